This is an optimization exercise on Yosys and OpenROAD, whose aim is small area, not a production implementation.
At most, simulation tests tie the RTL to the original design; equivalence was not proved.
The runs stand in the order in which they began. Some may have run side by side, so a run need not build on the results above it, and the first need not be the original design.
Some runs may be left out. An edit can pass the tests and still lose a function that they never use.
No functional check of the RTL was part of run 1.
The clock cells of runs 6 to 13 come from the design's own scripts or RTL, not from TritonCTS.
No driver is modelled on the clock port, so clock power and skew are understated where the tree is cut down; a real chip needs a root buffer or a tree.
Power figures rest on the tool's default switching activity, not on a simulated workload.

<file path="design.v">
module top(
    input logic clk,         
    input logic rst,         
    output logic RGB_R,      
    output logic RGB_G,      
    output logic RGB_B       
);
    localparam CLK_FREQ = 12_000_000;  
    localparam PWM_RESOLUTION = 8;   
    localparam PWM_MAX = (1 << PWM_RESOLUTION) - 1;   
    localparam PWM_CYCLES = 256;   
    localparam DEGREES_MAX = 360;
    localparam CYCLES_PER_DEGREE = CLK_FREQ / DEGREES_MAX;   
    typedef enum logic [1:0] {
        STATE_PWM_COUNT,
        STATE_DEGREE_COUNT,
        STATE_HSV_CALC,
        STATE_PWM_OUTPUT
    } state_t;
    logic [PWM_RESOLUTION-1:0] pwm_counter;
    logic [PWM_RESOLUTION-1:0] red_pwm_value, green_pwm_value, blue_pwm_value;
    logic [31:0] degree_counter;
    logic [8:0] current_degree;
    state_t current_state;
    state_t next_state;
    always_ff @(posedge clk) begin
        if (rst) current_state <= STATE_PWM_COUNT;
        else current_state <= next_state;
    end
    always_comb begin  
        case (current_state)
            STATE_PWM_COUNT: begin
                if (degree_counter == CYCLES_PER_DEGREE - 1) begin
                    next_state = STATE_DEGREE_COUNT;
                end else begin
                    next_state = STATE_PWM_COUNT;
                end
            end
            STATE_DEGREE_COUNT: begin
                next_state = STATE_HSV_CALC;
            end
            STATE_HSV_CALC: begin
                next_state = STATE_PWM_OUTPUT;
            end
            STATE_PWM_OUTPUT: begin
                next_state = STATE_PWM_COUNT;
            end
            default: begin
                next_state = STATE_PWM_COUNT;
            end
        endcase
    end
    always_ff @(posedge clk) begin
        if (rst) begin
            pwm_counter <= 0;
            degree_counter <= 0;
            current_degree <= 0;
            red_pwm_value <= 0;
            green_pwm_value <= 0;
            blue_pwm_value <= 0;
        end else
        case (current_state)
            STATE_PWM_COUNT: begin
                pwm_counter <= pwm_counter + 1;                
                if (degree_counter == CYCLES_PER_DEGREE - 1) begin
                    degree_counter <= 0;
                end else begin
                    degree_counter <= degree_counter + 1;
                end
            end
            STATE_DEGREE_COUNT: begin
                if (current_degree == DEGREES_MAX - 1) begin
                    current_degree <= 0;
                end else begin
                    current_degree <= current_degree + 1;
                end
            end
            STATE_HSV_CALC: begin
                if (current_degree < 60) begin
                    red_pwm_value <= PWM_MAX;
                end else if (current_degree < 120) begin
                    red_pwm_value <= PWM_MAX - ((current_degree - 60) * PWM_MAX / 60);
                end else if (current_degree < 240) begin
                    red_pwm_value <= 0;
                end else if (current_degree < 300) begin
                    red_pwm_value <= (current_degree - 240) * PWM_MAX / 60;
                end else begin
                    red_pwm_value <= PWM_MAX;
                end
                if (current_degree < 60) begin
                    green_pwm_value <= current_degree * PWM_MAX / 60;
                end else if (current_degree < 180) begin
                    green_pwm_value <= PWM_MAX;
                end else if (current_degree < 240) begin
                    green_pwm_value <= PWM_MAX - ((current_degree - 180) * PWM_MAX / 60);
                end else begin
                    green_pwm_value <= 0;
                end
                if (current_degree < 120) begin
                    blue_pwm_value <= 0;
                end else if (current_degree < 180) begin
                    blue_pwm_value <= (current_degree - 120) * PWM_MAX / 60;
                end else if (current_degree < 300) begin
                    blue_pwm_value <= PWM_MAX;
                end else begin
                    blue_pwm_value <= PWM_MAX - ((current_degree - 300) * PWM_MAX / 60);
                end
            end
            STATE_PWM_OUTPUT: begin
            end
        endcase
    end
    assign RGB_R = (pwm_counter > red_pwm_value) ? 1'b1 : 1'b0;
    assign RGB_G = (pwm_counter > green_pwm_value) ? 1'b1 : 1'b0;
    assign RGB_B = (pwm_counter > blue_pwm_value) ? 1'b1 : 1'b0;
endmodule
</file>
<file path="run.sh">
#!/bin/bash
# synth_recipe.tcl (not shown) runs the flow's synth.tcl, then flattens the netlist and writes it again
# the make line also repeats each setting of config.mk as NAME=value (left out here)
make -C /OpenROAD-flow-scripts/flow DESIGN_CONFIG=/design/flow/config.mk WORK_HOME=/design/flow/orfs CLKGATE_MAP_FILE= SYNTH_SCRIPT=/design/flow/synth_recipe.tcl finish
</file>
<file path="config.mk">
export PLATFORM = sky130hd
export DESIGN_NAME = top
export DESIGN_NICKNAME = top
export VERILOG_FILES = /design/flow/design.v
export SDC_FILE = /design/flow/constraint.sdc
export NUM_CORES = 4
export LEC_CHECK = 0
export CAP_MARGIN = 20
export CORE_MARGIN = 2
export CORE_UTILIZATION = 40
export SLEW_MARGIN = 20
</file>
<file path="constraint.sdc">
create_clock -name core_clock -period 14.0 [get_ports {clk}]
set_input_delay 2.8000 -clock core_clock [delete_from_list [all_inputs] [get_ports {clk}]]
set_output_delay 2.8000 -clock core_clock [all_outputs]
set_load 0.01 [all_outputs]
</file>
==> metrics.cfg, run 1 <==
[clocking]
hold_buffers=0
cts.sinks=75
cts_tree=built
max-clock-path-buffers=2
htree_levels=3
cts_resized=0
numCtsBuffers=9
clk_latency_ps=370
post_cts_buffers=0
cts-root-buf=clkbuf_16
clk_pin_slew_ps=80

[floorplan]
dieArea_sq_um=72400
rows=97
die_x_um=269
num_io_pins=5
floorplan.initialDensity=0.403
core-area_sq_um=69800
dieHeight_um=269

[finish]
regArea_sq_um=1500
fin_area_sq_um=29100
area_delta_synth_final_pct=3.63
fillers=7167
num_antenna_cells=0
nets=3958
multiInputGateArea_sq_um=24100
drive_gt1_frac=0.0722

[hold_path]
holdPathStages=2
hold_start=green_pwm_value[2]
worstHoldEndpoint=green_pwm_value[2]
hp-class=flop to flop

[yosys]
synth_top_area_frac=0.154
synth_common_cells=483 x inv_1, 258 x nand2_1, 241 x ha_1
yosysWarnings=1
ys_seq_elements=75
ys_seq_area_frac=0.0535
synth_top_area_cell=fa_1
synth-async-reset-ratio=0
syn_inst=3569
syn-cell-area_sq_um=28100
synth_cell_types=159
avgSynthCellArea_sq_um=7.87
synth_flop_cell=dfxtp_1
synth.net_count=4028
synth_edf_count=0
synth_area_leaders=fa_1 15%, ha_1 11%, inv_1 6.5%
post-synth-top-count-cell=inv_1

[global_route]
grt.met1_usage=0.289
gr-total-overflow=0
grt_use_total=0.204
use_met2=0.338
first_global_vias=24100
gr-max-usage-layer=met2
grt_pass1_wl_um=123000
grt_max_degree=38
gr-usage-met3=0.0224
antenna_found_initial=0

[route]
via_per_inst=5.81
drc=0
ant_nets=0
routed_wirelength_um=74800
drt-initial-drc-count=1734
vias=25800
dr.pass1.iters=5
avgRoutedWirePerCell_um=16.8

[timing]
finalHoldViolations=0
relSlewSlack=0.232
rsz0062_at_grt=no
clock_skew_ps=12.7
setup_viol=0
post-route-min-period_ps=12820
post-route-period-util=0.915
fin_tns_setup_ps=0
slew_violations=0
tightest_slew_ps=1140
fmax_ghz=0.0780
fin_hold_ws_ps=465

[critical_path]
slowest_delay_ps=940
critPathMostFrequentCell=inv_1
r2r-start=current_degree[6]
cp.required_ps=14230
reg2regPathDepth=37
reg2reg_slack_ps=1180
worst_ep_arrival_time_ps=13050
r2r-end=blue_pwm_value[1]
crit_start=current_degree[6]
slowest_stage=dfxtp_1
end_kind=flop
cp-start-kind=flop
cp_max_fo=17
critical_path_class=flop to flop

[job]
maxCapViolCount=0

[status]
status=no timing/DRC/antenna violations

[placement]
placed_area_sq_um=28800
port_buffers=4
gp_congestion=0.931
place_hpwl_um=61900

## cell families after synthesis
kind of cell             share of synthesized area
adder cells (fa/ha/maj)                      0.263
buffers and inverters                       0.0885
XOR/XNOR                                    0.0860
AO/OA/AOI/OAI                                0.300
AND/OR/NAND/NOR                              0.183
multiplexers                                0.0261
flip-flops                                  0.0535
## per-stage QoR
step | util | std cells | worst slack, ps
final | 0.417 | 4444 | 1180
after global routing | 0.417 | 4444 | 201
after CTS | 0.417 | 4444 | 1380
after detailed placement | 0.413 | 4428 | 1430
after global placement | 0.412 | 4428 | 1340
after floorplan | - | 3569 | 2910
## worst max-delay path, delay by kind of cell (launching register included)
kind | cells | cell delay, ps
and+or+nand+nor | 4 | 960
AOI/OAI and AO/OA | 19 | 5770
DFF | 1 | 940
adders and majority gates | 6 | 2850
xor gates and xnor gates | 2 | 1290
buffers and inverters | 6 | 850
## worst max path at each step
stage	to	slack (ps)	cells past startpoint
4_1_cts	blue_pwm_value[1]	1380	38
6_report	blue_pwm_value[1]	1180	37
3_3_place_gp	blue_pwm_value[2]	1340	37
2_1_floorplan	blue_pwm_value[0]	2910	39
5_1_grt	blue_pwm_value[2]	200	36
3_5_place_dp	blue_pwm_value[1]	1430	37
## area by class of cell
type / instances / area share
Multi-Input combinational cell: 2904 / 0.829
Inverter: 489 / 0.0632
Sequential cell: 75 / 0.0516
Tap cell: 940 / 0.0404
Clock buffer: 9 / 0.00774
Timing Repair Buffer: 20 / 0.00550
Clock inverter: 7 / 0.00284
## cell usage in the layout (no fill, tap or decap), types with 48 or more instances in the layout
cell and instances:
xnor2_1 155, a21o_1 66, o21ai_0 139, ha_1 241, inv_1 483, nor3_1 62, xor2_1 99, nor2_1 223
nand3_1 102, nand4_1 48, o211ai_1 64, a21oi_1 213, a211oi_1 67, nand2_1 258, dfxtp_1 75, fa_1 216
## state kept, by name, summed over array words and instances, names as in the netlist
signal / flops
current_degree: 9
red_pwm_value: 8
pwm_counter: 8
blue_pwm_value: 8
green_pwm_value: 8
degree_counter: 32
current_state: 2
## metal layers
layer	share of wire	wire length, um	vias up
met1	0.48	36200	12400
li1	-	-	12800
met3	0.047	3490	63
met2	0.45	33900	577
met4	0.017	1270	0
met5	0	0	-
Power of run 1 is not shown: the default activity estimate is doubtful for this run.
==> inputs of run 2 (changes only) <==
==> design.v (replaced) <==
module top(
    input logic clk,         
    input logic rst,         
    output logic RGB_R,      
    output logic RGB_G,      
    output logic RGB_B       
);
    localparam logic [15:0] LFSR_INIT = 16'hb6d4;
    logic [15:0] dc;         
    logic [7:0]  pwm;        
    logic [2:0]  seg;        
    logic [5:0]  x;          
    wire upd_phase = ~|dc[15:3];            
    wire calc      = upd_phase & dc[1];     
    wire wrap      = upd_phase & dc[2];     
    wire fb        = dc[15] ^ dc[8] ^ dc[6] ^ dc[1];
    always_ff @(posedge clk) begin
        if (rst | wrap) dc <= LFSR_INIT;
        else            dc <= {dc[14:0], fb};
    end
    always_ff @(posedge clk) begin
        if (rst)             pwm <= 8'd0;
        else if (!upd_phase) pwm <= pwm + 8'd1;
    end
    wire invalid = seg[2] & seg[1];
    always_ff @(posedge clk) begin
        if (rst) begin
            seg <= 3'd6;
            x   <= 6'd0;
        end else if (calc) begin
            if (invalid) begin
                seg <= 3'd0;
                x   <= 6'd1;
            end else if (x == 6'd59) begin
                x   <= 6'd0;
                seg <= (seg == 3'd5) ? 3'd0 : seg + 3'd1;
            end else begin
                x   <= x + 6'd1;
            end
        end
    end
    wire [7:0] up = {x, 2'b00} + {4'b0, x[5:2]};
    wire ramp_gt = seg[0] ? (pwm > ~up) : (pwm > up);
    wire nz = |pwm;
    always_comb begin
        case (seg)
            3'd0: {RGB_R, RGB_G, RGB_B} = {1'b0,    ramp_gt, nz};
            3'd1: {RGB_R, RGB_G, RGB_B} = {ramp_gt, 1'b0,    nz};
            3'd2: {RGB_R, RGB_G, RGB_B} = {nz,      1'b0,    ramp_gt};
            3'd3: {RGB_R, RGB_G, RGB_B} = {nz,      ramp_gt, 1'b0};
            3'd4: {RGB_R, RGB_G, RGB_B} = {ramp_gt, nz,      1'b0};
            3'd5: {RGB_R, RGB_G, RGB_B} = {1'b0,    nz,      ramp_gt};
            default: {RGB_R, RGB_G, RGB_B} = {nz,   nz,      nz};
        endcase
    end
endmodule
==> metrics.cfg, run 2 <==
[status]
status=no timing/DRC/antenna violations

[yosys]
avgSynthCellArea_sq_um=9.16
yosysWarnings=1
post-synth-top-count-cell=dfxtp_1
syn-cell-area_sq_um=1990
synth_flop_cell=dfxtp_1
ys_seq_area_frac=0.332
synth_top_area_frac=0.332
ys_seq_elements=33
synth_cell_types=44
synth.net_count=244
synth_area_leaders=dfxtp_1 33%, ha_1 15%, nor2_1 5.1%
synth-async-reset-ratio=0
synth_edf_count=0
syn_inst=217
synth_top_area_cell=dfxtp_1
synth_common_cells=33 x dfxtp_1, 27 x nor2_1, 24 x ha_1

[route]
routed_wirelength_um=3510
drt-initial-drc-count=46
vias=1444
dr.pass1.iters=4
avgRoutedWirePerCell_um=12.2
drc=0
via_per_inst=5.03
ant_nets=0

[clocking]
post_cts_buffers=0
cts_tree=built
cts_resized=0
numCtsBuffers=5
cts-root-buf=clkbuf_8
hold_buffers=0
htree_levels=2
clk_pin_slew_ps=70
clk_latency_ps=280
cts.sinks=33
max-clock-path-buffers=2

[global_route]
grt_use_total=0.149
gr-usage-met3=0.0366
first_global_vias=1401
antenna_found_initial=0
use_met2=0.231
gr-total-overflow=0
gr-max-usage-layer=met2
grt.met1_usage=0.196
grt_max_degree=29
grt_pass1_wl_um=6270

[timing]
clock_skew_ps=5.02
post-route-min-period_ps=6530
post-route-period-util=0.466
rsz0062_at_grt=no
relSlewSlack=0.388
setup_viol=0
slew_violations=0
fin_tns_setup_ps=0
tightest_slew_ps=915
fmax_ghz=0.153
finalHoldViolations=0

[floorplan]
core-area_sq_um=4750
dieArea_sq_um=5550
dieHeight_um=74.5
num_io_pins=5
die_x_um=74.5
rows=25
floorplan.initialDensity=0.418

[finish]
area_delta_synth_final_pct=10.1
biggestRegsByFlops=dc: 16 flops, pwm: 8 flops, x: 6 flops
fin_area_sq_um=2190
drive_gt1_frac=0.0682
layout_common_cells=33 x dfxtp_1, 27 x nor2_1, 24 x ha_1, 16 x inv_1, 11 x xnor2_1
max_flop_register=dc
num_antenna_cells=0
nets=246
layout.cells.non_filler=287
largest_register_ffs=16
fillers=488
final_common_cell=dfxtp_1

[power]
power_density_nw_per_um2=97.0
vdd_drop_max_v=0.0000758
p_leak_nw=0.965

[placement]
place_hpwl_um=2670
placedCellCount=279
placed_area_sq_um=2070
port_buffers=4
gp_congestion=0.784

[critical_path]
worst-path-buf-inv=1
slowest_stage=nor4b_1
crit_start=x[4]
cp-start-kind=flop
slowest_delay_ps=480
critPathMostFrequentCell=ha_1
critPathTopFamily=adder cells
crit_end=RGB_B
path_cells=ha_1 -> fa_1 -> nand3_1 -> xnor2_1 -> ha_1 -> nor4b_1 -> a21oi_1 -> o21ai_0 -> o311a_1 -> o32ai_1 -> a211o_1 -> clkdlybuf4s50_1
r2r-start=dc[11]
end_kind=primary output
reg2regPathDepth=5
cp.depth=12
reg2reg_slack_ps=12110
r2r-end=dc[11]
worst_ep_arrival_time_ps=3730
cp.required_ps=11200
cp_max_fo=7
critical_path_class=flop to primary output

[hold_path]
holdPathStages=1
hp-class=flop to flop

[job]
maxCapViolCount=0

run 2: changes by cell type in the layout (fill, tap and decap cells not counted), sizes merged, moves of 105 or more:
cell   delta
inv     -476
nand2   -255
a21oi   -223
ha      -217
fa      -215
nor2    -199
o21ai   -171
xnor2   -149
nand3   -105
run 2: how the worst min path moves through the flow:
stage	startpoint	end
finish	dc[0]	dc[1]
global route	dc[0]	dc[1]
CTS	dc[0]	dc[1]
detailed placement	dc[0]	dc[1]
global placement	dc[0]	dc[1]
floorplan	dc[0]	dc[1]
run 2: layout make-up:
class | instances | area, sq um | share of cell area
Clock buffer | 5 | 68.8 | 0.0314
Timing Repair Buffer | 4 | 40.0 | 0.0183
Multi-Input combinational cell | 159 | 1230 | 0.561
Inverter | 16 | 60.1 | 0.0274
Tap cell | 67 | 83.8 | 0.0383
Sequential cell | 33 | 661 | 0.302
Clock inverter | 3 | 46.3 | 0.0212
run 2: metrics by stage:
step,power (mW),hold WS (ps),utilization,worst slack (ps)
after floorplan,0.119,406,-,8560
after detailed placement,0.125,421,0.436,7790
after global placement,0.125,411,0.436,7850
after CTS,0.216,436,0.460,7470
after global routing,0.223,445,0.460,7180
final,0.212,439,0.460,7470
run 2: logic make-up after synthesis:
kind of cell    synth area share
mux                      0.00503
flops                      0.332
fa+ha+maj                  0.161
simple gates               0.258
xor+xnor                  0.0837
buf+inv                   0.0497
compound gates             0.110
run 2: per-layer routing:
layer,share of wire,vias up,wire length (um)
met2,0.45,13,1580
met4,0.014,0,48
met5,0,-,0
met3,0.022,2,76
li1,-,756,-
met1,0.51,673,1800
run 2: power by group:
part	switching (mW)	internal, mW
clock	0.0360	0.0532
sequential	0.00323	0.0982
combinational	0.0102	0.0115
total	0.0495	0.163
==> inputs of run 3 (changes only) <==
--- a/config.mk
+++ b/config.mk
@@ -6,4 +6,5 @@
 export NUM_CORES = 4
 export LEC_CHECK = 0
+export ABC_AREA = 1
 export CAP_MARGIN = 20
 export CORE_MARGIN = 2
==> metrics.cfg, run 3 <==
[clocking]
post_cts_buffers=0
numCtsBuffers=5
cts-root-buf=clkbuf_8
clk_latency_ps=290
htree_levels=2
max-clock-path-buffers=2
cts_resized=0
hold_buffers=0
cts.sinks=33
clk_pin_slew_ps=70
cts_tree=built

[critical_path]
worst-path-buf-inv=2
reg2regPathDepth=10
critPathTopFamily=adder cells
critPathMostFrequentCell=nand2_1
cp-start-kind=flop
slowest_stage=clkdlybuf4s50_1
worst_ep_arrival_time_ps=3000
end_kind=primary output
path_cells=ha_1 -> fa_1 -> nand3_1 -> xor2_1 -> ha_1 -> inv_1 -> nand2_1 -> nor2_1 -> nor2b_1 -> nor2_1 -> nand2_1 -> nand2_1 -> nand2_1 -> nand2_1 -> clkdlybuf4s50_1
cp_max_fo=7
reg2reg_slack_ps=12320
slowest_delay_ps=470
r2r-start=dc[4]
critical_path_class=flop to primary output
r2r-end=dc[3]
cp.required_ps=11200

[job]
maxCapViolCount=0

[route]
ant_nets=0
dr.pass1.iters=4
routed_wirelength_um=3970
via_per_inst=4.52
vias=1731
drc=0
drt-initial-drc-count=54
avgRoutedWirePerCell_um=10.4

[placement]
placedCellCount=375
place_hpwl_um=3080
gp_congestion=0.818
port_buffers=4

[floorplan]
floorplan.initialDensity=0.415
die_x_um=77.0
dieHeight_um=77.0
dieArea_sq_um=5930
num_io_pins=5
rows=26
core-area_sq_um=5140

[finish]
max_flop_register=dc
final_common_cell=nand2_1
layout_common_cells=82 x nand2_1, 44 x inv_1, 35 x nor2_1, 33 x dfxtp_1, 24 x ha_1
biggestRegsByFlops=dc: 16 flops, pwm: 8 flops, x: 6 flops
drive_gt1_frac=0.0735
nets=339
area_delta_synth_final_pct=8.98
largest_register_ffs=16
num_antenna_cells=0
fillers=580
layout.cells.non_filler=383

[timing]
fmax_ghz=0.173
clock_skew_ps=7.17
relSlewSlack=0.737
post-route-min-period_ps=5800
tightest_slew_ps=393
post-route-period-util=0.414
finalHoldViolations=0
fin_tns_setup_ps=0
setup_viol=0
slew_violations=0
fin_hold_ws_ps=415
rsz0062_at_grt=no

[hold_path]
hp-class=flop to flop
hold_start=dc[0]
holdPathStages=2
worstHoldEndpoint=dc[1]

[yosys]
avgSynthCellArea_sq_um=6.92
synth.net_count=335
synth_cell_types=28
synth_top_area_cell=dfxtp_1
synth_flop_cell=dfxtp_1
ys_seq_elements=33
syn_inst=308
synth_edf_count=0
ys_seq_area_frac=0.310
synth-async-reset-ratio=0
yosysWarnings=1
synth_common_cells=82 x nand2_1, 44 x inv_1, 35 x nor2_1
syn-cell-area_sq_um=2130
synth_area_leaders=dfxtp_1 31%, nand2_1 14%, ha_1 14%
synth_top_area_frac=0.310
post-synth-top-count-cell=nand2_1

[power]
switchingPower_uw=49.5
p_leak_nw=1.17
power.total_uw=209
pwr-share-comb=0.088
p_sw_frac=0.237
seq_power_share=0.482
p_clk_frac=0.430
power_density_nw_per_um2=90.0
vdd_drop_max_v=0.0000820
p_int_uw=160

[global_route]
antenna_found_initial=0
first_global_vias=1633
gr-total-overflow=0
grt_use_total=0.151
grt_pass1_wl_um=7200
grt_max_degree=14

[status]
status=no timing/DRC/antenna violations

==> run 3: how the worst max path moves through the flow <==
stage,start,end,slack (ps),cells after the start
after detailed placement,x[0],RGB_G,8510,15
after CTS,x[0],RGB_G,8180,15
final,x[0],RGB_G,8200,15
after floorplan,x[0],RGB_R,9080,14
after global placement,x[0],RGB_R,8540,15
after global routing,x[2],RGB_R,7890,15
==> run 3: power by group through the flow <==
stage	clock (mW)	sequential, mW	combinational (mW)
finish	0.0899	0.101	0.0183
global route	0.0962	0.101	0.0212
CTS	0.0933	0.101	0.0187
detailed placement	0	0.103	0.0186
global placement	0	0.103	0.0185
floorplan	0	0.102	0.0135
==> run 3: cells by family after synthesis <==
family / synth area share
AOI/OAI and AO/OA: 0.0740
xor gates and xnor gates: 0.0411
adders and majority gates: 0.150
buffers and inverters: 0.107
DFF: 0.310
and+or+nand+nor: 0.318
==> run 3: final cells by class <==
class	instances	area (sq um)	area share
clock inverter	3	46.3	0.0199
clock buffer	5	68.8	0.0296
multi-input combinational	221	1240	0.535
timing repair buffer	4	40.0	0.0172
inverter	47	176	0.0760
sequential	33	661	0.284
tap	70	87.6	0.0377
==> run 3: routing by layer <==
| layer | track usage | wire length, um | vias to the layer above |
|---|---|---|---|
| met4 | 0.0536 | 46 | 0 |
| met3 | 0.0388 | 101 | 5 |
| met5 | 0 | 0 | - |
| met1 | 0.197 | 2080 | 753 |
| met2 | 0.241 | 1740 | 14 |
| li1 | - | - | 959 |
==> run 3: metrics by stage <==
stage	utilization	setup WS, ps	area, sq um
after floorplan	-	9080	2130
after global placement	0.429	8540	2210
after detailed placement	0.429	8510	2210
after CTS	0.452	8180	2320
after global routing	0.452	7890	2320
final	0.452	8200	2320
==> run 3: tightest hold or removal path: cells and delay by family (launching register included) <==
kind,cells,cell delay (ps)
buffers and inverters,1,40
AND/OR/NAND/NOR,1,30
flip-flops,1,300
==> inputs of run 4 (changes only) <==
--- a/config.mk
+++ b/config.mk
@@ -10,3 +10,6 @@
 export CORE_MARGIN = 2
 export CORE_UTILIZATION = 40
+export CTS_BUF_LIST = sky130_fd_sc_hd__clkbuf_8
+export CTS_CLUSTER_DIAMETER = 200
+export CTS_CLUSTER_SIZE = 50
 export SLEW_MARGIN = 20
==> metrics.cfg, run 4 <==
[clocking]
numCtsBuffers=5
cts_tree=built
hold_buffers=0
cts_resized=0
post_cts_buffers=0
max-clock-path-buffers=2
htree_levels=2
clk_pin_slew_ps=70
clk_latency_ps=290
cts-root-buf=clkbuf_8
cts.sinks=33

[critical_path]
r2r-start=dc[4]
cp-start-kind=flop
slowest_delay_ps=470
cp.required_ps=11200
cp.depth=15
critPathMostFrequentCell=nand2_1
path_cells=ha_1 -> fa_1 -> nand3_1 -> xor2_1 -> ha_1 -> inv_1 -> nand2_1 -> nor2_1 -> nor2b_1 -> nor2_1 -> nand2_1 -> nand2_1 -> nand2_1 -> nand2_1 -> clkdlybuf4s50_1
worst_ep_arrival_time_ps=3000
crit_end=RGB_G
slowest_stage=clkdlybuf4s50_1
critPathTopFamily=adder cells
cp_max_fo=7
worst-path-buf-inv=2
r2r-end=dc[3]
critical_path_class=flop to primary output
reg2regPathDepth=10
reg2reg_slack_ps=12320
end_kind=primary output
crit_start=x[0]

[placement]
place_hpwl_um=3080
port_buffers=4
gp_congestion=0.818

[yosys]
synth_top_area_cell=dfxtp_1
ys_seq_area_frac=0.310
synth-async-reset-ratio=0
synth_edf_count=0
syn-cell-area_sq_um=2130
post-synth-top-count-cell=nand2_1
synth_cell_types=28
synth.net_count=335
syn_inst=308
synth_top_area_frac=0.310
yosysWarnings=1
ys_seq_elements=33
synth_flop_cell=dfxtp_1
synth_area_leaders=dfxtp_1 31%, nand2_1 14%, ha_1 14%
avgSynthCellArea_sq_um=6.92
synth_common_cells=82 x nand2_1, 44 x inv_1, 35 x nor2_1

[global_route]
gr-total-overflow=0
first_global_vias=1633
antenna_found_initial=0
grt_use_total=0.151
grt_pass1_wl_um=7200
grt_max_degree=14

[power]
p_leak_nw=1.17
power.total_uw=209
p_clk_frac=0.430
p_sw_frac=0.237
vdd_drop_max_v=0.0000820
switchingPower_uw=49.5
p_int_uw=160
seq_power_share=0.482
pwr-share-comb=0.088
power_density_nw_per_um2=90.0

[timing]
relSlewSlack=0.737
finalHoldViolations=0
tightest_slew_ps=393
clock_skew_ps=7.17
fmax_ghz=0.173
post-route-period-util=0.414
fin_tns_setup_ps=0
setup_viol=0
post-route-min-period_ps=5800
rsz0062_at_grt=no
slew_violations=0

[finish]
multiInputGateArea_sq_um=1240
biggestRegsByFlops=dc: 16 flops, pwm: 8 flops, x: 6 flops
num_antenna_cells=0
drive_gt1_frac=0.0735
fin_util=0.452
fillers=580
area_delta_synth_final_pct=8.98
nets=339
regArea_sq_um=661
largest_register_ffs=16
max_flop_register=dc
layout_common_cells=82 x nand2_1, 44 x inv_1, 35 x nor2_1, 33 x dfxtp_1, 24 x ha_1
final_common_cell=nand2_1

[floorplan]
floorplan.initialDensity=0.415
core-area_sq_um=5140
num_io_pins=5
dieArea_sq_um=5930
dieHeight_um=77.0
die_x_um=77.0
rows=26

[route]
vias=1731
drt-initial-drc-count=54
via_per_inst=4.52
routed_wirelength_um=3970
avgRoutedWirePerCell_um=10.4
drc=0
ant_nets=0
dr.pass1.iters=4

[status]
status=no timing/DRC/antenna violations

[hold_path]
holdPathStages=2
hp-class=flop to flop

[job]
maxCapViolCount=0

-- run 4: cell counts after synthesis --
No cell type changed its count.
-- run 4: layout make-up --
type,instances,share of cell area
multi-input cells,221,0.535
flip-flops and latches,33,0.284
inverters,47,0.0760
well taps,70,0.0377
clock buffers,5,0.0296
clock inverters,3,0.0199
repair buffers,4,0.0172
-- run 4: metrics by stage --
stage / instances / area (sq um) / setup slack (ps) / hold slack [ps]
2_1_floorplan: 308 / 2130 / 9080 / 394
3_3_place_gp: 375 / 2210 / 8540 / 397
3_5_place_dp: 375 / 2210 / 8510 / 404
4_1_cts: 383 / 2320 / 8180 / 416
5_1_grt: 383 / 2320 / 7890 / 431
6_report: 383 / 2320 / 8200 / 415
-- run 4: worst reg2reg max path: cells and delay by family (launching register included) --
| family | cells | cell delay, ps |
|---|---|---|
| and+or+nand+nor | 7 | 900 |
| buffers and inverters | 3 | 370 |
| DFF | 1 | 320 |
-- run 4: worst min-delay path by stage --
stage | end | slack (ps) | from
final | dc[1] | 410 | dc[0]
after floorplan | dc[1] | 390 | dc[0]
after detailed placement | dc[1] | 400 | dc[0]
after global routing | dc[1] | 430 | dc[0]
after CTS | dc[1] | 420 | dc[0]
after global placement | dc[1] | 400 | dc[0]
-- run 4: cell families (layout without fill, tap and decap cells) --
kind of cell             after synthesis  after routing  share of synthesized area
AO/OA/AOI/OAI                         30             30                     0.0740
adder cells (fa/ha/maj)               25             25                      0.150
flip-flops                            33             33                      0.310
XOR/XNOR                              10             10                     0.0411
AND/OR/NAND/NOR                      156            156                      0.318
buffers and inverters                 54             59                      0.107
-- run 4: power groups by stage --
stage	sequential (mW)	combinational, mW	clock (mW)
CTS	0.101	0.0187	0.0933
detailed placement	0.103	0.0186	0
finish	0.101	0.0183	0.0899
global route	0.101	0.0212	0.0962
floorplan	0.102	0.0135	0
global placement	0.103	0.0185	0
-- run 4: metal layers --
layer  wire [um]  GRT usage  up-vias  share of wire
met5           0          0        -              0
met2        1740      0.241       14           0.44
met4          46     0.0536        0          0.012
met3         101     0.0388        5          0.025
met1        2080      0.197      753           0.52
li1            -          -      959              -
==> inputs of run 5 (changes only) <==
--- a/design.v
+++ b/design.v
@@ -6,16 +6,16 @@
     output logic RGB_B       
 );
-    localparam logic [15:0] LFSR_INIT = 16'hb6d4;
+    localparam logic [15:0] DC_INIT = 16'hb6d4 ^ 16'haaaa;
     logic [15:0] dc;         
     logic [7:0]  pwm;        
     logic [2:0]  seg;        
     logic [5:0]  x;          
-    wire upd_phase = ~|dc[15:3];            
-    wire calc      = upd_phase & dc[1];     
-    wire wrap      = upd_phase & dc[2];     
+    wire upd_phase = (dc[15:3] == 13'h1555);    
+    wire calc      = upd_phase & ~dc[1];        
+    wire wrap      = upd_phase & dc[2];         
     wire fb        = dc[15] ^ dc[8] ^ dc[6] ^ dc[1];
     always_ff @(posedge clk) begin
-        if (rst | wrap) dc <= LFSR_INIT;
-        else            dc <= {dc[14:0], fb};
+        if (rst | wrap) dc <= DC_INIT;
+        else            dc <= {~dc[14:0], fb};
     end
     always_ff @(posedge clk) begin
@@ -24,4 +24,5 @@
     end
     wire invalid = seg[2] & seg[1];
+    wire x_last  = x[5] & x[4] & x[3] & x[1] & x[0];    
     always_ff @(posedge clk) begin
         if (rst) begin
@@ -29,17 +30,12 @@
             x   <= 6'd0;
         end else if (calc) begin
-            if (invalid) begin
-                seg <= 3'd0;
-                x   <= 6'd1;
-            end else if (x == 6'd59) begin
-                x   <= 6'd0;
-                seg <= (seg == 3'd5) ? 3'd0 : seg + 3'd1;
-            end else begin
-                x   <= x + 6'd1;
-            end
+            x <= x_last ? 6'd0 : x + 6'd1;
+            if (invalid | x_last)
+                seg <= (seg[2] & (seg[1] | seg[0])) ? 3'd0 : seg + 3'd1;
         end
     end
     wire [7:0] up = {x, 2'b00} + {4'b0, x[5:2]};
-    wire ramp_gt = seg[0] ? (pwm > ~up) : (pwm > up);
+    wire [8:0] sum = {1'b0, pwm} + {1'b0, up ^ {8{~seg[0]}}};
+    wire ramp_gt = sum[8];
     wire nz = |pwm;
     always_comb begin
==> flow/run.sh (new file) <==
#!/bin/bash
# Own layout flow: the standard synthesis, then its combinational logic
# re-mapped by ABC for area (registers kept as they are), then the standard
# layout with a smaller clock tree, small port buffers and power recovery.
set -euo pipefail
R=orfs/results/sky130hd/top/base
LIB=$FLOW_HOME/platforms/sky130hd/lib/sky130_fd_sc_hd__tt_025C_1v80.lib

bash standard.sh synth > 1_synth_standard.log 2>&1
cp $R/1_2_yosys.v $R/1_2_yosys_standard.v

python3 flow/gen_models.py $LIB models.v > gen_models.log 2>&1
DU=""
for c in $(sed -n '/^export DONT_USE_CELLS/,/^#/p' $FLOW_HOME/platforms/sky130hd/config.mk | grep -o 'sky130_fd_sc_hd__[a-z0-9_]*'); do
  DU="$DU -dont_use $c"
done
ABC_SCRIPT="+strash;&get,-n;&deepsyn,-T,${RESYN_SECONDS:-30};&put;&get,-n;&dch,-f;&nf,-R,1000;&put"
yosys -l resyn.log -p "
read_verilog models.v
read_verilog flow/dff_stub.v
read_verilog $R/1_2_yosys_standard.v
hierarchy -top $FLOW_TOP
flatten
opt -purge
techmap
opt -fast
abc -script $ABC_SCRIPT -liberty $LIB $DU
opt_clean -purge
setundef -zero
hilomap -singleton -hicell sky130_fd_sc_hd__conb_1 HI -locell sky130_fd_sc_hd__conb_1 LO
splitnets
opt_clean -purge
rename -hide w:*.*
tee -o resyn_stat.txt stat -liberty $LIB
write_verilog -noattr -nohex -nodec $R/1_2_yosys.v
" > /dev/null 2>&1
touch $R/1_2_yosys.v

bash standard.sh \
  CTS_ARGS="-sink_clustering_enable -repair_clock_nets -dont_use_dummy_load -sink_clustering_size 50 -sink_clustering_max_diameter 1000 -buf_list sky130_fd_sc_hd__clkbuf_8" \
  BUFFER_PORTS_ARGS="-buffer_cell sky130_fd_sc_hd__buf_1" \
  RECOVER_POWER=100 \
  finish > 2_layout_standard.log 2>&1
==> flow/dff_stub.v (new file) <==
(* blackbox *)
module sky130_fd_sc_hd__dfxtp_1(input CLK, input D, output Q);
endmodule
==> flow/gen_models.py (new file) <==
# Write Verilog models of the combinational sky130hd cells from the liberty file.
import re,sys
lib=open(sys.argv[1]).read()
out=[]
# split into cells
for m in re.finditer(r'\n    cell \("(\w+)"\) \{(.*?)\n    \}', lib, re.S):
    name, body = m.group(1), m.group(2)
    if re.search(r'\n\s*(ff|latch|statetable)\s*\(', body): continue
    pins=[]; funcs={}
    for pm in re.finditer(r'\n        pin \("(\w+)"\) \{(.*?)\n        \}', body, re.S):
        pn, pb = pm.group(1), pm.group(2)
        d=re.search(r'direction : "(\w+)"',pb).group(1)
        f=re.search(r'function : "([^"]*)"',pb)
        pins.append((pn,d))
        if d=='output':
            if not f: break
            funcs[pn]=f.group(1)
    else:
        outs=[p for p,d in pins if d=='output']
        if not outs or any(o not in funcs for o in outs): continue
        if any('VPWR' in f or 'VGND' in f for f in funcs.values()): continue
        ports=", ".join(("input " if d=='input' else "output ")+p for p,d in pins)
        out.append("module %s(%s);"%(name,ports))
        for o in outs:
            f=funcs[o].replace('!','~').replace('+','|').replace('*','&')
            out.append("  assign %s = %s;"%(o,f))
        out.append("endmodule")
open(sys.argv[2],'w').write("\n".join(out)+"\n")
print(len([l for l in out if l.startswith('module')]),"models")
==> standard.sh (new file) <==
#!/bin/bash
# synth_recipe.tcl (not shown) runs the flow's synth.tcl, then flattens the netlist and writes it again
# the make line also repeats each setting of config.mk as NAME=value (left out here)
make -C /OpenROAD-flow-scripts/flow DESIGN_CONFIG=/design/flow/config.mk WORK_HOME=/design/flow/orfs CLKGATE_MAP_FILE= SYNTH_SCRIPT=/design/flow/synth_recipe.tcl "${@:-finish}"
==> config.mk (replaced) <==
export PLATFORM = sky130hd
export DESIGN_NAME = top
export DESIGN_NICKNAME = top
export VERILOG_FILES = /design/flow/design.v
export SDC_FILE = /design/flow/constraint.sdc
export NUM_CORES = 4
export LEC_CHECK = 0
export CAP_MARGIN = 20
export CORE_MARGIN = 2
export CORE_UTILIZATION = 40
export SLEW_MARGIN = 20
removed: run.sh
==> metrics.cfg, run 5 <==
[critical_path]
worst_ep_arrival_time_ps=2770
cp-start-kind=flop
slowest_stage=dfxtp_1
end_kind=primary output
cp_max_fo=9
critical_path_class=flop to primary output
reg2regPathDepth=10
crit_start=seg[0]
reg2reg_slack_ps=11730
cp.required_ps=11200
slowest_delay_ps=570
r2r-start=dc[10]
path_cells=xnor2_1 -> a22o_1 -> o21ai_0 -> a21oi_1 -> maj3_1 -> o21ai_0 -> a21oi_1 -> maj3_1 -> a22o_1 -> buf_1

[power]
p_clk_frac=0.339
switchingPower_uw=42.1
p_leak_nw=0.589
p_sw_frac=0.233
power_density_nw_per_um2=117
p_int_uw=139
seq_power_share=0.574
power.total_uw=181
pwr-share-comb=0.087
vdd_drop_max_v=0.0000818

[finish]
drive_gt1_frac=0.0298
regArea_sq_um=661
num_antenna_cells=0
multiInputGateArea_sq_um=734
layout.cells.non_filler=214
area_delta_synth_final_pct=10.1
max_flop_register=dc
largest_register_ffs=16
fillers=328
fin_area_sq_um=1540
final_common_cell=dfxtp_1
biggestRegsByFlops=dc: 16 flops, pwm: 8 flops, x: 6 flops
nets=172
layout_common_cells=33 x dfxtp_1, 29 x nor2_1, 15 x nand2_1, 11 x xnor2_1, 10 x a21oi_1

[timing]
post-route-min-period_ps=5570
fmax_ghz=0.180
tightest_slew_ps=837
rsz0062_at_grt=no
relSlewSlack=0.442
fin_tns_setup_ps=0
clock_skew_ps=19.6
setup_viol=0
slew_violations=0
finalHoldViolations=0
setup_ws_ps=8430
post-route-period-util=0.398

[clocking]
clk_pin_slew_ps=50
max-clock-path-buffers=2
cts_tree=built
clk_latency_ps=280
hold_buffers=0
cts_resized=0
cts.sinks=33
post_cts_buffers=0
numCtsBuffers=5
cts-root-buf=clkbuf_8
htree_levels=2

[placement]
port_buffers=4
dp_slack_ps=8720
gp_congestion=0.766
placed_area_sq_um=1470
place_hpwl_um=1790
placedCellCount=209

[floorplan]
die_x_um=63.1
dieArea_sq_um=3990
floorplan.initialDensity=0.419
num_io_pins=5
dieHeight_um=63.1
rows=21
core-area_sq_um=3340

[route]
ant_nets=0
vias=1084
via_per_inst=5.07
routed_wirelength_um=2470
drt-initial-drc-count=61
drc=0
dr.pass1.iters=4
avgRoutedWirePerCell_um=11.5

[global_route]
gr-total-overflow=0
grt_pass1_wl_um=4400
grt_max_degree=20
antenna_found_initial=0
first_global_vias=1054
grt_use_total=0.141

[yosys]
avgSynthCellArea_sq_um=8.80
syn-cell-area_sq_um=1400
yosysWarnings=1
syn_inst=159
synth.net_count=161

[job]
maxCapViolCount=0

[hold_path]
hold_start=dc[0]
holdPathStages=1
hp-class=flop to flop

[status]
status=no timing/DRC/antenna violations

run 5: worst paths after layout:
check                           endpoint
worst min register to register     dc[1]
worst max register to register    pwm[6]
worst min-delay path               dc[1]
worst max-delay path               RGB_B
run 5: area by class of cell:
type	instances	area share
multi-input cells	125	0.477
flip-flops and latches	33	0.429
clock buffers	5	0.0447
well taps	46	0.0374
repair buffers	4	0.00975
inverters	1	0.00244
run 5: through the flow:
stage                     utilization  hold WS [ps]
after floorplan                     -           343
after global placement          0.441           350
after detailed placement        0.441           359
after CTS                       0.462           370
after global routing            0.462           379
final                           0.462           365
run 5: worst max-delay path: cells and delay by family (launching register included):
family	cells	cell delay (ps)
AOI/OAI and AO/OA	6	870
adders and majority gates	2	740
DFF	1	570
xor gates and xnor gates	1	190
buffers and inverters	1	120
run 5: power by group through the flow:
stage               clock [mW]  sequential (mW)  combinational, mW
floorplan                    0            0.105             0.0123
global placement             0            0.106             0.0153
detailed placement           0            0.106             0.0157
CTS                     0.0635            0.104             0.0158
global route            0.0674            0.105             0.0178
finish                  0.0613            0.104             0.0156
run 5: layer usage:
| metal | wire length (um) | track usage | vias up |
|---|---|---|---|
| li1 | - | - | 573 |
| met1 | 1170 | 0.162 | 488 |
| met2 | 1180 | 0.229 | 16 |
| met3 | 74 | 0.0536 | 7 |
| met4 | 48 | 0.0667 | 0 |
| met5 | 0 | 0 | - |
==> inputs of run 6 (changes only) <==
--- a/flow/run.sh
+++ b/flow/run.sh
@@ -2,8 +2,10 @@
 # Own layout flow: the standard synthesis, then its combinational logic
 # re-mapped by ABC for area (registers kept as they are), then the standard
-# layout with a smaller clock tree, small port buffers and power recovery.
+# floorplan and placement with small port buffers, a clock step of its own
+# (two clock buffers driven by the clock port), and the standard routing.
 set -euo pipefail
 R=orfs/results/sky130hd/top/base
 LIB=$FLOW_HOME/platforms/sky130hd/lib/sky130_fd_sc_hd__tt_025C_1v80.lib
+MAKE_VARS=(BUFFER_PORTS_ARGS="-buffer_cell sky130_fd_sc_hd__buf_1" RECOVER_POWER=100)
 
 bash standard.sh synth > 1_synth_standard.log 2>&1
@@ -15,5 +17,5 @@
   DU="$DU -dont_use $c"
 done
-ABC_SCRIPT="+strash;&get,-n;&deepsyn,-T,${RESYN_SECONDS:-30};&put;&get,-n;&dch,-f;&nf,-R,1000;&put"
+ABC_SCRIPT="+strash;&get,-n;&deepsyn,-T,${RESYN_SECONDS:-10};&put;&get,-n;&dch,-f;&nf,-R,1000;&put"
 yosys -l resyn.log -p "
 read_verilog models.v
@@ -37,7 +39,8 @@
 touch $R/1_2_yosys.v
 
-bash standard.sh \
-  CTS_ARGS="-sink_clustering_enable -repair_clock_nets -dont_use_dummy_load -sink_clustering_size 50 -sink_clustering_max_diameter 1000 -buf_list sky130_fd_sc_hd__clkbuf_8" \
-  BUFFER_PORTS_ARGS="-buffer_cell sky130_fd_sc_hd__buf_1" \
-  RECOVER_POWER=100 \
-  finish > 2_layout_standard.log 2>&1
+bash standard.sh "${MAKE_VARS[@]}" place > 2_place_standard.log 2>&1
+
+FLOW_RESULTS=$R FLOW_FLOW_DIR=flow CLOCK_BUF=sky130_fd_sc_hd__clkbuf_8 CLOCK_NBUF=2 \
+  openroad -no_init -exit flow/clock.tcl > 3_clock.log 2>&1
+
+bash standard.sh "${MAKE_VARS[@]}" finish > 4_route_standard.log 2>&1
==> flow/clock.tcl (new file) <==
# Clock tree step in place of ORFS's CTS: a few clock buffers driven by the
# clock port, each driving an equal share of the registers.
set R $::env(FLOW_RESULTS)
set P $::env(FLOW_HOME)/platforms/sky130hd
read_liberty $P/lib/sky130_fd_sc_hd__tt_025C_1v80.lib
read_db $R/3_place.odb
read_sdc $R/3_place.sdc
source $P/setRC.tcl
source $::env(FLOW_FLOW_DIR)/clock_buffers.tcl
my_clock_buffers $::env(CLOCK_BUF) $::env(CLOCK_NBUF)
detailed_placement
check_placement -verbose
set_propagated_clock [all_clocks]
estimate_parasitics -placement
report_clock_skew
report_checks -path_delay min_max
foreach p [get_pins */CLK] { puts "clock pin slew [get_full_name $p] [get_property $p slew_max]" }
write_db $R/4_1_cts.odb
write_sdc -no_timestamp $R/4_cts.sdc
==> flow/clock_buffers.tcl (new file) <==
# Clock distribution for a small design: the clock port drives NBUF clock
# buffers, each placed at the centroid of the clock sinks it drives. The sinks
# are split into NBUF groups of equal size by position (along the longer side
# of their bounding box), so all registers see about the same clock arrival.
proc my_clock_buffers { master_name nbuf } {
  set block [ord::get_db_block]
  set master [[ord::get_db] findMaster $master_name]
  set clknet [[$block findBTerm clk] getNet]
  set sinks {}
  set xs {}; set ys {}
  foreach it [$clknet getITerms] {
    set loc [[$it getInst] getLocation]
    lappend sinks [list $it [lindex $loc 0] [lindex $loc 1]]
    lappend xs [lindex $loc 0]; lappend ys [lindex $loc 1]
  }
  set xs [lsort -integer $xs]; set ys [lsort -integer $ys]
  set w [expr {[lindex $xs end] - [lindex $xs 0]}]
  set h [expr {[lindex $ys end] - [lindex $ys 0]}]
  set key [expr {$w >= $h ? 1 : 2}]
  set sinks [lsort -integer -index $key $sinks]
  set n [llength $sinks]
  for {set b 0} {$b < $nbuf} {incr b} {
    set lo [expr {($b * $n) / $nbuf}]
    set hi [expr {(($b + 1) * $n) / $nbuf - 1}]
    set net [odb::dbNet_create $block "clknet_leaf_$b"]
    $net setSigType CLOCK
    set sx 0; set sy 0
    foreach s [lrange $sinks $lo $hi] {
      lassign $s it x y
      set sx [expr {$sx + $x}]; set sy [expr {$sy + $y}]
      $it disconnect
      $it connect $net
    }
    set cnt [expr {$hi - $lo + 1}]
    set buf [odb::dbInst_create $block $master "clkbuf_leaf_$b"]
    [$buf findITerm A] connect $clknet
    [$buf findITerm X] connect $net
    $buf setLocation [expr {$sx / $cnt}] [expr {$sy / $cnt}]
    $buf setPlacementStatus PLACED
    puts "my_clock_buffers: $master_name clkbuf_leaf_$b drives $cnt sinks"
  }
}
==> metrics.cfg, run 6 <==
[power]
power.total_uw=148
power_density_nw_per_um2=101
p_leak_nw=0.526
vdd_drop_max_v=0.0000610

[global_route]
gr-usage-met3=0.00543
antenna_found_initial=0
grt_pass1_wl_um=4110
first_global_vias=903
grt_max_degree=23
grt.met1_usage=0.173
gr-total-overflow=0
grt_use_total=0.121
use_met2=0.208
gr-max-usage-layer=met2

[finish]
nets=156
layout_common_cells=33 x dfxtp_1, 18 x nor2_1, 13 x a21oi_1, 12 x nand2_1, 10 x xnor2_1
fin_util=0.442
final_common_cell=dfxtp_1
fin_area_sq_um=1460
num_antenna_cells=0
largest_register_ffs=16
regArea_sq_um=661
fillers=349
max_flop_register=dc
drive_gt1_frac=0.0132
area_delta_synth_final_pct=7.35
biggestRegsByFlops=dc: 16 flops, pwm: 8 flops, x: 6 flops
multiInputGateArea_sq_um=702

[clocking]
clk_pin_slew_ps=100
clk_latency_ps=160

[critical_path]
cp_max_fo=7
cp.required_ps=11200
r2r-end=x[5]
slowest_stage=dfxtp_1
r2r-start=dc[10]
worst_ep_arrival_time_ps=2400
cp-start-kind=flop
worst-path-buf-inv=1
slowest_delay_ps=450
cp.depth=11
critPathTopFamily=compound AO/OA/AOI/OAI gates
reg2reg_slack_ps=11090
critical_path_class=flop to primary output
path_cells=and3_1 -> nor2_1 -> nor2_1 -> xor2_1 -> o22ai_1 -> a21oi_1 -> a221o_1 -> o221ai_1 -> a21oi_1 -> a22o_1 -> buf_1
reg2regPathDepth=9
end_kind=primary output

[timing]
finalHoldViolations=0
slew_violations=0
post-route-min-period_ps=5200
clock_skew_ps=10.7
fmax_ghz=0.192
post-route-period-util=0.371
setup_viol=0
relSlewSlack=0.324
rsz0062_at_grt=no
fin_tns_setup_ps=0
setup_ws_ps=8800
tightest_slew_ps=1010

[floorplan]
num_io_pins=5
dieArea_sq_um=3890
rows=21
floorplan.initialDensity=0.412
core-area_sq_um=3310
die_x_um=62.4
dieHeight_um=62.4

[route]
routed_wirelength_um=2330
vias=1005
drc=0
drt-initial-drc-count=37
via_per_inst=5.08
avgRoutedWirePerCell_um=11.7
dr.pass1.iters=4
ant_nets=0

[yosys]
syn_inst=146
synth.net_count=148
yosysWarnings=1
avgSynthCellArea_sq_um=9.33
syn-cell-area_sq_um=1360

[placement]
place_hpwl_um=1680
gp_congestion=0.765
dp_slack_ps=9030
placed_area_sq_um=1440
port_buffers=4

[hold_path]
hp-class=flop to flop
hold_start=dc[0]
worstHoldEndpoint=dc[1]
holdPathStages=1

[status]
status=no timing/DRC/antenna violations

[job]
maxCapViolCount=0

## run 6: per-layer routing
layer	vias up	wire, um
met4	0	36
met1	454	1250
met2	12	995
met3	2	48
met5	-	0
li1	537	-
## run 6: report_power, final
group	switching [mW]	internal (mW)	total (mW)
Combinational	0.00582	0.00520	0.0110
Sequential	0.00285	0.0980	0.101
Clock	0.0230	0.0133	0.0362
Total	0.0316	0.116	0.148
## run 6: how the worst max path moves through the flow
stage / start / endpoint / slack [ps]
finish: x[0] / RGB_G / 8800
detailed placement: x[0] / RGB_G / 9030
global placement: x[0] / RGB_B / 9040
floorplan: x[0] / RGB_B / 9330
global route: x[0] / RGB_R / 8540
## run 6: area by class of cell
| class | instances | area share |
|---|---|---|
| buffer | 2 | 0.0188 |
| multi-input combinational | 113 | 0.480 |
| sequential | 33 | 0.452 |
| tap | 46 | 0.0393 |
| timing repair buffer | 4 | 0.0103 |
## run 6: through the flow
stage	std cells	hold WS, ps
after global placement	196	347
after detailed placement	196	356
final	198	378
after floorplan	146	343
after global routing	198	398
==> inputs of run 7 (changes only) <==
==> design.v (replaced) <==
module top(
    input logic clk,         
    input logic rst,         
    output logic RGB_R,      
    output logic RGB_G,      
    output logic RGB_B       
);
    localparam logic [15:0] DC_INIT = 16'hb6d4 ^ 16'haaaa;
    logic [15:0] dc;         
    logic [7:0]  pwm;        
    logic [2:0]  seg;        
    logic [5:0]  x;          
    wire upd_phase = (dc[15:3] == 13'h1555);    
    wire calc      = upd_phase & ~dc[1];        
    wire wrap      = upd_phase & dc[2];         
    wire fb        = dc[15] ^ dc[8] ^ dc[6] ^ dc[1];
    always_ff @(posedge clk) begin
        if (rst | wrap) dc <= DC_INIT;
        else            dc <= {~dc[14:0], fb};
    end
    always_ff @(posedge clk) begin
        if (rst)             pwm <= 8'd0;
        else if (!upd_phase) pwm <= pwm + 8'd1;
    end
    localparam logic [2:0] SEG0 = 3'd0;
    localparam logic [2:0] SEG1 = 3'd1;
    localparam logic [2:0] SEG2 = 3'd2;
    localparam logic [2:0] SEG3 = 3'd3;
    localparam logic [2:0] SEG4 = 3'd4;
    localparam logic [2:0] SEG5 = 3'd5;
    localparam logic [2:0] SEG_NONE = 3'd6;
    logic invalid, odd;
    logic [2:0] seg_next;
    logic ramp_gt, nz;
    wire x_last  = x[5] & x[4] & x[3] & x[1] & x[0];    
    always_ff @(posedge clk) begin
        if (rst) begin
            seg <= SEG_NONE;
            x   <= 6'd0;
        end else if (calc) begin
            x <= x_last ? 6'd0 : x + 6'd1;
            if (invalid | x_last)
                seg <= seg_next;
        end
    end
    wire [7:0] up = {x, 2'b00} + {4'b0, x[5:2]};
    wire [8:0] sum = {1'b0, pwm} + {1'b0, up ^ {8{~odd}}};
    assign ramp_gt = sum[8];
    assign nz = |pwm;
    always_comb begin
        case (seg)
            SEG0:     begin invalid = 1'b0; odd = 1'b0; seg_next = SEG1; {RGB_R, RGB_G, RGB_B} = {1'b0, ramp_gt, nz}; end
            SEG1:     begin invalid = 1'b0; odd = 1'b1; seg_next = SEG2; {RGB_R, RGB_G, RGB_B} = {ramp_gt, 1'b0, nz}; end
            SEG2:     begin invalid = 1'b0; odd = 1'b0; seg_next = SEG3; {RGB_R, RGB_G, RGB_B} = {nz, 1'b0, ramp_gt}; end
            SEG3:     begin invalid = 1'b0; odd = 1'b1; seg_next = SEG4; {RGB_R, RGB_G, RGB_B} = {nz, ramp_gt, 1'b0}; end
            SEG4:     begin invalid = 1'b0; odd = 1'b0; seg_next = SEG5; {RGB_R, RGB_G, RGB_B} = {ramp_gt, nz, 1'b0}; end
            SEG5:     begin invalid = 1'b0; odd = 1'b1; seg_next = SEG0; {RGB_R, RGB_G, RGB_B} = {1'b0, nz, ramp_gt}; end
            default:  begin invalid = 1'b1; odd = 1'b0; seg_next = SEG0; {RGB_R, RGB_G, RGB_B} = {nz, nz, nz}; end
        endcase
    end
endmodule
==> flow/run.sh (replaced) <==
#!/bin/bash
# Own layout flow: the standard synthesis, then its combinational logic
# re-mapped by ABC for area (registers kept as they are, see resyn.py), then
# the standard floorplan and placement with small port buffers, a clock step
# of its own (clock.tcl: two clock buffers driven by the clock port), and the
# standard routing and finishing.
set -euo pipefail
R=orfs/results/sky130hd/top/base
LIB=$FLOW_HOME/platforms/sky130hd/lib/sky130_fd_sc_hd__tt_025C_1v80.lib
MAKE_VARS=(BUFFER_PORTS_ARGS="-buffer_cell sky130_fd_sc_hd__buf_1" RECOVER_POWER=100)

bash standard.sh synth > 1_synth_standard.log 2>&1
cp $R/1_2_yosys.v $R/1_2_yosys_standard.v

python3 flow/resyn.py $LIB $FLOW_HOME/platforms/sky130hd/config.mk "$FLOW_TOP" \
  $R/1_2_yosys_standard.v $R/1_2_yosys.v 16 "${NUM_CORES:-4}" > 1_resyn.log 2>&1
touch $R/1_2_yosys.v

bash standard.sh "${MAKE_VARS[@]}" place > 2_place_standard.log 2>&1

FLOW_RESULTS=$R FLOW_FLOW_DIR=flow CLOCK_BUF=sky130_fd_sc_hd__clkbuf_8 CLOCK_NBUF=2 \
  openroad -no_init -exit flow/clock.tcl > 3_clock.log 2>&1

bash standard.sh "${MAKE_VARS[@]}" finish > 4_route_standard.log 2>&1
==> flow/resyn.py (new file) <==
#!/usr/bin/env python3
# Re-map the combinational logic of the standard synthesis netlist with ABC,
# keeping every register instance as it is. Several ABC runs (different
# random seeds of &deepsyn) are made and the one with the smallest cell area
# is kept.
# usage: resyn.py LIB PLATFORM_CONFIG TOP IN.v OUT.v NSEEDS NJOBS
import concurrent.futures as cf
import os, re, subprocess, sys

lib, platform_cfg, top, src, dst = sys.argv[1:6]
nseeds, njobs = int(sys.argv[6]), int(sys.argv[7])
here = os.path.dirname(os.path.abspath(__file__))

# cell areas from the liberty file
area = {}
cur = None
for line in open(lib):
    m = re.match(r'\s*cell\s*\(\s*"?(\w+)"?\s*\)', line)
    if m:
        cur = m.group(1)
        continue
    m = re.match(r'\s*area\s*:\s*([\d.]+)', line)
    if m and cur and cur not in area:
        area[cur] = float(m.group(1))

# the platform's don't-use cells
txt = open(platform_cfg).read()
blk = txt[txt.index('export DONT_USE_CELLS'):]
blk = blk[:blk.index('\n#')]
dont_use = " ".join("-dont_use " + c for c in re.findall(r'sky130_fd_sc_hd__\w+', blk))

subprocess.run([sys.executable, os.path.join(here, 'gen_models.py'), lib, 'resyn_models.v'], check=True)

def cost(v):
    return sum(area[c] for c in re.findall(r'^\s*(sky130_fd_sc_hd__\w+)\s', open(v).read(), re.M))

def run(seed):
    out = "resyn_seed%d.v" % seed
    script = ("+strash;&get,-n;&deepsyn,-I,1,-J,20,-S,%d;&put;"
              "&get,-n;&dch,-f;&nf,-p,-R,1000;&put" % seed)
    cmds = f"""
read_verilog resyn_models.v
read_verilog {here}/dff_stub.v
read_verilog {src}
hierarchy -top {top}
flatten
opt -purge
techmap
opt -fast
abc -script {script} -liberty {lib} {dont_use}
opt_clean -purge
setundef -zero
hilomap -singleton -hicell sky130_fd_sc_hd__conb_1 HI -locell sky130_fd_sc_hd__conb_1 LO
splitnets
opt_clean -purge
rename -hide w:*.*
write_verilog -noattr -nohex -nodec {out}
"""
    with open("resyn_seed%d.log" % seed, "w") as log:
        r = subprocess.run(["yosys", "-p", cmds], stdout=log, stderr=subprocess.STDOUT)
    if r.returncode != 0 or not os.path.exists(out):
        return (float('inf'), seed, out)
    return (cost(out), seed, out)

with cf.ThreadPoolExecutor(njobs) as ex:
    results = sorted(ex.map(run, range(nseeds)))
for a, s, o in results:
    print("seed %d: area %.2f" % (s, a))
best = results[0]
if best[0] == float('inf'):
    sys.exit("no ABC run succeeded")
pass
with open(best[2]) as f, open(dst, "w") as g:
    g.write(f.read())
==> metrics.cfg, run 7 <==
[status]
status=no timing/DRC/antenna violations

[critical_path]
slowest_stage=dfxtp_1
critPathTopFamily=compound AO/OA/AOI/OAI gates
cp_max_fo=7
critical_path_class=flop to primary output
path_cells=and3_1 -> nor2_1 -> nor2_1 -> xnor2_1 -> o22ai_1 -> a21oi_1 -> a21oi_1 -> nor2_1 -> a221oi_1 -> o21ai_0 -> clkinv_1 -> o21ai_0 -> buf_1
r2r-end=x[4]
cp.required_ps=11200
slowest_delay_ps=470
r2r-start=dc[10]
end_kind=primary output
reg2reg_slack_ps=11840
critPathMostFrequentCell=nor2_1
worst_ep_arrival_time_ps=2510
worst-path-buf-inv=2
reg2regPathDepth=8
cp-start-kind=flop

[timing]
post-route-min-period_ps=5310
clock_skew_ps=13.5
fin_tns_setup_ps=0
fmax_ghz=0.188
setup_viol=0
post-route-period-util=0.379
tightest_slew_ps=800
slew_violations=0
finalHoldViolations=0
rsz0062_at_grt=no
relSlewSlack=0.466

[power]
p_leak_nw=0.550
power_density_nw_per_um2=104
vdd_drop_max_v=0.0000524

[placement]
place_hpwl_um=1700
gp_congestion=0.740
port_buffers=4
placed_area_sq_um=1410

[finish]
num_antenna_cells=0
final_common_cell=dfxtp_1
regArea_sq_um=661
max_flop_register=dc
area_delta_synth_final_pct=7.30
multiInputGateArea_sq_um=661
nets=162
layout_common_cells=33 x dfxtp_1, 24 x nor2_1, 14 x nand2_1, 14 x a21oi_1, 9 x xnor2_1
largest_register_ffs=16
fin_area_sq_um=1430
biggestRegsByFlops=dc: 16 flops, pwm: 8 flops, x: 6 flops
fillers=310
drive_gt1_frac=0.0127
fin_util=0.458

[hold_path]
hold_start=dc[0]
hp-class=flop to flop
holdPathStages=1
worstHoldEndpoint=dc[1]

[route]
ant_nets=0
dr.pass1.iters=4
vias=1039
avgRoutedWirePerCell_um=11.3
routed_wirelength_um=2280
drc=0
via_per_inst=5.14
drt-initial-drc-count=40

[global_route]
gr-total-overflow=0
grt_pass1_wl_um=3880
grt_max_degree=20
antenna_found_initial=0
grt_use_total=0.127
first_global_vias=903

[floorplan]
core-area_sq_um=3130
rows=20
die_x_um=61.8
num_io_pins=5
floorplan.initialDensity=0.427
dieArea_sq_um=3820
dieHeight_um=61.8

[yosys]
avgSynthCellArea_sq_um=8.79
yosysWarnings=1
syn-cell-area_sq_um=1340
synth.net_count=154
syn_inst=152

[clocking]
clk_latency_ps=160
clk_pin_slew_ps=110

[job]
maxCapViolCount=0

## run 7: how the worst max path moves through the flow
stage | start | end | cells past startpoint
after floorplan | x[4] | RGB_B | 12
after global placement | x[4] | RGB_B | 13
after detailed placement | x[4] | RGB_B | 13
after global routing | x[4] | RGB_G | 13
final | x[4] | RGB_B | 13
## run 7: area by class of cell
cell class / instances / share of cell area
sequential: 33 / 0.461
multi-input combinational: 115 / 0.461
timing repair buffer: 4 / 0.0105
buffer: 2 / 0.0192
inverter: 4 / 0.0105
tap: 44 / 0.0384
## run 7: power by group
part,internal (mW),switching (mW),total (mW)
Combinational,0.00509,0.00644,0.0115
Clock,0.0133,0.0233,0.0366
Sequential,0.0981,0.00278,0.101
Total,0.116,0.0325,0.149
## run 7: stage by stage
stage | std cells | hold WS (ps) | setup WS [ps] | power (mW)
2_1_floorplan | 152 | 343 | 9210 | 0.111
3_3_place_gp | 200 | 347 | 9010 | 0.114
3_5_place_dp | 200 | 353 | 8900 | 0.115
5_1_grt | 202 | 390 | 8360 | 0.156
6_report | 202 | 375 | 8690 | 0.149
## run 7: layer usage
| metal | share of wire | GRT usage | wire length [um] | up-vias |
|---|---|---|---|---|
| li1 | - | - | - | 546 |
| met1 | 0.54 | 0.195 | 1230 | 474 |
| met2 | 0.42 | 0.200 | 952 | 17 |
| met3 | 0.032 | 0.0104 | 73 | 2 |
| met4 | 0.011 | 0.0152 | 26 | 0 |
| met5 | 0 | 0 | 0 | - |
==> inputs of run 8 (changes only) <==
--- a/flow/run.sh
+++ b/flow/run.sh
@@ -3,5 +3,5 @@
 # re-mapped by ABC for area (registers kept as they are, see resyn.py), then
 # the standard floorplan and placement with small port buffers, a clock step
-# of its own (clock.tcl: two clock buffers driven by the clock port), and the
+# of its own (clock.tcl: three clock buffers driven by the clock port), and the
 # standard routing and finishing.
 set -euo pipefail
@@ -19,5 +19,5 @@
 bash standard.sh "${MAKE_VARS[@]}" place > 2_place_standard.log 2>&1
 
-FLOW_RESULTS=$R FLOW_FLOW_DIR=flow CLOCK_BUF=sky130_fd_sc_hd__clkbuf_8 CLOCK_NBUF=2 \
+FLOW_RESULTS=$R FLOW_FLOW_DIR=flow CLOCK_BUF=sky130_fd_sc_hd__clkbuf_4 CLOCK_NBUF=3 \
   openroad -no_init -exit flow/clock.tcl > 3_clock.log 2>&1
 
==> metrics.cfg, run 8 <==
[critical_path]
r2r-start=dc[10]
cp.required_ps=11200
reg2regPathDepth=8
r2r-end=x[4]
cp-start-kind=flop
end_kind=primary output
cp_max_fo=7
critical_path_class=flop to primary output
worst_ep_arrival_time_ps=2520
reg2reg_slack_ps=11830

[timing]
post-route-period-util=0.380
setup_viol=0
rsz0062_at_grt=no
fmax_ghz=0.188
slew_violations=0
tightest_slew_ps=794
fin_hold_ws_ps=380
post-route-min-period_ps=5320
relSlewSlack=0.470
fin_tns_setup_ps=0
setup_ws_ps=8680
finalHoldViolations=0
clock_skew_ps=10.1

[yosys]
syn_inst=152
yosysWarnings=1
syn-cell-area_sq_um=1340
synth.net_count=154
avgSynthCellArea_sq_um=8.79

[finish]
fillers=306
layout_common_cells=33 x dfxtp_1, 24 x nor2_1, 14 x nand2_1, 14 x a21oi_1, 9 x xnor2_1
num_antenna_cells=0
biggestRegsByFlops=dc: 16 flops, pwm: 8 flops, x: 6 flops
largest_register_ffs=16
area_delta_synth_final_pct=6.93
nets=163
final_common_cell=dfxtp_1
drive_gt1_frac=0.0189
layout.cells.non_filler=203
fin_area_sq_um=1430
max_flop_register=dc

[power]
seq_power_share=0.689
pwr-share-comb=0.079
power_density_nw_per_um2=102
switchingPower_uw=32.9
p_clk_frac=0.232
vdd_drop_max_v=0.0000435
p_sw_frac=0.225
p_int_uw=114
p_leak_nw=0.549

[status]
status=no timing/DRC/antenna violations

[floorplan]
rows=20
num_io_pins=5
dieArea_sq_um=3820
die_x_um=61.8
floorplan.initialDensity=0.427
dieHeight_um=61.8
core-area_sq_um=3130

[global_route]
antenna_found_initial=0
gr-total-overflow=0
first_global_vias=928
grt_pass1_wl_um=4020
grt_max_degree=20
grt_use_total=0.131

[placement]
placed_area_sq_um=1410
port_buffers=4
placedCellCount=200
dp_slack_ps=8900
place_hpwl_um=1700
gp_congestion=0.740

[route]
drt-initial-drc-count=44
vias=1036
dr.pass1.iters=4
drc=0
routed_wirelength_um=2300
avgRoutedWirePerCell_um=11.3
ant_nets=0
via_per_inst=5.10

[clocking]
clk_pin_slew_ps=110
clk_latency_ps=170

[hold_path]
hp-class=flop to flop
hold_start=dc[0]
worstHoldEndpoint=dc[1]
holdPathStages=1

[job]
maxCapViolCount=0

-- run 8: cell type report --
cell class	instances	area (sq um)	area share
buffer	3	22.5	0.0158
inverter	4	15.0	0.0105
timing repair buffer	4	15.0	0.0105
tap	44	55.1	0.0385
multi-input combinational	115	661	0.462
sequential	33	661	0.462
-- run 8: worst max-delay path: stages (launching register included) --
cell      delay (ps)
dfxtp_1          470
and3_1           230
nor2_1            50
nor2_1           230
xnor2_1          190
o22ai_1          110
a21oi_1          140
a21oi_1           60
nor2_1           110
a221oi_1          50
o21ai_0          250
clkinv_1         120
o21ai_0          170
buf_1            170
-- run 8: stage by stage --
step | total power [mW] | util
finish | 0.146 | 0.457
global route | 0.155 | 0.457
detailed placement | 0.115 | 0.450
global placement | 0.114 | 0.450
floorplan | 0.111 | -
-- run 8: layer usage --
layer  vias up  share of wire  routed length, um  track usage
met5         -              0                  0            0
met2         6           0.42                970        0.205
met4         0          0.016                 37       0.0213
met1       477           0.54               1240        0.203
li1        549              -                  -            -
met3         4          0.022                 51       0.0104
-- run 8: worst max path at each step --
| stage | from | cells past startpoint | end |
|---|---|---|---|
| 2_1_floorplan | x[4] | 12 | RGB_B |
| 3_3_place_gp | x[4] | 13 | RGB_B |
| 3_5_place_dp | x[4] | 13 | RGB_B |
| 5_1_grt | x[4] | 13 | RGB_G |
| 6_report | x[4] | 13 | RGB_B |
-- run 8: power by group through the flow --
stage               combinational, mW  clock, mW  sequential (mW)
floorplan                     0.00866          0            0.102
global placement               0.0111          0            0.103
detailed placement             0.0116          0            0.103
global route                   0.0131     0.0403            0.102
finish                         0.0115     0.0340            0.101
==> inputs of run 9 (changes only) <==
--- a/config.mk
+++ b/config.mk
@@ -8,4 +8,5 @@
 export CAP_MARGIN = 20
 export CORE_MARGIN = 2
-export CORE_UTILIZATION = 40
+export CORE_UTILIZATION = 60
+export PLACE_DENSITY = 0.9
 export SLEW_MARGIN = 20
==> metrics.cfg, run 9 <==
[timing]
relSlewSlack=0.458
slew_violations=0
fin_hold_ws_ps=393
rsz0062_at_grt=no
fmax_ghz=0.186
setup_viol=0
setup_ws_ps=8640
clock_skew_ps=9.67
finalHoldViolations=0
post-route-period-util=0.383
post-route-min-period_ps=5360
tightest_slew_ps=814
fin_tns_setup_ps=0

[placement]
place_hpwl_um=1910
port_buffers=4
gp_congestion=0.775
dp_slack_ps=8860

[status]
status=no timing/DRC/antenna violations

[yosys]
synth.net_count=154
yosysWarnings=1
avgSynthCellArea_sq_um=8.79
syn_inst=152
syn-cell-area_sq_um=1340

[finish]
nets=163
biggestRegsByFlops=dc: 16 flops, pwm: 8 flops, x: 6 flops
area_delta_synth_final_pct=5.43
layout_common_cells=33 x dfxtp_1, 24 x nor2_1, 14 x nand2_1, 14 x a21oi_1, 9 x xnor2_1
max_flop_register=dc
final_common_cell=dfxtp_1
largest_register_ffs=16
num_antenna_cells=0
drive_gt1_frac=0.0189

[power]
p_leak_nw=0.549
seq_power_share=0.693
p_clk_frac=0.226
p_sw_frac=0.223
power_density_nw_per_um2=104
pwr-share-comb=0.082
p_int_uw=113
switchingPower_uw=32.5
vdd_drop_max_v=0.000106

[route]
drc=0
wl_met3_um=67
routed_wirelength_um=2570
drt-initial-drc-count=41
avgRoutedWirePerCell_um=13.8
top_layer_used=met4
ant_nets=0
dr_wl_met2_um=1270
wl_met1_um=1170
vias=1101
via_per_inst=5.89
dr.pass1.iters=4

[critical_path]
cp-start-kind=flop
end_kind=primary output
worst_ep_arrival_time_ps=2560
critical_path_class=flop to primary output
cp_max_fo=7
reg2reg_slack_ps=11760
cp.required_ps=11200

[clocking]
clk_pin_slew_ps=100
clk_latency_ps=170

[floorplan]
rows=17
core-area_sq_um=2150
dieHeight_um=51.2
floorplan.initialDensity=0.622
num_io_pins=5
die_x_um=51.2
dieArea_sq_um=2620

[global_route]
first_global_vias=1044
gr-total-overflow=0
grt_use_total=0.224
antenna_found_initial=0
grt_pass1_wl_um=4600
grt_max_degree=20

[job]
maxCapViolCount=0

[hold_path]
hp-class=flop to flop

## run 9: cell counts in the layout (fill, tap and decap cells not counted)
Identical to the previous run, type by type.
## run 9: power by group through the flow
stage,clock (mW),sequential [mW],combinational [mW]
2_1_floorplan,0,0.102,0.00866
3_3_place_gp,0,0.103,0.0110
3_5_place_dp,0,0.103,0.0118
5_1_grt,0.0371,0.102,0.0133
6_report,0.0329,0.101,0.0119
## run 9: worst max-delay path, stage by stage, from the launching register on
cell and delay, ps:
dfxtp_1 480, and3_1 250, nor2_1 50, nor2_1 240, xnor2_1 190, o22ai_1 100, a21oi_1 120, a21oi_1 60
nor2_1 100, a221oi_1 50, o21ai_0 260, clkinv_1 120, o21ai_0 200, buf_1 190
## run 9: cell type report
cell class                 count  area [sq um]
buffer                         3          22.5
fill                         175           739
inverter                       4          15.0
multi-input combinational    115           661
sequential                    33           661
tap                           28          35.0
timing repair buffer           4          15.0
## run 9: stage by stage
stage	power, mW	util	cells	area [sq um]
2_1_floorplan	0.111	-	152	1340
3_3_place_gp	0.114	0.645	184	1390
3_5_place_dp	0.115	0.645	184	1390
5_1_grt	0.152	0.656	187	1410
6_report	0.146	0.656	187	1410
## run 9: routing by layer
metal | vias up | GRT usage
met5 | - | 0
met2 | 18 | 0.394
met1 | 525 | 0.282
met4 | 0 | 0.0811
li1 | 550 | -
met3 | 8 | 0.0234
## run 9: final timing paths
path | startpoint | endpoint | depth (start not counted)
hold reg to reg | dc[5] | dc[6] | 1
setup / recovery | x[4] | RGB_B | 13
hold / removal | dc[5] | dc[6] | 1
setup reg to reg | dc[10] | x[4] | 8
==> inputs of run 10 (changes only) <==
--- a/flow/run.sh
+++ b/flow/run.sh
@@ -3,5 +3,5 @@
 # re-mapped by ABC for area (registers kept as they are, see resyn.py), then
 # the standard floorplan and placement with small port buffers, a clock step
-# of its own (clock.tcl: three clock buffers driven by the clock port), and the
+# of its own (clock.tcl: one clock buffer driven by the clock port), and the
 # standard routing and finishing.
 set -euo pipefail
@@ -19,5 +19,5 @@
 bash standard.sh "${MAKE_VARS[@]}" place > 2_place_standard.log 2>&1
 
-FLOW_RESULTS=$R FLOW_FLOW_DIR=flow CLOCK_BUF=sky130_fd_sc_hd__clkbuf_4 CLOCK_NBUF=3 \
+FLOW_RESULTS=$R FLOW_FLOW_DIR=flow CLOCK_BUF=sky130_fd_sc_hd__clkbuf_16 CLOCK_NBUF=1 \
   openroad -no_init -exit flow/clock.tcl > 3_clock.log 2>&1
 
--- a/config.mk
+++ b/config.mk
@@ -8,5 +8,4 @@
 export CAP_MARGIN = 20
 export CORE_MARGIN = 2
-export CORE_UTILIZATION = 60
-export PLACE_DENSITY = 0.9
+export CORE_UTILIZATION = 40
 export SLEW_MARGIN = 20
==> metrics.cfg, run 10 <==
[global_route]
grt_max_degree=34
grt_pass1_wl_um=3850
gr-usage-met3=0.0104
antenna_found_initial=0
gr-max-usage-layer=met2
use_met2=0.200
grt_use_total=0.125
first_global_vias=882
grt.met1_usage=0.191
gr-total-overflow=0

[yosys]
avgSynthCellArea_sq_um=8.79
syn_inst=152
yosysWarnings=1
syn-cell-area_sq_um=1340
synth.net_count=154

[floorplan]
dieArea_sq_um=3820
num_io_pins=5
dieHeight_um=61.8
rows=20
die_x_um=61.8
floorplan.initialDensity=0.427
core-area_sq_um=3130

[finish]
max_flop_register=dc
layout_common_cells=33 x dfxtp_1, 24 x nor2_1, 14 x nand2_1, 14 x a21oi_1, 9 x xnor2_1
largest_register_ffs=16
num_antenna_cells=0
fin_area_sq_um=1430
biggestRegsByFlops=dc: 16 flops, pwm: 8 flops, x: 6 flops
fin_util=0.458
nets=161
area_delta_synth_final_pct=7.12
final_common_cell=dfxtp_1
layout.cells.non_filler=201
drive_gt1_frac=0.00637

[power]
power_density_nw_per_um2=103
vdd_drop_max_v=0.0000337
power.total_uw=148
p_leak_nw=0.548

[critical_path]
critPathTopFamily=compound AO/OA/AOI/OAI gates
critical_path_class=flop to primary output
critPathMostFrequentCell=nor2_1
reg2reg_slack_ps=11830
slowest_delay_ps=470
reg2regPathDepth=8
cp_max_fo=7
cp.depth=13
path_cells=and3_1 -> nor2_1 -> nor2_1 -> xnor2_1 -> o22ai_1 -> a21oi_1 -> a21oi_1 -> nor2_1 -> a221oi_1 -> o21ai_0 -> clkinv_1 -> o21ai_0 -> buf_1
worst-path-buf-inv=2
end_kind=primary output
r2r-end=x[4]
cp-start-kind=flop
r2r-start=dc[10]
cp.required_ps=11200
slowest_stage=dfxtp_1
crit_start=x[4]
worst_ep_arrival_time_ps=2520

[hold_path]
hp-class=flop to flop
holdPathStages=1
hold_start=dc[0]
worstHoldEndpoint=dc[1]

[timing]
relSlewSlack=0.472
fin_hold_ws_ps=380
slew_violations=0
setup_viol=0
post-route-period-util=0.380
fmax_ghz=0.188
post-route-min-period_ps=5320
finalHoldViolations=0
clock_skew_ps=3.59
rsz0062_at_grt=no
setup_ws_ps=8680
tightest_slew_ps=791
fin_tns_setup_ps=0

[clocking]
clk_latency_ps=170
clk_pin_slew_ps=110

[placement]
placed_area_sq_um=1410
place_hpwl_um=1700
gp_congestion=0.740
dp_slack_ps=8900
placedCellCount=200
port_buffers=4

[route]
drt-initial-drc-count=63
drc=0
routed_wirelength_um=2240
dr.pass1.iters=4
via_per_inst=5.11
vias=1027
ant_nets=0
avgRoutedWirePerCell_um=11.2

[job]
maxCapViolCount=0

[status]
status=no timing/DRC/antenna violations

==> run 10: layout make-up <==
type	count	area (sq um)
Fill cell	305	1700
Sequential cell	33	661
Multi-Input combinational cell	115	661
Tap cell	44	55.1
Buffer	1	25.0
Timing Repair Buffer	4	15.0
Inverter	4	15.0
==> run 10: how the worst max path moves through the flow <==
stage,end,slack (ps)
6_report,RGB_B,8680
5_1_grt,RGB_G,8350
3_5_place_dp,RGB_B,8900
3_3_place_gp,RGB_B,9010
2_1_floorplan,RGB_B,9210
==> run 10: worst reg2reg max path, stage by stage (launching register included) <==
cell      delay [ps]
dfxtp_1          320
nand4b_1         160
nor4b_1          270
nand4b_1         220
nor2_1           320
and3_1           300
and3_1           250
nor2_1            50
a211oi_1         200
==> run 10: routing by layer <==
layer,up-vias,share of wire
li1,547,-
met1,464,0.53
met3,2,0.031
met5,-,0
met4,0,0.010
met2,14,0.43
==> run 10: where the power goes <==
part / switching (mW) / internal (mW)
Combinational: 0.00643 / 0.00509
Clock: 0.0223 / 0.0133
Sequential: 0.00279 / 0.0981
==> inputs of run 11 (changes only) <==
--- a/design.v
+++ b/design.v
@@ -6,13 +6,15 @@
     output logic RGB_B       
 );
-    localparam logic [15:0] DC_INIT = 16'hb6d4 ^ 16'haaaa;
+    localparam logic [15:0] DC_INIT  = 16'hc206 ^ 16'haaaa;
+    localparam logic [15:0] UPD_MASK = 16'hf9df;
+    localparam logic [15:0] UPD_VAL  = (16'h01ff ^ 16'haaaa) & UPD_MASK;
     logic [15:0] dc;         
     logic [7:0]  pwm;        
     logic [2:0]  seg;        
     logic [5:0]  x;          
-    wire upd_phase = (dc[15:3] == 13'h1555);    
-    wire calc      = upd_phase & ~dc[1];        
-    wire wrap      = upd_phase & dc[2];         
-    wire fb        = dc[15] ^ dc[8] ^ dc[6] ^ dc[1];
+    wire upd_phase = ((dc & UPD_MASK) == UPD_VAL);   
+    wire calc      = upd_phase & ~dc[9] & ~dc[10];   
+    wire wrap      = upd_phase & dc[10];   
+    wire fb        = ~(dc[15] ^ dc[8]);   
     always_ff @(posedge clk) begin
         if (rst | wrap) dc <= DC_INIT;
==> metrics.cfg, run 11 <==
[floorplan]
rows=20
dieHeight_um=61.3
die_x_um=61.3
floorplan.initialDensity=0.427
dieArea_sq_um=3760
num_io_pins=5
core-area_sq_um=3080

[global_route]
antenna_found_initial=0
grt_pass1_wl_um=4110
first_global_vias=935
grt_max_degree=34
gr-total-overflow=0
grt_use_total=0.138

[timing]
clock_skew_ps=5.26
fin_tns_setup_ps=0
relSlewSlack=0.596
setup_ws_ps=8880
tightest_slew_ps=606
fmax_ghz=0.195
post-route-period-util=0.366
post-route-min-period_ps=5120
slew_violations=0
finalHoldViolations=0
rsz0062_at_grt=no
setup_viol=0

[hold_path]
holdPathStages=1
hp-class=flop to flop

[finish]
final_common_cell=dfxtp_1
fillers=312
max_flop_register=dc
biggestRegsByFlops=dc: 16 flops, pwm: 8 flops, x: 6 flops
largest_register_ffs=16
nets=165
drive_gt1_frac=0.00621
num_antenna_cells=0
area_delta_synth_final_pct=7.23
fin_util=0.458
layout_common_cells=33 x dfxtp_1, 26 x nor2_1, 23 x nand2_1, 12 x a21oi_1, 12 x o21ai_0

[route]
vias=1045
via_per_inst=5.10
drt-initial-drc-count=49
ant_nets=0
dr.pass1.iters=4
drc=0
routed_wirelength_um=2330
avgRoutedWirePerCell_um=11.4

[critical_path]
reg2reg_slack_ps=11020
path_cells=xor2_1 -> xnor2_1 -> nor2_1 -> o21ai_0 -> a21oi_1 -> o21ai_0 -> o21ai_0 -> a21oi_1 -> a21oi_1 -> o21ai_0 -> buf_1
slowest_delay_ps=570
end_kind=primary output
critical_path_class=flop to primary output
r2r-start=dc[15]
cp.required_ps=11200
cp_max_fo=9
r2r-end=seg[2]
reg2regPathDepth=10
worst_ep_arrival_time_ps=2320
cp-start-kind=flop
crit_start=seg[0]
crit_end=RGB_G
critPathMostFrequentCell=o21ai_0
slowest_stage=dfxtp_1

[clocking]
clk_latency_ps=170
clk_pin_slew_ps=110

[status]
status=no timing/DRC/antenna violations

[placement]
port_buffers=4
dp_slack_ps=9120
place_hpwl_um=1770
gp_congestion=0.768

[power]
p_clk_frac=0.249
power_density_nw_per_um2=101
seq_power_share=0.689
pwr-share-comb=0.061
p_int_uw=113
p_leak_nw=0.514
p_sw_frac=0.208
vdd_drop_max_v=0.0000447
switchingPower_uw=29.7

[yosys]
syn_inst=156
avgSynthCellArea_sq_um=8.43
yosysWarnings=1
syn-cell-area_sq_um=1320
synth.net_count=158

[job]
maxCapViolCount=0

[run 11: worst min-delay path by stage]
stage	start	endpoint	slack [ps]
5_1_grt	dc[5]	dc[6]	410
2_1_floorplan	dc[12]	dc[13]	360
6_report	dc[13]	dc[14]	390
3_5_place_dp	dc[13]	dc[14]	370
3_3_place_gp	dc[13]	dc[14]	360
[run 11: layout make-up]
type	instances	area, sq um	share of cell area
Multi-Input combinational cell	122	651	0.461
Buffer	1	25.0	0.0177
Sequential cell	33	661	0.469
Tap cell	44	55.1	0.0390
Inverter	1	3.75	0.00266
Timing Repair Buffer	4	15.0	0.0106
[run 11: power groups by stage]
stage / combinational [mW] / sequential, mW / clock [mW]
2_1_floorplan: 0.00621 / 0.100 / 0
3_5_place_dp: 0.00887 / 0.101 / 0
5_1_grt: 0.0103 / 0.0990 / 0.0394
3_3_place_gp: 0.00871 / 0.101 / 0
6_report: 0.00877 / 0.0986 / 0.0356
[run 11: metrics by stage]
stage	std cells	instance area (sq um)	total power, mW	hold slack, ps
2_1_floorplan	156	1320	0.106	358
3_3_place_gp	204	1390	0.109	361
3_5_place_dp	204	1390	0.109	367
5_1_grt	205	1410	0.149	412
6_report	205	1410	0.143	394
[run 11: critical path, delay by kind of cell (launching register included)]
kind / cells / cell delay (ps)
XOR/XNOR: 2 / 470
AND/OR/NAND/NOR: 1 / 50
flip-flops: 1 / 570
AO/OA/AOI/OAI: 7 / 870
buffers and inverters: 1 / 170
[run 11: layer usage]
layer | global-route usage | routed length [um] | up-vias | part of all wire
met4 | 0.0122 | 16 | 0 | 0.0069
li1 | - | - | 545 | -
met2 | 0.236 | 1030 | 10 | 0.44
met3 | 0.00630 | 44 | 2 | 0.019
met5 | 0 | 0 | - | 0
met1 | 0.201 | 1240 | 488 | 0.53
==> inputs of run 12 (changes only) <==
--- a/flow/run.sh
+++ b/flow/run.sh
@@ -3,5 +3,5 @@
 # re-mapped by ABC for area (registers kept as they are, see resyn.py), then
 # the standard floorplan and placement with small port buffers, a clock step
-# of its own (clock.tcl: one clock buffer driven by the clock port), and the
+# of its own (clock.tcl: two clock buffers driven by the clock port), and the
 # standard routing and finishing.
 set -euo pipefail
@@ -14,10 +14,10 @@
 
 python3 flow/resyn.py $LIB $FLOW_HOME/platforms/sky130hd/config.mk "$FLOW_TOP" \
-  $R/1_2_yosys_standard.v $R/1_2_yosys.v 16 "${NUM_CORES:-4}" > 1_resyn.log 2>&1
+  $R/1_2_yosys_standard.v $R/1_2_yosys.v 64 "${NUM_CORES:-4}" > 1_resyn.log 2>&1
 touch $R/1_2_yosys.v
 
 bash standard.sh "${MAKE_VARS[@]}" place > 2_place_standard.log 2>&1
 
-FLOW_RESULTS=$R FLOW_FLOW_DIR=flow CLOCK_BUF=sky130_fd_sc_hd__clkbuf_16 CLOCK_NBUF=1 \
+FLOW_RESULTS=$R FLOW_FLOW_DIR=flow CLOCK_BUF=sky130_fd_sc_hd__buf_6 CLOCK_NBUF=2 \
   openroad -no_init -exit flow/clock.tcl > 3_clock.log 2>&1
 
==> metrics.cfg, run 12 <==
[status]
status=no timing/DRC/antenna violations

[finish]
nets=161
final_common_cell=dfxtp_1
max_flop_register=dc
layout_common_cells=33 x dfxtp_1, 22 x nor2_1, 17 x nand2_1, 15 x a21oi_1, 10 x o21ai_0
area_delta_synth_final_pct=7.05
drive_gt1_frac=0.0127
biggestRegsByFlops=dc: 16 flops, pwm: 8 flops, x: 6 flops
largest_register_ffs=16
fin_util=0.457
num_antenna_cells=0

[critical_path]
critical_path_class=flop to primary output
cp-start-kind=flop
worst_ep_arrival_time_ps=2470
slowest_delay_ps=510
critPathTopFamily=compound AO/OA/AOI/OAI gates
end_kind=primary output
crit_start=x[4]
worst-path-buf-inv=2
slowest_stage=dfxtp_1
path_cells=and3_1 -> nor2_1 -> nor2_1 -> xnor2_1 -> o22ai_1 -> a21oi_1 -> a21oi_1 -> nor2_1 -> a221oi_1 -> o21ai_0 -> clkinv_1 -> o21ai_0 -> buf_1
cp_max_fo=9
cp.required_ps=11200
critPathMostFrequentCell=nor2_1
r2r-start=dc[15]

[timing]
rsz0062_at_grt=no
relSlewSlack=0.633
post-route-period-util=0.376
finalHoldViolations=0
clock_skew_ps=13.0
setup_viol=0
fmax_ghz=0.190
fin_tns_setup_ps=0
post-route-min-period_ps=5270
slew_violations=0
tightest_slew_ps=546

[floorplan]
core-area_sq_um=3080
die_x_um=61.3
dieHeight_um=61.3
num_io_pins=5
floorplan.initialDensity=0.427
rows=20
dieArea_sq_um=3760

[power]
p_sw_frac=0.215
power_density_nw_per_um2=101
p_int_uw=112
p_leak_nw=0.536
switchingPower_uw=30.6
seq_power_share=0.693
vdd_drop_max_v=0.0000399
pwr-share-comb=0.062
p_clk_frac=0.245

[route]
via_per_inst=5.10
avgRoutedWirePerCell_um=11.5
dr.pass1.iters=4
drt-initial-drc-count=43
ant_nets=0
drc=0
routed_wirelength_um=2310
vias=1025

[hold_path]
hp-class=flop to flop
hold_start=dc[13]

[placement]
gp_congestion=0.762
port_buffers=4
place_hpwl_um=1720

[global_route]
grt_pass1_wl_um=4250
first_global_vias=946
gr-total-overflow=0
antenna_found_initial=0
grt_max_degree=18
grt_use_total=0.142

[yosys]
yosysWarnings=1
syn_inst=151
syn-cell-area_sq_um=1310
synth.net_count=153
avgSynthCellArea_sq_um=8.70

[clocking]
clk_pin_slew_ps=100
clk_latency_ps=140

[job]
maxCapViolCount=0

run 12: final timing paths:
kind | end | slack (ps) | depth (start not counted)
worst max-delay path | RGB_B | 8730 | 13
worst min-delay path | dc[14] | 390 | 1
worst max register to register | seg[2] | 11130 | 8
worst min register to register | dc[14] | 390 | 1
run 12: layout make-up:
type	instances	area, sq um
fill	327	1670
timing repair buffer	4	15.0
inverter	3	11.3
multi-input combinational	115	642
sequential	33	661
buffer	2	22.5
tap	44	55.1
run 12: metal layers:
metal	up-vias	global-route usage	part of all wire
met5	-	0	0
met4	0	0.0124	0.0082
met3	2	0.00840	0.020
met2	4	0.229	0.45
met1	472	0.216	0.52
li1	547	-	-
run 12: power by group through the flow:
stage	Clock, mW	Combinational (mW)	Sequential, mW
floorplan	0	0.00641	0.100
global placement	0	0.00876	0.101
detailed placement	0	0.00899	0.101
global route	0.0399	0.0106	0.0988
finish	0.0348	0.00885	0.0984
run 12: worst register-to-register path, cell delays in order, from the launching register on:
cell and delay, ps:
dfxtp_1 350, nor4bb_1 270, nand2_1 70, nor3_1 490
nor3b_1 530, and3_1 360, and4_1 270, a22oi_1 130
a211o_1 320
run 12: through the flow:
stage	instances	power [mW]	setup slack [ps]	hold WS [ps]	cell area (sq um)
floorplan	151	0.106	9190	358	1310
detailed placement	199	0.110	8920	370	1380
global route	201	0.149	8360	421	1410
finish	201	0.142	8730	392	1410
global placement	199	0.109	8990	363	1380
==> inputs of run 13 (changes only) <==
--- a/flow/resyn.py
+++ b/flow/resyn.py
@@ -3,5 +3,6 @@
 # keeping every register instance as it is. Several ABC runs (different
 # random seeds of &deepsyn) are made and the one with the smallest cell area
-# is kept.
+# is kept. ABC's mfs3 uses only combinational don't-cares (registers are free
+# inputs), so the result is combinationally equivalent to the input.
 # usage: resyn.py LIB PLATFORM_CONFIG TOP IN.v OUT.v NSEEDS NJOBS
 import concurrent.futures as cf
@@ -38,5 +39,5 @@
     out = "resyn_seed%d.v" % seed
     script = ("+strash;&get,-n;&deepsyn,-I,1,-J,20,-S,%d;&put;"
-              "&get,-n;&dch,-f;&nf,-p,-R,1000;&put" % seed)
+              "&get,-n;&dch,-f;&nf,-p,-R,1000;&put;mfs3,-a;mfs3,-ar" % seed)
     cmds = f"""
 read_verilog resyn_models.v
==> metrics.cfg, run 13 <==
[status]
status=no timing/DRC/antenna violations

[timing]
setup_viol=0
tightest_slew_ps=707
fin_tns_setup_ps=0
rsz0062_at_grt=no
fmax_ghz=0.189
clock_skew_ps=11.7
finalHoldViolations=0
setup_ws_ps=8720
slew_violations=0
relSlewSlack=0.524
post-route-min-period_ps=5280
post-route-period-util=0.377

[route]
ant_nets=0
avgRoutedWirePerCell_um=11.8
via_per_inst=5.27
drt-initial-drc-count=49
routed_wirelength_um=2390
vias=1064
drc=0
dr.pass1.iters=4

[floorplan]
rows=20
core-area_sq_um=3080
num_io_pins=5
dieHeight_um=61.2
dieArea_sq_um=3740
floorplan.initialDensity=0.425
die_x_um=61.2

[yosys]
avgSynthCellArea_sq_um=8.60
synth.net_count=154
yosysWarnings=1
syn_inst=152
syn-cell-area_sq_um=1310

[hold_path]
hp-class=flop to flop

[clocking]
clk_pin_slew_ps=110
clk_latency_ps=140

[power]
power_density_nw_per_um2=102
vdd_drop_max_v=0.0000544
power.total_uw=142
p_leak_nw=0.519

[global_route]
antenna_found_initial=0
grt_pass1_wl_um=4100
gr-total-overflow=0
grt_use_total=0.138
grt_max_degree=18
first_global_vias=920

[placement]
gp_congestion=0.824
port_buffers=4
placed_area_sq_um=1380
dp_slack_ps=8930
place_hpwl_um=1790

[critical_path]
critical_path_class=flop to primary output
cp_max_fo=9
cp-start-kind=flop
worst_ep_arrival_time_ps=2480
end_kind=primary output
cp.required_ps=11200

[finish]
final_common_cell=dfxtp_1
layout_common_cells=33 x dfxtp_1, 24 x nor2_1, 16 x nand2_1, 15 x a21oi_1, 11 x o21ai_0
area_delta_synth_final_pct=7.08
fin_area_sq_um=1400
fillers=313
biggestRegsByFlops=dc: 16 flops, pwm: 8 flops, x: 6 flops
max_flop_register=dc
nets=162
num_antenna_cells=0
drive_gt1_frac=0.0127
largest_register_ffs=16

[job]
maxCapViolCount=0

## run 13: where the power goes
group	leakage (nW)	total, mW	internal [mW]	switching (mW)
logic	0.237	0.00883	0.00330	0.00554
clock network	0.0121	0.0352	0.0116	0.0237
registers	0.270	0.0984	0.0966	0.00187
total	0.519	0.142	0.111	0.0311
## run 13: cell type report
class / count / area [sq um] / area share
sequential: 33 / 661 / 0.472
multi-input combinational: 116 / 636 / 0.454
timing repair buffer: 4 / 15.0 / 0.0107
tap: 44 / 55.1 / 0.0393
inverter: 3 / 11.3 / 0.00804
buffer: 2 / 22.5 / 0.0161
## run 13: worst max-delay path, stage by stage, from the launching register on
cell	delay [ps]
dfxtp_1	520
and3_1	220
nor2_1	40
nor2_1	230
xnor2_1	180
o22ai_1	100
a21oi_1	130
a21oi_1	50
nor2_1	90
a221oi_1	50
o21ai_0	270
clkinv_1	120
o21ai_0	180
buf_1	170
## run 13: worst paths after layout
path                              from     end  slack, ps  depth (start not counted)
worst max-delay path              x[4]   RGB_B       8720                         13
worst min-delay path             dc[5]   dc[6]        390                          1
worst max register to register  dc[15]  seg[2]      11440                          8
worst min register to register   dc[5]   dc[6]        390                          1
## run 13: routing by layer
| metal | vias to the layer above | track usage | share of wire |
|---|---|---|---|
| li1 | 553 | - | - |
| met1 | 494 | 0.204 | 0.52 |
| met2 | 15 | 0.229 | 0.45 |
| met3 | 2 | 0.00840 | 0.023 |
| met4 | 0 | 0.0155 | 0.010 |
| met5 | - | 0 | 0 |
## run 13: metrics by stage
stage	hold WS, ps	utilization	std cells
after global placement	366	0.448	200
final	394	0.455	202
after floorplan	358	-	152
after global routing	412	0.455	202
after detailed placement	373	0.448	200

-- afterwards: timing with drivers on the ports --
The results above use ideal ports. As a check the final layouts listed here were re-extracted and re-timed, cells and wires unchanged. Step 1 (the two cells are an assumption about what drives the block):
set clk [get_ports {clk}]
set_driving_cell -lib_cell sky130_fd_sc_hd__clkbuf_16 $clk
set_driving_cell -lib_cell sky130_fd_sc_hd__buf_2 [delete_from_list [all_inputs] $clk]
Step 2 adds t to the input delays and takes it off the output delays; t is the mean of the earliest and latest rising clock arrival at the registers after step 1. Input paths then give back, and output paths get back, about the clock's delay inside the block. a / b / c = ideal / step 1 / step 2; a / b = the first two.
run | shift t [ns] | setup slack, ns | worst setup path after step 2 | clock arrival spread, ns
run 1 | 0.400 | 1.184 / 1.184 / 1.184 | register to register | 0.012 / 0.012
run 2 | 0.307 | 7.473 / 7.442 / 7.749 | register to output | 0.005 / 0.005
run 3 | 0.309 | 8.204 / 8.178 / 8.487 | register to output | 0.008 / 0.008
run 4 | 0.309 | 8.204 / 8.178 / 8.487 | register to output | 0.008 / 0.008
run 5 | 0.295 | 8.429 / 8.406 / 8.701 | register to output | 0.020 / 0.020
run 6 | 0.186 | 8.800 / 8.767 / 8.953 | register to output | 0.011 / 0.011
run 7 | 0.187 | 8.690 / 8.657 / 8.844 | register to output | 0.015 / 0.014
run 8 | 0.201 | 8.675 / 8.642 / 8.843 | register to output | 0.010 / 0.010
run 9 | 0.197 | 8.637 / 8.607 / 8.804 | register to output | 0.009 / 0.010
run 10 | 0.200 | 8.680 / 8.650 / 8.850 | register to output | 0.004 / 0.004
run 11 | 0.200 | 8.878 / 8.848 / 9.048 | register to output | 0.006 / 0.006
run 12 | 0.165 | 8.731 / 8.699 / 8.864 | register to output | 0.013 / 0.013
run 13 | 0.170 | 8.716 / 8.680 / 8.850 | register to output | 0.012 / 0.012
After both steps setup and hold are still met in every run listed.
